From an optimization exercise on the open Yosys and OpenROAD flow, aimed at small area and a short achievable clock period; shortcuts taken in it are not production practice.
Where RTL was checked, it was by simulation tests only, not by an equivalence proof against the original.
The runs stand in the order in which they began. Some may have run side by side, so a run need not build on the results above it, and the first need not be the original design.
Not every run is shown, and edits may drop behaviour that the tests do not exercise.
Only the layout flow was run in runs 2 to 10; the RTL was not checked for function there.

==> flow/design.v <==
module commit_fifo #(
    parameter int P_ADDR_WIDTH = 5,
    parameter int P_DATA_WIDTH = 32
) (
    input  logic                    clk,
    input  logic                    rst,
    input  logic                    wr_en,
    input  logic                    commit,
    input  logic [P_DATA_WIDTH-1:0] data_in,
    output logic                    full,
    input  logic                    rd_en,
    output logic [P_DATA_WIDTH-1:0] data_out,
    output logic                    empty
);
logic [P_DATA_WIDTH-1:0] ram [2**P_ADDR_WIDTH];
logic [P_ADDR_WIDTH:0] waddr_q;
logic [P_ADDR_WIDTH:0] waddr_commit;
logic [P_ADDR_WIDTH:0] raddr_q;
logic  addr_eq;
logic  addr_wrap;
assign addr_eq   = raddr_q[P_ADDR_WIDTH-1:0] == waddr_q[P_ADDR_WIDTH-1:0];
assign addr_wrap = raddr_q[P_ADDR_WIDTH]     != waddr_q[P_ADDR_WIDTH];  
logic [P_ADDR_WIDTH:0] waddr_inc;
assign waddr_inc = waddr_q + 'd1;
assign full = addr_eq && addr_wrap;
always_ff @(posedge clk)
    if (wr_en && !full)
        ram[waddr_q[P_ADDR_WIDTH-1:0]] <= data_in;
logic discarding;
always_ff @(posedge clk)
    if (rst)
        discarding <= 0;
    else if (wr_en)
        if (commit)
            discarding <= 0;
        else if (full)
            discarding <= 1;
always_ff @(posedge clk)
    if (rst) begin
        waddr_q      <= 0;
        waddr_commit <= 0;
    end else if (wr_en)
        if (full || discarding) begin
            waddr_q <= waddr_commit;
        end else begin
            waddr_q <= waddr_inc;
            if (commit)
                waddr_commit <= waddr_inc;
        end
logic  empty_p;
assign empty_p = waddr_commit == raddr_q;
logic output_slot_avail;
logic ready;
always_ff @(posedge clk)
    if (rst)
        output_slot_avail <= 1'b1;
    else 
        output_slot_avail <= empty_p && ready;
assign ready = rd_en || output_slot_avail;
assign empty = output_slot_avail;
always_ff @(posedge clk)
    if (rst)
        raddr_q <= 'h0;
    else if (ready && !empty_p)
        raddr_q <= raddr_q + 1;
always_ff @(posedge clk)
    if (ready)
        data_out <= ram[raddr_q[P_ADDR_WIDTH-1:0]];
endmodule
==> flow/run.sh <==
#!/bin/bash
# synth_recipe.tcl (not shown) runs the flow's synth.tcl, then flattens the netlist and writes it again
# the make line also repeats each setting of config.mk as NAME=value (left out here)
make -C /OpenROAD-flow-scripts/flow DESIGN_CONFIG=/design/flow/config.mk WORK_HOME=/design/flow/orfs CLKGATE_MAP_FILE= SYNTH_SCRIPT=/design/flow/synth_recipe.tcl finish
==> flow/config.mk <==
export PLATFORM = sky130hd
export DESIGN_NAME = commit_fifo
export DESIGN_NICKNAME = commit_fifo
export VERILOG_FILES = /design/flow/design.v
export SDC_FILE = /design/flow/constraint.sdc
export NUM_CORES = 4
export LEC_CHECK = 0
export CAP_MARGIN = 20
export CORE_MARGIN = 2
export CORE_UTILIZATION = 40
export SLEW_MARGIN = 20
==> flow/constraint.sdc <==
create_clock -name core_clock -period 5.0 [get_ports {clk}]
set_input_delay 1.0000 -clock core_clock [delete_from_list [all_inputs] [get_ports {clk}]]
set_output_delay 1.0000 -clock core_clock [all_outputs]
set_load 0.01 [all_outputs]
==> results.cfg, run 1 <==
[timing]
rsz0062_at_grt = false
max_freq_mhz = 249
post-route-min-period_ns = 4.01
hold_viol = 0
finalMaxSlewViolations = 0
setup_tns_ns = 0
worst_pin_slew_ns = 1.15
slew_headroom_pct = 22.7
finalSetupViolCount = 0
clock-skew-final_ns = 0.0344
fin_crit_sh_pct = 80.3

[global_route]
grt_start_max_net_pins = 142
grt_overflow = 0
grt_pass1_vias = 20500
grt_usage_pct = 19.3
antenna_found_initial = 5
grt_pass1_wl_um = 148000

[hold_path]
hold_start = waddr_commit[0]$_SDFFE_PP0P_
hold_class = register to register

[setup_path]
worst-setup-path-type = register to output pin
critPathMaxFanout = 33
regToRegStartpoint = raddr_q[1]$_SDFFE_PP0P_
cp_data_arrival_time_ns = 3.01
start_kind = register
endpoint_kind = output pin
startpoint = raddr_q[1]$_SDFFE_PP0P_
critPathRequiredTime_ns = 4.00

[synthesis]
synth_area_sq_mm = 0.0415
yosysMostFrequentCell = edfxtp_1
synth_flop_cell = edfxtp_1
seq_area_frac_synth_pct = 77.3
synth_top_area_share_pct = 76.3
netlist_top_cells_area = edfxtp_1 (76%), mux2i_1 (7.8%), mux4_2 (6.9%)
syn_nets = 2098
synth.distinct_cells = 44
synth_edf_count = 1056
synth_cells = 2056
avgSynthCellArea_sq_um = 20.2
synth-seq-cells = 1076
synth_common_cells = edfxtp_1 (1056), mux2i_1 (325), mux4_2 (128)
postSynth.asyncResetShare_pct = 0
synth_top_area_cell = edfxtp_1
yosysWarnings = 1

[clocking]
htreeDepth = 3
clkLatencyLatePin_ns = 0.68
ctsResizeCount = 0
cts_buffers = 109
cts.path.max_buffers = 3
cts_tree = built
root_buffer = clkbuf_16
hold_buffers = 0
path_clk_slew_ns = 0.06
post_cts_buffers = 0
cts.sinks = 1076

[detailed_routing]
drc = 0
routedWlPerCell_um = 28.1
wl_um = 103000
firstDrtPassIters = 5
drt_iter0_markers = 2318
vias_per_cell = 5.57
vias = 20500
ant_nets = 0

[layout]
areaGrowthSynthToFinish_pct = 15.9
fin_nets = 2251
multiInputGateArea_sq_mm = 0.00905
fill_cells = 8460
ff_latch_area_sq_mm = 0.0321
finalNonFillerCells = 3678
final_layout_size_suffix_gt1_share_pct = 18.8

[die]
die-area_sq_mm = 0.106
num_rows = 118
die_x_um = 326
die_height_um = 326
core_sq_mm = 0.103
initial_core_util_pct = 40.3
ios = 71

[run]
maxCapViolations = 0

[placed_design]
hpwl_um = 63400
place_congestion = 0.844
place_inst = 3472
io_buffers = 70

[run_status]
run_status = complete, no violations
## state kept, by name, indices dropped and copies added, names as in the netlist
register,flops
waddr_commit,6
raddr_q,6
output_slot_avail,1
data_out,32
waddr_q,6
ram,1024
discarding,1
## worst max-delay path: stages, from the launching register on
cell and delay, ns:
dfxtp_4 0.75, xor2_1 0.20, nor4_4 0.46, nand2_2 0.22, inv_2 0.15, clkdlybuf4s50_1 0.54
## routing by layer
layer	GRT usage [%]	share of wire [%]	vias to the layer above
met5	0	0	-
li1	-	-	8785
met4	4.71	1.8	0
met2	29.8	46	860
met1	27.9	43	10700
met3	4.50	8.9	105
## cell type report
type	count	share of cell area (%)
multi-input cells	860	18.8
diodes	1	0.00520
clock buffers	130	5.87
flip-flops and latches	1076	66.7
inverters	6	0.0468
well taps	1380	3.59
clock inverters	69	1.75
repair buffers	156	3.25
## stage by stage
stage	hold slack [ns]	util [%]	setup WS [ns]	cell area [sq um]
2_1_floorplan	0.499	-	1.46	41500
3_3_place_gp	0.524	43.0	1.14	44300
3_5_place_dp	0.531	43.0	1.15	44300
4_1_cts	0.537	46.5	0.919	48000
5_1_grt	0.565	46.7	0.811	48200
6_report	0.530	46.7	0.987	48200
## cell usage in the layout (no fill, tap or decap), types with 3 or more instances in the layout
cell type,count
a211oi_1,3
a211oi_2,4
a21oi_1,40
a22o_1,50
a22oi_1,46
a31oi_1,33
and3_1,9
buf_12,12
buf_16,4
buf_4,70
bufinv_16,17
clkbuf_1,20
clkbuf_16,110
clkdlybuf4s50_1,68
clkinv_1,20
clkinv_2,21
clkinvlp_4,6
dfxtp_1,17
dfxtp_4,3
edfxtp_1,1056
ha_1,5
inv_1,4
mux2i_1,325
mux4_2,128
nand2_1,42
nand3_1,9
nand3b_1,4
nand4_1,3
nor2_1,19
nor2_4,33
nor2b_1,3
nor3_1,27
o21a_1,3
o221ai_1,32
xnor2_1,8
xor2_1,11
## cells by family after synthesis
| group | synth area share [%] |
|---|---|
| and+or+nand+nor | 1.90 |
| AOI/OAI and AO/OA | 3.90 |
| adders and majority gates | 0.151 |
| xor gates and xnor gates | 0.401 |
| buffers and inverters | 1.56 |
| DFF | 77.3 |
| muxes | 14.8 |
## final timing paths
kind,end,slack [ns],cells after the start
hold reg to reg,waddr_commit[0]$_SDFFE_PP0P_,0.53,2
setup / recovery,full,0.99,5
hold / removal,waddr_commit[0]$_SDFFE_PP0P_,0.53,2
setup reg to reg,data_out[1]$_DFFE_PP_,1.54,5
Power of run 1 is not shown: the default activity estimate is doubtful for this run.
==> run 2, diff against run 1 <==
==> flow/design.v (replaced) <==
module commit_fifo #(
    parameter int P_ADDR_WIDTH = 5,
    parameter int P_DATA_WIDTH = 32
) (
    input  logic                    clk,
    input  logic                    rst,
    input  logic                    wr_en,
    input  logic                    commit,
    input  logic [P_DATA_WIDTH-1:0] data_in,
    output logic                    full,
    input  logic                    rd_en,
    output logic [P_DATA_WIDTH-1:0] data_out,
    output logic                    empty
);
localparam int N = 2**P_ADDR_WIDTH;
logic [P_DATA_WIDTH-1:0] ram [N];
logic [P_ADDR_WIDTH:0] waddr_q;
logic [P_ADDR_WIDTH:0] waddr_commit;
logic [P_ADDR_WIDTH:0] raddr_q;
logic                  full_q;       
logic                  empty_p;      
logic                  discarding;
logic                  output_slot_avail;
logic [P_ADDR_WIDTH:0] waddr_inc;
logic [P_ADDR_WIDTH:0] raddr_inc;
logic                  occ_m1;       
logic                  ccnt_full;    
logic                  ccnt_one;     
assign waddr_inc = waddr_q + 1'b1;
assign raddr_inc = raddr_q + 1'b1;
assign occ_m1    = (waddr_inc    ^ raddr_q) == {1'b1, {P_ADDR_WIDTH{1'b0}}};
assign ccnt_full = (waddr_commit ^ raddr_q) == {1'b1, {P_ADDR_WIDTH{1'b0}}};
assign ccnt_one  = waddr_commit == raddr_inc;
logic ready, adv, wr_ok, wr_drop, wr_commit;
assign ready     = rd_en || output_slot_avail;
assign adv       = ready && !empty_p;
assign wr_ok     = wr_en && !full_q && !discarding;
assign wr_drop   = wr_en && (full_q || discarding);
assign wr_commit = wr_ok && commit;
assign full  = full_q;
assign empty = output_slot_avail;
always_ff @(posedge clk)
    if (!full_q)
        ram[waddr_q[P_ADDR_WIDTH-1:0]] <= data_in;
always_ff @(posedge clk)
    if (rst) begin
        discarding        <= 1'b0;
        waddr_q           <= '0;
        waddr_commit      <= '0;
        raddr_q           <= '0;
        full_q            <= 1'b0;
        empty_p           <= 1'b1;
        output_slot_avail <= 1'b1;
    end else begin
        if (wr_en)
            discarding <= !commit && (full_q || discarding);
        if (wr_drop)
            waddr_q <= waddr_commit;
        else if (wr_ok)
            waddr_q <= waddr_inc;
        if (wr_commit)
            waddr_commit <= waddr_inc;
        if (adv)
            raddr_q <= raddr_inc;
        full_q  <= !adv && (wr_ok ? occ_m1 : wr_drop ? ccnt_full : full_q);
        empty_p <= !wr_commit && (adv ? ccnt_one : empty_p);
        output_slot_avail <= empty_p && ready;
    end
always_ff @(posedge clk)
    if (ready)
        data_out <= ram[raddr_q[P_ADDR_WIDTH-1:0]];
endmodule
==> results.cfg, run 2 <==
[synthesis]
seq_area_frac_synth_pct = 78.1
yosysMostFrequentCell = edfxtp_1
synth_edf_count = 1056
synth.distinct_cells = 39
avgSynthCellArea_sq_um = 24.3
syn_nets = 1734
synth_top_area_share_pct = 77.1
synth-seq-cells = 1078
synth_area_sq_mm = 0.0411
netlist_top_cells_area = edfxtp_1 (77%), mux4_2 (18%), dfxtp_1 (1.1%)
synth_common_cells = edfxtp_1 (1056), mux4_2 (320), clkbuf_1 (58)
synth_cells = 1691
synth_flop_cell = edfxtp_1
postSynth.asyncResetShare_pct = 0
synth_top_area_cell = edfxtp_1
yosysWarnings = 1

[hold_path]
hold_start = empty_p$_SDFF_PP1_
hold_class = register to register
worstHoldEndpoint = output_slot_avail$_SDFF_PP1_
min_path_cells = 1

[setup_path]
critPathRequiredTime_ns = 5.42
r2r_setup_slack_ns = 1.79
cp_data_arrival_time_ns = 3.62
worst-setup-path-type = register to register
reg2reg_to = data_out[10]$_DFFE_PN_
critPathMaxFanout = 69
start_kind = register
reg2reg_depth = 4
regToRegStartpoint = raddr_q[0]$_SDFFE_PP0P_
endpoint_kind = register

[placed_design]
placed_area_sq_mm = 0.0441
place_congestion = 0.736
place_inst = 3107
hpwl_um = 52100
io_buffers = 70

[detailed_routing]
routedWlPerCell_um = 29.7
wl_um = 97900
ant_nets = 0
firstDrtPassIters = 5
vias_per_cell = 5.62
drt_iter0_markers = 2231
drc = 0
vias = 18600

[layout]
fill_cells = 8318
areaGrowthSynthToFinish_pct = 15.3
final_common_cell = edfxtp_1
fin_nets = 1891
finalNonFillerCells = 3303
largest_register_ffs = 1024
layout_common_cells = edfxtp_1 (1056), mux4_2 (320), clkbuf_16 (107)
final_layout_size_suffix_gt1_share_pct = 32.0
final_area_sq_mm = 0.0475
diodes = 0

[die]
die_height_um = 325
ios = 71
die-area_sq_mm = 0.105
num_rows = 117
die_x_um = 325
core_sq_mm = 0.102
initial_core_util_pct = 40.4

[run_status]
run_status = complete, no violations

[global_route]
antenna_found_initial = 5
grt_pass1_wl_um = 140000
grt_overflow = 0
grt_pass1_vias = 19300
grt_start_max_net_pins = 85
grt_usage_pct = 18.6

[clocking]
clkLatencyLatePin_ns = 0.67
post_cts_buffers = 0
ctsResizeCount = 0
htreeDepth = 3
cts.sinks = 1078
path_clk_slew_ns = 0.06
cts_tree = built
cts.path.max_buffers = 3
root_buffer = clkbuf_16
cts_buffers = 107
hold_buffers = 0

[timing]
finalSetupViolCount = 0
finalMaxSlewViolations = 0
max_freq_mhz = 312
hold_viol = 0
post-route-min-period_ns = 3.21
worst_pin_slew_ns = 1.15
rsz0062_at_grt = false
setup_tns_ns = 0
fin_crit_sh_pct = 64.1
clock-skew-final_ns = 0.0323
slew_headroom_pct = 23.2

[run]
maxCapViolations = 0
-- run 2: cell types whose count changed after synthesis, sizes merged, moves of 33 or more --
cell | previous run | this run
a21oi | 42 | 6
a22o | 50 | 1
a22oi | 46 | 4
buf | 89 | 34
clkbuf | 25 | 58
mux2i | 325 | 2
mux4 | 128 | 320
-- run 2: cell type report --
type	instances	area, sq um	area share [%]
Inverter	3	11.3	0.0237
Clock buffer	126	2750	5.79
Tap cell	1368	1710	3.61
Timing Repair Buffer	140	1370	2.90
Clock inverter	70	659	1.39
Multi-Input combinational cell	518	8780	18.5
Sequential cell	1078	32200	67.8
-- run 2: routing by layer --
layer  up-vias  wire [um]  track usage (%)
li1       7586          -                -
met2       644      49600             31.2
met5         -         39                0
met1     10200      39700             24.9
met4         6       2000             4.57
met3       150       6560             3.77
-- run 2: cells by family after synthesis --
kind of cell / after synthesis / share of synthesized area [%]
buffers and inverters: 95 / 1.11
adder cells (fa/ha/maj): 6 / 0.182
AND/OR/NAND/NOR: 105 / 1.16
AO/OA/AOI/OAI: 32 / 0.520
multiplexers: 354 / 18.4
flip-flops: 1078 / 78.1
XOR/XNOR: 21 / 0.447
-- run 2: critical path, stage by stage (launching register included) --
cell,delay (ns)
dfxtp_4,0.92
buf_12,0.54
mux4_2,0.59
mux4_2,0.52
mux2_2,0.28
-- run 2: worst max path at each step --
stage | from | endpoint | slack, ns | cells after the start
final | raddr_q[0]$_SDFFE_PP0P_ | data_out[10]$_DFFE_PN_ | 1.79 | 4
after global routing | raddr_q[0]$_SDFFE_PP0P_ | data_out[10]$_DFFE_PN_ | 1.58 | 4
after CTS | raddr_q[0]$_SDFFE_PP0P_ | data_out[10]$_DFFE_PN_ | 1.69 | 4
after detailed placement | raddr_q[0]$_SDFFE_PP0P_ | data_out[10]$_DFFE_PN_ | 1.69 | 4
after global placement | raddr_q[0]$_SDFFE_PP0P_ | data_out[0]$_DFFE_PN_ | 1.73 | 4
after floorplan | waddr_q[3]$_SDFFE_PP0P_ | ram[10][0]$_DFFE_PP_ | 2.11 | 3
-- run 2: metrics by stage --
step	util [%]	hold slack (ns)	setup WS, ns
4_1_cts	46.6	0.482	1.69
6_report	46.6	0.476	1.79
3_5_place_dp	43.2	0.466	1.69
3_3_place_gp	43.1	0.459	1.73
2_1_floorplan	-	0.441	2.11
5_1_grt	46.6	0.502	1.58
Power of run 2 is not shown: the default activity estimate is doubtful for this run.
==> run 3, diff against run 2 <==
==> flow/design.v (replaced) <==
module commit_fifo #(
    parameter int P_ADDR_WIDTH = 5,
    parameter int P_DATA_WIDTH = 32
) (
    input  logic                    clk,
    input  logic                    rst,
    input  logic                    wr_en,
    input  logic                    commit,
    input  logic [P_DATA_WIDTH-1:0] data_in,
    output logic                    full,
    input  logic                    rd_en,
    output logic [P_DATA_WIDTH-1:0] data_out,
    output logic                    empty
);
localparam int N = 2**P_ADDR_WIDTH;
logic [P_DATA_WIDTH-1:0] ram [N];
logic [P_ADDR_WIDTH:0] waddr_q;
logic [P_ADDR_WIDTH:0] waddr_commit;
logic [P_ADDR_WIDTH:0] raddr_q;
logic [N-1:0]          rsel_q;       
logic                  full_q;       
logic                  not_full_q;   
logic                  empty_p;      
logic                  discarding;
logic                  output_slot_avail;   
logic                  slot_used_q;         
logic [P_ADDR_WIDTH:0] waddr_inc;
logic [P_ADDR_WIDTH:0] raddr_inc;
logic                  occ_m1;       
logic                  ccnt_full;    
logic                  ccnt_one;     
assign waddr_inc = waddr_q + 1'b1;
assign raddr_inc = raddr_q + 1'b1;
assign occ_m1    = (waddr_inc    ^ raddr_q) == {1'b1, {P_ADDR_WIDTH{1'b0}}};
assign ccnt_full = (waddr_commit ^ raddr_q) == {1'b1, {P_ADDR_WIDTH{1'b0}}};
assign ccnt_one  = waddr_commit == raddr_inc;
logic ready, adv, wr_ok, wr_drop, wr_commit, full_next, avail_next;
assign ready     = rd_en || !slot_used_q;
assign adv       = ready && !empty_p;
assign wr_ok     = wr_en && not_full_q && !discarding;
assign wr_drop   = wr_en && !(not_full_q && !discarding);
assign wr_commit = wr_ok && commit;
assign full_next  = !rst && !adv && (wr_ok ? occ_m1 : wr_drop ? ccnt_full : !not_full_q);
assign avail_next = rst || (empty_p && ready);
assign full  = full_q;
assign empty = output_slot_avail;
for (genvar i = 0; i < N; i++) begin : g_ram
    always_ff @(posedge clk)
        if (not_full_q && waddr_q[P_ADDR_WIDTH-1:0] == i)
            ram[i] <= data_in;
end
logic [P_DATA_WIDTH-1:0] rdata;
always_comb begin
    rdata = '0;
    for (int i = 0; i < N; i++)
        rdata = rdata | ({P_DATA_WIDTH{rsel_q[i]}} & ram[i]);
end
always_ff @(posedge clk) begin
    full_q            <= full_next;
    not_full_q        <= !full_next;
    output_slot_avail <= avail_next;
    slot_used_q       <= !avail_next;
end
always_ff @(posedge clk)
    if (rst) begin
        discarding        <= 1'b0;
        waddr_q           <= '0;
        waddr_commit      <= '0;
        raddr_q           <= '0;
        rsel_q            <= {{(N-1){1'b0}}, 1'b1};
        empty_p           <= 1'b1;
    end else begin
        if (wr_en)
            discarding <= !commit && !(not_full_q && !discarding);
        if (wr_drop)
            waddr_q <= waddr_commit;
        else if (wr_ok)
            waddr_q <= waddr_inc;
        if (wr_commit)
            waddr_commit <= waddr_inc;
        if (adv) begin
            raddr_q <= raddr_inc;
            rsel_q  <= {rsel_q[N-2:0], rsel_q[N-1]};
        end
        empty_p <= !wr_commit && (adv ? ccnt_one : empty_p);
    end
always_ff @(posedge clk)
    if (ready)
        data_out <= rdata;
endmodule
--- a/flow/config.mk
+++ b/flow/config.mk
@@ -8,4 +8,5 @@
 export CAP_MARGIN = 20
 export CORE_MARGIN = 2
 export CORE_UTILIZATION = 40
+export SETUP_SLACK_MARGIN = 2.8
 export SLEW_MARGIN = 20
==> results.cfg, run 3 <==
[clocking]
path_clk_slew_ns = 0.06
htreeDepth = 3
cts.path.max_buffers = 3
clkLatencyLatePin_ns = 0.71
cts_buffers = 110
cts_tree = built
cts.sinks = 1112
root_buffer = clkbuf_16
hold_buffers = 0

[synthesis]
synth.distinct_cells = 40
yosysMostFrequentCell = edfxtp_1
synth_edf_count = 1056
netlist_top_cells_area = edfxtp_1 (80%), a22oi_1 (9.7%), dfxtp_1 (2.8%)
synth_flop_cell = edfxtp_1
syn_nets = 2249
yosysWarnings = 2
synth_cells = 2205
synth_area_sq_mm = 0.0397
synth-seq-cells = 1112
avgSynthCellArea_sq_um = 18.0
postSynth.asyncResetShare_pct = 0
synth_common_cells = edfxtp_1 (1056), a22oi_1 (515), clkbuf_1 (148)
synth_top_area_share_pct = 79.8
seq_area_frac_synth_pct = 82.6
synth_top_area_cell = edfxtp_1

[die]
die_height_um = 319
die-area_sq_mm = 0.102
die_x_um = 319
ios = 71
num_rows = 115
core_sq_mm = 0.0984
initial_core_util_pct = 40.4

[placed_design]
dp_slack_ns = 1.68
hpwl_um = 65900
place_congestion = 0.812
io_buffers = 70

[layout]
final_layout_size_suffix_gt1_share_pct = 17.7
areaGrowthSynthToFinish_pct = 17.7
layout_common_cells = edfxtp_1 (1056), a22oi_1 (515), nand4_1 (129)
final_util_pct = 47.5
fill_cells = 8192
fin_nets = 2425
final_common_cell = edfxtp_1
largest_register_ffs = 1024

[setup_path]
cp_num_cells = 1
reg2reg_depth = 4
cp_data_arrival_time_ns = 1.34
critPathSlowestCell = edfxtp_1
startpoint = data_out[30]$_DFFE_PN_
path_delay_family = flip-flops
path_buf_inv = 1
critPathRequiredTime_ns = 4.00
regToRegStartpoint = rsel_q[17]$_SDFFE_PP0P_
start_kind = register
crit_chain = buf_2
reg2reg_to = data_out[17]$_DFFE_PN_
cpPeakStageDelay_ns = 0.46
critPathMaxFanout = 1
endpoint_kind = output pin
r2r_setup_slack_ns = 2.75
worst-setup-path-type = register to output pin
worstSetupEndpoint = data_out[30]

[run]
maxCapViolations = 0

[timing]
clock-skew-final_ns = 0.0579
rsz0062_at_grt = true
fin_crit_sh_pct = 46.7
finalSetupViolCount = 0
hold_viol = 0
setup_tns_ns = 0
finalMaxSlewViolations = 0
fin_ws_ns = 2.66
max_freq_mhz = 428
post-route-min-period_ns = 2.34
worst_pin_slew_ns = 1.08
slew_headroom_pct = 27.5

[global_route]
grt_overflow = 0
grt_start_max_net_pins = 55
antenna_found_initial = 4
grt_pass1_vias = 23000
grt_usage_pct = 24.7
grt_pass1_wl_um = 177000

[detailed_routing]
dr.max_layer_used = met5
wl_met3_um = 14000
firstDrtPassIters = 6
ant_nets = 0
vias_per_cell = 6.34
wl_met1_um = 48000
wl_um = 128000
drt_iter0_markers = 3748
routedWlPerCell_um = 34.1
vias = 23900
met2_length_um = 60300
drc = 0

[run_status]
run_status = complete, no violations

[hold_path]
hold_class = register to register
[run 3: worst reg2reg max path: stages, from the launching register on]
cell and delay [ns]:
dfxtp_2 0.45, buf_4 0.38, a22oi_1 0.27, nand4_1 0.21, or4_1 0.63
[run 3: layer usage]
metal / GRT usage, % / up-vias
met2: 39.4 / 1686
met4: 10.1 / 4
met3: 4.39 / 332
met5: 0 / -
met1: 33.5 / 12300
li1: - / 9500
[run 3: per-stage QoR]
stage | area (sq um) | instances | hold WS [ns]
final | 46800 | 3763 | 0.500
after global routing | 46800 | 3763 | 0.538
after CTS | 46700 | 3761 | 0.501
after detailed placement | 42400 | 3485 | 0.483
after global placement | 42300 | 3483 | 0.493
after floorplan | 39800 | 2205 | 0.475
[run 3: logic make-up after synthesis]
logic type                 synth area share (%)
muxes                                    0.0756
xor gates and xnor gates                  0.520
adders and majority gates                 0.220
AOI/OAI and AO/OA                          10.6
DFF                                        82.6
and+or+nand+nor                            4.42
buffers and inverters                      1.54
[run 3: worst min-delay path by stage]
stage / from / endpoint / slack, ns / depth (start not counted)
floorplan: empty_p$_SDFF_PP1_ / output_slot_avail$_DFF_P_ / 0.48 / 1
global placement: rsel_q[30]$_SDFFE_PP0P_ / rsel_q[30]$_SDFFE_PP0P_ / 0.49 / 2
detailed placement: rsel_q[30]$_SDFFE_PP0P_ / rsel_q[30]$_SDFFE_PP0P_ / 0.48 / 2
CTS: rsel_q[30]$_SDFFE_PP0P_ / rsel_q[30]$_SDFFE_PP0P_ / 0.50 / 2
global route: rsel_q[30]$_SDFFE_PP0P_ / rsel_q[30]$_SDFFE_PP0P_ / 0.54 / 2
finish: rsel_q[30]$_SDFFE_PP0P_ / rsel_q[30]$_SDFFE_PP0P_ / 0.50 / 2
[run 3: layout make-up]
class | instances | area (sq um) | area share (%)
Antenna cell | 1 | 2.50 | 0.00535
Clock buffer | 138 | 2910 | 6.22
Clock inverter | 68 | 773 | 1.65
Inverter | 6 | 22.5 | 0.0482
Multi-Input combinational cell | 936 | 6640 | 14.2
Sequential cell | 1112 | 32900 | 70.4
Tap cell | 1287 | 1610 | 3.44
Timing Repair Buffer | 215 | 1910 | 4.08
[run 3: repair_timing]
| item | in CTS | in global routing |
|---|---|---|
| gates cloned | 4 | 1 |
| buffers inserted | 66 | 0 |
| setup endpoints to repair | 998 | 119 |
| resized for setup | 181 | 17 |
| pin swaps | 33 | 0 |
Power of run 3 is not shown: the default activity estimate is doubtful for this run.
==> run 4, diff against run 3 <==
--- a/flow/config.mk
+++ b/flow/config.mk
@@ -8,5 +8,4 @@
 export CAP_MARGIN = 20
 export CORE_MARGIN = 2
 export CORE_UTILIZATION = 40
-export SETUP_SLACK_MARGIN = 2.8
 export SLEW_MARGIN = 20
==> results.cfg, run 4 <==
[run_status]
run_status = complete, no violations

[clocking]
post_cts_buffers = 0
clkLatencyLatePin_ns = 0.70
root_buffer = clkbuf_16
path_clk_slew_ns = 0.06
cts_tree = built
cts.path.max_buffers = 3
cts.sinks = 1112
ctsResizeCount = 0
cts_buffers = 110
htreeDepth = 3
hold_buffers = 0

[die]
initial_core_util_pct = 40.4
die_height_um = 319
ios = 71
num_rows = 115
core_sq_mm = 0.0984
die-area_sq_mm = 0.102
die_x_um = 319

[timing]
max_freq_mhz = 345
finalSetupViolCount = 0
post-route-min-period_ns = 2.90
finalMaxSlewViolations = 0
rsz0062_at_grt = false
hold_viol = 0
slew_headroom_pct = 20.1
setup_tns_ns = 0
worst_pin_slew_ns = 1.20
clock-skew-final_ns = 0.0412
fin_crit_sh_pct = 57.9
holdWs_ns = 0.460
fin_ws_ns = 2.10

[synthesis]
synth.distinct_cells = 40
synth_cells = 2205
netlist_top_cells_area = edfxtp_1 (80%), a22oi_1 (9.7%), dfxtp_1 (2.8%)
synth_top_family_by_area = compound AO/OA/AOI/OAI gates
synth_fa_ha_area_share_pct = 0.220
synth_common_cells = edfxtp_1 (1056), a22oi_1 (515), clkbuf_1 (148)
synth_simple_gate_area_share_pct = 4.42
yosysMostFrequentCell = edfxtp_1
synth_top_area_cell = edfxtp_1
postSynth.asyncResetShare_pct = 0
synth_xor_area_share_pct = 0.520
synth-seq-cells = 1112
yosysWarnings = 2
seq_area_frac_synth_pct = 82.6
synth_edf_count = 1056
synth_compound_area_share_pct = 10.6
synth_flop_cell = edfxtp_1
synthMuxAreaShare_pct = 0.0756
synth_top_area_share_pct = 79.8
avgSynthCellArea_sq_um = 18.0
syn_nets = 2249
synth_area_sq_mm = 0.0397

[placed_design]
place_inst = 3478
hpwl_um = 63300
dp_slack_ns = 1.81
io_buffers = 70
place_congestion = 0.792

[global_route]
grt_overflow = 0
met3_usage_pct = 4.55
grt_start_max_net_pins = 55
busiest_layer = met2
grt_usage_pct = 24.0
grt_pass1_vias = 22600
grt_pass1_wl_um = 173000
grtUsageMet2_pct = 39.0
met1_usage_pct = 32.7
antenna_found_initial = 3

[setup_path]
worst-setup-path-type = register to register
cp_data_arrival_time_ns = 3.24
regToRegStartpoint = waddr_q[0]$_SDFFE_PP0P_
start_kind = register
reg2reg_to = ram[23][13]$_DFFE_PP_
critPathRequiredTime_ns = 5.34
critPathMaxFanout = 19
reg2reg_depth = 4
endpoint_kind = register
r2r_setup_slack_ns = 2.10

[detailed_routing]
routedWlPerCell_um = 33.9
drt_iter0_markers = 3503
vias = 23300
firstDrtPassIters = 5
drc = 0
ant_nets = 0
vias_per_cell = 6.33
wl_um = 125000

[layout]
fill_cells = 8253
final_layout_size_suffix_gt1_share_pct = 12.7
layout_common_cells = edfxtp_1 (1056), a22oi_1 (515), nand4_1 (129)
multiInputGateArea_sq_mm = 0.00653
ff_latch_area_sq_mm = 0.0329
finalNonFillerCells = 3681
areaGrowthSynthToFinish_pct = 15.1
fin_nets = 2347
largest_register_ffs = 1024
final_common_cell = edfxtp_1

[hold_path]
worstHoldEndpoint = rsel_q[19]$_SDFFE_PP0P_
min_path_cells = 2
hold_class = register to register
hold_start = rsel_q[18]$_SDFFE_PP0P_

[run]
maxCapViolations = 0
-- run 4: cell count changes in the layout (fill, tap and decap cells not counted), sizes merged, moves of 2 or more --
| cell | before | now |
|---|---|---|
| bufinv | 14 | 10 |
| nor2 | 51 | 48 |
| buf | 186 | 82 |
| clkdlybuf4s50 | 27 | 59 |
| clkbuf | 138 | 136 |
| clkinvlp | 1 | 4 |
| clkinv | 50 | 48 |
-- run 4: kinds of logic (layout without fill, tap and decap cells) --
group,after synthesis,count (layout)
flip-flops,1112,1112
AO/OA/AOI/OAI,578,578
AND/OR/NAND/NOR,322,322
buffers and inverters,161,349
XOR/XNOR,22,22
adder cells (fa/ha/maj),7,7
multiplexers,3,3
other,0,1
-- run 4: area by class of cell --
cell class	count	area share, %
Inverter	6	0.0492
Clock inverter	66	1.36
Multi-Input combinational cell	932	14.3
Antenna cell	1	0.00547
Sequential cell	1112	71.9
Timing Repair Buffer	141	2.58
Clock buffer	136	6.37
Tap cell	1287	3.52
-- run 4: worst max path at each step --
stage / start / to / slack, ns
2_1_floorplan: rd_en / rsel_q[20]$_SDFFE_PP0P_ / 2.11
3_3_place_gp: rd_en / raddr_q[2]$_SDFFE_PP0P_ / 1.78
3_5_place_dp: rd_en / raddr_q[2]$_SDFFE_PP0P_ / 1.81
4_1_cts: waddr_q[0]$_SDFFE_PP0P_ / ram[7][11]$_DFFE_PP_ / 2.15
5_1_grt: waddr_q[0]$_SDFFE_PP0P_ / ram[7][11]$_DFFE_PP_ / 2.06
6_report: waddr_q[0]$_SDFFE_PP0P_ / ram[23][13]$_DFFE_PP_ / 2.10
-- run 4: worst max-delay path, cell delays in order (launching register included) --
cell	delay [ns]
dfxtp_1	0.51
ha_1	0.33
nand3_1	0.28
nor2_4	0.98
buf_4	0.46
-- run 4: metrics by stage --
stage	utilization (%)	cell area (sq um)
floorplan	-	39700
global placement	42.9	42300
detailed placement	42.9	42300
CTS	46.5	45800
global route	46.5	45700
finish	46.5	45800
-- run 4: per-layer routing --
metal | part of all wire, % | vias up
met3 | 11 | 244
met5 | 0.029 | -
met1 | 39 | 12200
met2 | 48 | 1543
li1 | - | 9335
met4 | 3.1 | 6
Power of run 4 is not shown: the default activity estimate is doubtful for this run.
==> run 5, diff against run 4 <==
--- a/flow/design.v
+++ b/flow/design.v
@@ -18,6 +18,7 @@
 logic [P_ADDR_WIDTH:0] waddr_commit;
 logic [P_ADDR_WIDTH:0] raddr_q;
 logic [N-1:0]          rsel_q;       
+logic [N-1:0]          wsel_q;       
 logic                  full_q;       
 logic                  not_full_q;   
 logic                  empty_p;      
@@ -44,9 +45,22 @@
 assign avail_next = rst || (empty_p && ready);
 assign full  = full_q;
 assign empty = output_slot_avail;
+logic [N-1:0] wsel_next;
+always_comb
+    for (int i = 0; i < N; i++)
+        if (rst)
+            wsel_next[i] = i == 0;
+        else if (wr_drop)
+            wsel_next[i] = waddr_commit[P_ADDR_WIDTH-1:0] == i;
+        else if (wr_ok)
+            wsel_next[i] = wsel_q[(i+N-1)%N];
+        else
+            wsel_next[i] = wsel_q[i];
+always_ff @(posedge clk)
+    wsel_q <= wsel_next;
 for (genvar i = 0; i < N; i++) begin : g_ram
     always_ff @(posedge clk)
-        if (not_full_q && waddr_q[P_ADDR_WIDTH-1:0] == i)
+        if (not_full_q && wsel_q[i])
             ram[i] <= data_in;
 end
 logic [P_DATA_WIDTH-1:0] rdata;
@@ -85,6 +99,5 @@
         empty_p <= !wr_commit && (adv ? ccnt_one : empty_p);
     end
 always_ff @(posedge clk)
-    if (ready)
-        data_out <= rdata;
+    data_out <= (rdata & {P_DATA_WIDTH{ready}}) | (data_out & {P_DATA_WIDTH{!ready}});
 endmodule
--- a/flow/config.mk
+++ b/flow/config.mk
@@ -8,4 +8,5 @@
 export CAP_MARGIN = 20
 export CORE_MARGIN = 2
 export CORE_UTILIZATION = 40
+export SETUP_SLACK_MARGIN = 3.0
 export SLEW_MARGIN = 20
==> results.cfg, run 5 <==
[synthesis]
yosysWarnings = 2
syn_nets = 2390
synth_top_area_cell = edfxtp_1
synth_top_area_share_pct = 77.1
postSynth.asyncResetShare_pct = 0
avgSynthCellArea_sq_um = 17.5
synth_area_sq_mm = 0.0411
yosysMostFrequentCell = edfxtp_1
synth.distinct_cells = 42
synth-seq-cells = 1144
synth_common_cells = edfxtp_1 (1056), a22oi_1 (514), nand4_1 (131)
seq_area_frac_synth_pct = 81.4
netlist_top_cells_area = edfxtp_1 (77%), a22oi_1 (9.4%), dfxtp_1 (4.3%)
synth_flop_cell = edfxtp_1
synth_cells = 2351
synth_edf_count = 1056

[layout]
largest_register_ffs = 1024
final_layout_size_suffix_gt1_share_pct = 15.4
fill_cells = 8599
final_util_pct = 46.5
ff_latch_area_sq_mm = 0.0336
areaGrowthSynthToFinish_pct = 15.2
fin_nets = 2492
finalNonFillerCells = 3917
final_common_cell = edfxtp_1
layout_common_cells = edfxtp_1 (1056), a22oi_1 (505), nand4_1 (131)
multiInputGateArea_sq_mm = 0.00718

[detailed_routing]
ant_nets = 0
wl_um = 144000
drc = 0
vias_per_cell = 6.56
vias = 25700
firstDrtPassIters = 6
routedWlPerCell_um = 36.8
drt_iter0_markers = 4758

[setup_path]
path_buf_inv = 1
cp_num_cells = 1
cp_data_arrival_time_ns = 1.42
crit_chain = buf_2
start_kind = register
path_delay_family = flip-flops
critPathSlowestCell = edfxtp_1
cpPeakStageDelay_ns = 0.52
critPathRequiredTime_ns = 4.00
reg2reg_depth = 4
critPathMaxFanout = 1
worst-setup-path-type = register to output pin
endpoint_kind = output pin

[placed_design]
hpwl_um = 67600
dp_slack_ns = 1.87
place_inst = 3673
io_buffers = 70
place_congestion = 0.830

[timing]
worst_pin_slew_ns = 1.17
fin_ws_ns = 2.58
clock-skew-final_ns = 0.0382
hold_viol = 0
rsz0062_at_grt = true
post-route-min-period_ns = 2.42
fin_crit_sh_pct = 48.5
finalSetupViolCount = 0
finalMaxSlewViolations = 0
slew_headroom_pct = 21.6
max_freq_mhz = 413
setup_tns_ns = 0

[hold_path]
hold_class = register to register
min_path_cells = 2

[clocking]
cts_buffers = 109
clkLatencyLatePin_ns = 0.70
path_clk_slew_ns = 0.06
cts.sinks = 1144
cts_tree = built
cts.path.max_buffers = 3
htreeDepth = 3
root_buffer = clkbuf_16

[global_route]
grt_usage_pct = 25.3
grt_pass1_wl_um = 188000
grt_pass1_vias = 24200
grt_overflow = 0
antenna_found_initial = 9
grt_start_max_net_pins = 50

[die]
num_rows = 117
initial_core_util_pct = 40.4
die_height_um = 325
core_sq_mm = 0.102
die-area_sq_mm = 0.105
ios = 71
die_x_um = 325

[run]
maxCapViolations = 0

[run_status]
run_status = complete, no violations
[run 5: worst paths after layout]
path / startpoint / slack, ns / endpoint
setup / recovery: register / 2.58 / data_out[30]
hold / removal: rsel_q[8]$_SDFFE_PP0P_ / 0.46 / rsel_q[8]$_SDFFE_PP0P_
setup reg to reg: rsel_q[15]$_SDFFE_PP0P_ / 2.94 / register
hold reg to reg: rsel_q[8]$_SDFFE_PP0P_ / 0.46 / rsel_q[8]$_SDFFE_PP0P_
[run 5: final cells by class]
cell class | count | area share, %
diodes | 4 | 0.0211
well taps | 1368 | 3.61
repair inverters | 1 | 0.0158
multi-input cells | 1036 | 15.1
inverters | 3 | 0.0317
clock inverters | 53 | 1.04
flip-flops and latches | 1144 | 70.8
repair buffers | 158 | 3.03
clock buffers | 150 | 6.26
[run 5: timing repair]
action                                  CTS  global route
setup buffers                             9            19
gates cloned                              1             7
resized for setup                       231            18
hold buffers                              0             0
endpoints found under the hold margin     0             0
pin swaps                                 1             6
endpoints found under the setup margin  867           206
[run 5: metrics by stage]
step / cell area (sq um) / hold WS (ns)
4_1_cts: 47000 / 0.461
3_3_place_gp: 43400 / 0.439
2_1_floorplan: 41100 / 0.465
5_1_grt: 47400 / 0.495
3_5_place_dp: 43400 / 0.445
6_report: 47400 / 0.459
[run 5: kinds of logic (layout without fill, tap and decap cells)]
kind of cell	count (synthesis)	in the layout	share of synthesized area (%)
fa+ha+maj	2	2	0.0608
simple gates	395	402	5.28
flops	1144	1144	81.4
xor+xnor	27	27	0.609
other cells	0	4	0
buf+inv	178	365	1.76
compound gates	605	605	10.9
[run 5: layer usage]
layer  GRT usage (%)  vias to the layer above  share of wire [%]
li1                -                     9905                  -
met1            34.1                    13200                 36
met2            40.5                     2216                 46
met3            5.11                      401                 13
met4            9.49                        8                5.0
met5               0                        -              0.035
Power of run 5 is not shown: the default activity estimate is doubtful for this run.
==> run 6, diff against run 5 <==
--- a/flow/config.mk
+++ b/flow/config.mk
@@ -7,6 +7,6 @@
 export LEC_CHECK = 0
 export CAP_MARGIN = 20
 export CORE_MARGIN = 2
-export CORE_UTILIZATION = 40
+export CORE_UTILIZATION = 65
 export SETUP_SLACK_MARGIN = 3.0
 export SLEW_MARGIN = 20
==> results.cfg, run 6 <==
[run_status]
run_status = complete, no violations

[detailed_routing]
vias = 26000
firstDrtPassIters = 6
ant_nets = 0
routedWlPerCell_um = 40.6
vias_per_cell = 7.60
drc = 0
drt_iter0_markers = 5011
wl_um = 139000

[synthesis]
avgSynthCellArea_sq_um = 17.5
seq_area_frac_synth_pct = 81.4
synth.distinct_cells = 42
yosysMostFrequentCell = edfxtp_1
syn_nets = 2390
netlist_top_cells_area = edfxtp_1 (77%), a22oi_1 (9.4%), dfxtp_1 (4.3%)
synth_cells = 2351
synth_edf_count = 1056
postSynth.asyncResetShare_pct = 0
synth_flop_cell = edfxtp_1
synth_top_area_share_pct = 77.1
yosysWarnings = 2
synth_common_cells = edfxtp_1 (1056), a22oi_1 (514), nand4_1 (131)
synth_top_area_cell = edfxtp_1
synth_area_sq_mm = 0.0411
synth-seq-cells = 1144

[timing]
rsz0062_at_grt = true
slew_headroom_pct = 27.1
max_freq_mhz = 432
fin_crit_sh_pct = 46.3
finalMaxSlewViolations = 0
worst_pin_slew_ns = 1.09
finalSetupViolCount = 0
post-route-min-period_ns = 2.31
hold_viol = 0
setup_tns_ns = 0
clock-skew-final_ns = 0.0202
fin_ws_ns = 2.69

[clocking]
cts_buffers = 108
cts_tree = built
cts.sinks = 1144
clkLatencyLatePin_ns = 0.67
hold_buffers = 0
htreeDepth = 3
path_clk_slew_ns = 0.06
cts.path.max_buffers = 3
root_buffer = clkbuf_16

[placed_design]
dp_slack_ns = 1.82
place_congestion = 0.836
placed_area_sq_mm = 0.0428
hpwl_um = 64400
io_buffers = 70

[layout]
final_common_cell = edfxtp_1
final_area_sq_mm = 0.0469
largest_register_ffs = 1024
fin_nets = 2519
layout_common_cells = edfxtp_1 (1056), a22oi_1 (510), nand4_1 (131)
areaGrowthSynthToFinish_pct = 14.1
fill_cells = 3745
final_util_pct = 74.6
final_layout_size_suffix_gt1_share_pct = 15.9

[die]
die-area_sq_mm = 0.0653
die_x_um = 256
die_height_um = 256
num_rows = 92
core_sq_mm = 0.0629
initial_core_util_pct = 65.4
ios = 71

[setup_path]
crit_chain = buf_2
path_delay_family = flip-flops
worst-setup-path-type = register to output pin
critPathRequiredTime_ns = 4.00
endpoint_kind = output pin
r2r_setup_slack_ns = 2.95
start_kind = register
cp_num_cells = 1
cp_data_arrival_time_ns = 1.31
reg2reg_depth = 4
regToRegStartpoint = rsel_q[29]$_SDFFE_PP0P_
worstSetupEndpoint = data_out[3]
critPathSlowestCell = edfxtp_1
cpPeakStageDelay_ns = 0.47
critPathMaxFanout = 1
path_buf_inv = 1

[global_route]
grt_start_max_net_pins = 48
grt_pass1_vias = 24300
grt_usage_pct = 42.4
grt_pass1_wl_um = 189000
antenna_found_initial = 5
grt_overflow = 0

[run]
maxCapViolations = 0

[hold_path]
hold_class = register to register
-- run 6: cell types whose count changed in the layout (fill, tap and decap cells not counted), moves of 4 or more --
cell	before	now
bufinv_16	7	11
buf_8	5	12
clkbuf_1	34	20
buf_6	22	18
buf_12	15	7
a22oi_1	505	510
clkinv_2	15	29
and2_2	8	17
clkdlybuf4s50_1	18	33
buf_2	49	34
a22oi_2	9	4
buf_4	47	70
-- run 6: cell type report --
class	count	area (sq um)	share of cell area (%)
sequential	1144	33600	71.6
multi-input combinational	1047	7230	15.4
clock buffer	132	2870	6.11
timing repair buffer	175	1550	3.31
tap	846	1060	2.26
clock inverter	69	601	1.28
inverter	3	15.0	0.0320
antenna	5	12.5	0.0267
timing repair inverter	1	7.51	0.0160
-- run 6: through the flow --
step,hold WS (ns),cells
finish,0.509,3422
global route,0.542,3418
CTS,0.512,3409
detailed placement,0.500,3160
global placement,0.483,3160
floorplan,0.465,2351
-- run 6: per-layer routing --
layer  global-route usage [%]  share of wire, %  vias to the layer above
li1                         -                 -                     9973
met1                     60.2                34                    13100
met2                     62.4                44                     2514
met3                     10.4                16                      419
met4                     21.1               5.7                        6
met5                        0             0.027                        -
-- run 6: worst register-to-register path, stage by stage, from the launching register on --
cell     delay (ns)
dfxtp_2        0.45
buf_6          0.30
a22oi_1        0.26
nand4_1        0.13
or4_1          0.61
-- run 6: what timing repair did --
| item | CTS | global route |
|---|---|---|
| cloned | 19 | 0 |
| setup buffers | 29 | 8 |
| gates resized for setup | 238 | 21 |
| pin swaps | 22 | 0 |
| setup endpoints to repair | 1190 | 109 |
-- run 6: worst min-delay path by stage --
stage                       startpoint                       to  slack [ns]  cells past startpoint
2_1_floorplan   wsel_q[0]$_SDFFE_PP1P_   wsel_q[0]$_SDFFE_PP1P_        0.46                      2
3_3_place_gp    wsel_q[0]$_SDFFE_PP1P_   wsel_q[0]$_SDFFE_PP1P_        0.48                      2
3_5_place_dp   wsel_q[31]$_SDFFE_PP0P_  wsel_q[31]$_SDFFE_PP0P_        0.50                      2
4_1_cts        wsel_q[31]$_SDFFE_PP0P_  wsel_q[31]$_SDFFE_PP0P_        0.51                      2
5_1_grt        wsel_q[31]$_SDFFE_PP0P_   wsel_q[0]$_SDFFE_PP1P_        0.54                      2
6_report       wsel_q[31]$_SDFFE_PP0P_  wsel_q[31]$_SDFFE_PP0P_        0.51                      2
-- run 6: kinds of logic (layout without fill, tap and decap cells) --
| kind of cell | Yosys count | count (layout) | synth area share, % |
|---|---|---|---|
| xor+xnor | 27 | 27 | 0.609 |
| flops | 1144 | 1144 | 81.4 |
| buf+inv | 178 | 380 | 1.76 |
| simple gates | 395 | 413 | 5.28 |
| fa+ha+maj | 2 | 2 | 0.0608 |
| other cells | 0 | 5 | 0 |
| compound gates | 605 | 605 | 10.9 |
Power of run 6 is not shown: the default activity estimate is doubtful for this run.
==> run 7, diff against run 6 <==
--- a/flow/config.mk
+++ b/flow/config.mk
@@ -8,5 +8,6 @@
 export CAP_MARGIN = 20
 export CORE_MARGIN = 2
 export CORE_UTILIZATION = 65
+export CTS_BUF_LIST = sky130_fd_sc_hd__clkbuf_8
 export SETUP_SLACK_MARGIN = 3.0
 export SLEW_MARGIN = 20
==> results.cfg, run 7 <==
[run_status]
run_status = complete, no violations

[synthesis]
synth_top_area_share_pct = 77.1
yosysWarnings = 2
synth_simple_gate_area_share_pct = 5.28
synth_flop_cell = edfxtp_1
seq_area_frac_synth_pct = 81.4
synthMuxAreaShare_pct = 0
avgSynthCellArea_sq_um = 17.5
yosysMostFrequentCell = edfxtp_1
synth_compound_area_share_pct = 10.9
synth_fa_ha_area_share_pct = 0.0609
synth_cells = 2351
synth_area_sq_mm = 0.0411
synth-seq-cells = 1144
synth_edf_count = 1056
synth_top_area_cell = edfxtp_1
syn_nets = 2390
netlist_top_cells_area = edfxtp_1 (77%), a22oi_1 (9.4%), dfxtp_1 (4.3%)
synth_common_cells = edfxtp_1 (1056), a22oi_1 (514), nand4_1 (131)
synth_top_family_by_area = compound AO/OA/AOI/OAI gates
synth.distinct_cells = 42
postSynth.asyncResetShare_pct = 0
synth_xor_area_share_pct = 0.609

[setup_path]
worst-setup-path-type = register to output pin
critPathSlowestCell = edfxtp_1
cpPeakStageDelay_ns = 0.46
start_kind = register
critPathMaxFanout = 1
cp_data_arrival_time_ns = 1.46
regToRegStartpoint = not_full_q$_DFF_P_
endpoint_kind = output pin
path_buf_inv = 1
path_delay_family = flip-flops
critPathRequiredTime_ns = 4.00
crit_chain = buf_2

[global_route]
antenna_found_initial = 5
grt_pass1_wl_um = 180000
grt_overflow = 0
grt_pass1_vias = 24400
grt_usage_pct = 40.0
grt_start_max_net_pins = 48

[layout]
fin_nets = 2554
layout_common_cells = edfxtp_1 (1056), a22oi_1 (512), clkbuf_8 (184)
final_layout_size_suffix_gt1_share_pct = 15.9
areaGrowthSynthToFinish_pct = 12.4
final_util_pct = 73.5
fill_cells = 3886
final_common_cell = edfxtp_1
largest_register_ffs = 1024

[timing]
finalMaxSlewViolations = 0
setup_tns_ns = 0
finalSetupViolCount = 0
post-route-min-period_ns = 2.46
clock-skew-final_ns = 0.0207
hold_viol = 0
max_freq_mhz = 407
worst_pin_slew_ns = 1.10
fin_crit_sh_pct = 49.2
slew_headroom_pct = 26.5
rsz0062_at_grt = true

[detailed_routing]
vias = 25700
drt_iter0_markers = 4886
ant_nets = 0
vias_per_cell = 7.35
wl_um = 131000
drc = 0
routedWlPerCell_um = 37.5
firstDrtPassIters = 7

[placed_design]
place_congestion = 0.836
io_buffers = 70
hpwl_um = 64400

[die]
ios = 71
die-area_sq_mm = 0.0653
initial_core_util_pct = 65.4
core_sq_mm = 0.0629
num_rows = 92
die_x_um = 256
die_height_um = 256

[clocking]
root_buffer = clkbuf_8
cts.sinks = 1144
htreeDepth = 4
cts_buffers = 173
clkLatencyLatePin_ns = 0.82
cts.path.max_buffers = 3
path_clk_slew_ns = 0.06
cts_tree = built

[hold_path]
hold_start = wsel_q[31]$_SDFFE_PP0P_
hold_class = register to register

[run]
maxCapViolations = 0
-- run 7: cell counts after synthesis --
Identical to the previous run, type by type.
-- run 7: logic make-up (layout without fill, tap and decap cells) --
group | count (synthesis) | in the layout
fa+ha+maj | 2 | 2
simple gates | 395 | 397
flops | 1144 | 1144
other cells | 0 | 4
compound gates | 605 | 605
xor+xnor | 27 | 27
buf+inv | 178 | 469
-- run 7: metal layers --
layer | up-vias | track usage (%) | part of all wire, %
li1 | 10000 | - | -
met1 | 13000 | 57.3 | 35
met2 | 2261 | 60.4 | 46
met3 | 379 | 9.88 | 15
met4 | 4 | 15.9 | 4.3
met5 | - | 0 | 0.018
-- run 7: final timing paths --
kind              cells past startpoint                      end  slack (ns)
hold / removal                        2  wsel_q[31]$_SDFFE_PP0P_        0.51
setup / recovery                      1              data_out[3]        2.54
hold reg to reg                       2  wsel_q[31]$_SDFFE_PP0P_        0.51
setup reg to reg                      3     ram[8][30]$_DFFE_PP_        2.87
-- run 7: final cells by class --
type / instances / area (sq um) / area share, %
Timing Repair inverter: 1 / 7.51 / 0.0162
Antenna cell: 4 / 10.0 / 0.0217
Sequential cell: 1144 / 33600 / 72.6
Inverter: 3 / 15.0 / 0.0325
Clock buffer: 184 / 2530 / 5.48
Multi-Input combinational cell: 1031 / 7090 / 15.3
Timing Repair Buffer: 161 / 1410 / 3.05
Clock inverter: 120 / 514 / 1.11
Tap cell: 846 / 1060 / 2.29
-- run 7: through the flow --
stage | std cells | worst slack (ns) | hold WS (ns) | cell area, sq um
floorplan | 2351 | 2.90 | 0.465 | 41100
global placement | 3160 | 1.87 | 0.483 | 42800
detailed placement | 3160 | 1.82 | 0.500 | 42800
CTS | 3477 | 2.51 | 0.512 | 46000
global route | 3493 | 2.49 | 0.544 | 46200
finish | 3494 | 2.54 | 0.510 | 46200
-- run 7: repair_timing --
action,in CTS,in global routing
gates resized for setup,239,12
hold buffers,0,0
gates cloned,2,1
endpoints found under the setup margin,1137,274
buffers inserted,11,12
Power of run 7 is not shown: the default activity estimate is doubtful for this run.
==> run 8, diff against run 7 <==
--- a/flow/design.v
+++ b/flow/design.v
@@ -98,6 +98,12 @@
         end
         empty_p <= !wr_commit && (adv ? ccnt_one : empty_p);
     end
+logic [P_DATA_WIDTH-1:0] data_hold;
+logic hold;
+assign hold = slot_used_q && !rd_en;    
 always_ff @(posedge clk)
-    data_out <= (rdata & {P_DATA_WIDTH{ready}}) | (data_out & {P_DATA_WIDTH{!ready}});
+    if (!hold)
+        data_hold <= rdata;
+always_ff @(posedge clk)
+    data_out <= ready ? rdata : data_hold;
 endmodule
--- a/flow/config.mk
+++ b/flow/config.mk
@@ -8,6 +8,5 @@
 export CAP_MARGIN = 20
 export CORE_MARGIN = 2
 export CORE_UTILIZATION = 65
-export CTS_BUF_LIST = sky130_fd_sc_hd__clkbuf_8
 export SETUP_SLACK_MARGIN = 3.0
 export SLEW_MARGIN = 20
==> results.cfg, run 8 <==
[run_status]
run_status = complete, no violations

[setup_path]
regToRegStartpoint = not_full_q$_DFF_P_
reg2reg_to = ram[28][0]$_DFFE_PP_
crit_chain = buf_6
cpPeakStageDelay_ns = 0.39
worst-setup-path-type = register to output pin
path_delay_family = flip-flops
r2r_setup_slack_ns = 2.94
critPathRequiredTime_ns = 4.00
critPathSlowestCell = dfxtp_4
start_kind = register
cp_data_arrival_time_ns = 1.17
path_buf_inv = 1
critPathMaxFanout = 1
endpoint_kind = output pin
cp_num_cells = 1
reg2reg_depth = 2

[synthesis]
synthMuxAreaShare_pct = 1.10
synth_xor_area_share_pct = 0.518
avgSynthCellArea_sq_um = 17.8
synth_top_area_cell = edfxtp_1
synth_simple_gate_area_share_pct = 5.23
synth.distinct_cells = 43
synth_top_family_by_area = compound AO/OA/AOI/OAI gates
synth_cells = 2420
synth-seq-cells = 1176
synth_edf_count = 1056
netlist_top_cells_area = edfxtp_1 (73%), a22oi_1 (8.2%), dfxtp_1 (5.6%)
synth_flop_cell = edfxtp_1
seq_area_frac_synth_pct = 79.0
synth_fa_ha_area_share_pct = 0.0579
postSynth.asyncResetShare_pct = 0
synth_compound_area_share_pct = 10.9
yosysWarnings = 2
yosysMostFrequentCell = edfxtp_1
synth_top_area_share_pct = 73.4
synth_common_cells = edfxtp_1 (1056), a22oi_1 (470), nand4_1 (130)
synth_area_sq_mm = 0.0432
syn_nets = 2459

[hold_path]
hold_class = register to register
hold_start = data_hold[4]$_DFFE_PN_
worstHoldEndpoint = data_out[4]$_DFF_P_
min_path_cells = 1

[detailed_routing]
vias = 27200
met2_length_um = 64700
wl_met3_um = 22500
drc = 0
routedWlPerCell_um = 41.2
drt_iter0_markers = 5183
vias_per_cell = 7.62
wl_met1_um = 50400
ant_nets = 0
dr.max_layer_used = met5
firstDrtPassIters = 6
wl_um = 147000

[placed_design]
place_congestion = 0.826
dp_slack_ns = 1.64
io_buffers = 70
hpwl_um = 66200

[clocking]
cts_buffers = 112
htreeDepth = 3
cts.path.max_buffers = 3
hold_buffers = 0
cts.sinks = 1176
root_buffer = clkbuf_16
path_clk_slew_ns = 0.06
clkLatencyLatePin_ns = 0.68
cts_tree = built

[global_route]
grt_overflow = 0
grt_start_max_net_pins = 45
antenna_found_initial = 4
grt_pass1_vias = 24800
grt_usage_pct = 42.4
grt_pass1_wl_um = 195000

[layout]
areaGrowthSynthToFinish_pct = 15.0
layout_common_cells = edfxtp_1 (1056), a22oi_1 (450), nand4_1 (130)
final_layout_size_suffix_gt1_share_pct = 21.9
largest_register_ffs = 1024
fill_cells = 3737
final_common_cell = edfxtp_1
fin_nets = 2634

[timing]
finalSetupViolCount = 0
finalMaxSlewViolations = 0
holdWs_ns = 0.476
clock-skew-final_ns = 0.0199
fin_ws_ns = 2.83
fin_crit_sh_pct = 43.5
slew_headroom_pct = 25.6
post-route-min-period_ns = 2.17
setup_tns_ns = 0
rsz0062_at_grt = true
max_freq_mhz = 460
hold_viol = 0
worst_pin_slew_ns = 1.11

[die]
die_x_um = 262
ios = 71
die-area_sq_mm = 0.0685
die_height_um = 262
core_sq_mm = 0.0657
num_rows = 94
initial_core_util_pct = 65.7

[run]
maxCapViolations = 0
[run 8: cell types whose count changed after synthesis, moves of 31 or more]
cell	before	now
a22oi_1	514	470
buf_6	0	81
mux2_4	0	31
clkbuf_1	127	52
a22oi_2	0	44
dfxtp_1	88	120
or4_1	32	1
or4_4	0	32
[run 8: stage by stage]
| step | instance area (sq um) | utilization [%] | cells |
|---|---|---|---|
| after floorplan | 43200 | - | 2420 |
| after global placement | 44200 | 67.2 | 3241 |
| after detailed placement | 44200 | 67.3 | 3242 |
| after CTS | 49300 | 75.0 | 3545 |
| after global routing | 49700 | 75.6 | 3559 |
| final | 49700 | 75.6 | 3565 |
[run 8: repair_timing]
action	4_1_cts	5_1_grt
gates resized for setup	303	41
pin swaps	23	7
gates cloned	18	5
buffers inserted	71	9
endpoints found under the hold margin	0	0
endpoints found under the setup margin	1197	115
[run 8: final cells by class]
class	count	area (sq um)	share of cell area [%]
clock buffer	150	3030	6.09
tap	864	1080	2.18
antenna	6	15.0	0.0302
inverter	4	15.0	0.0302
clock inverter	64	566	1.14
multi-input combinational	1076	8040	16.2
timing repair buffer	225	2680	5.40
sequential	1176	34300	69.0
[run 8: worst max-delay path by stage]
stage	startpoint	to
floorplan	rd_en	data_out[10]$_DFF_P_
global placement	rd_en	rsel_q[16]$_SDFFE_PP0P_
detailed placement	rd_en	rsel_q[16]$_SDFFE_PP0P_
CTS	data_out[31]$_DFF_P_	data_out[31]
global route	data_out[31]$_DFF_P_	data_out[31]
finish	data_out[31]$_DFF_P_	data_out[31]
[run 8: cell families after synthesis]
kind of cell               count (synthesis)
buffers and inverters                    182
DFF                                     1176
and+or+nand+nor                          395
AOI/OAI and AO/OA                        609
xor gates and xnor gates                  24
adders and majority gates                  2
muxes                                     32
[run 8: routing by layer]
layer	vias to the layer above	GRT usage [%]
li1	10300	-
met1	13800	60.0
met2	2541	63.8
met3	538	9.79
met4	4	19.6
met5	-	0
Power of run 8 is not shown: the default activity estimate is doubtful for this run.
==> run 9, diff against run 8 <==
--- a/flow/design.v
+++ b/flow/design.v
@@ -17,7 +17,7 @@
 logic [P_ADDR_WIDTH:0] waddr_q;
 logic [P_ADDR_WIDTH:0] waddr_commit;
 logic [P_ADDR_WIDTH:0] raddr_q;
-logic [N-1:0]          rsel_q;       
+logic [N-1:0]          rsel_n;       
 logic [N-1:0]          wsel_q;       
 logic                  full_q;       
 logic                  not_full_q;   
@@ -65,9 +65,9 @@
 end
 logic [P_DATA_WIDTH-1:0] rdata;
 always_comb begin
-    rdata = '0;
+    rdata = '1;
     for (int i = 0; i < N; i++)
-        rdata = rdata | ({P_DATA_WIDTH{rsel_q[i]}} & ram[i]);
+        rdata = rdata & ({P_DATA_WIDTH{rsel_n[i]}} | ram[i]);
 end
 always_ff @(posedge clk) begin
     full_q            <= full_next;
@@ -81,7 +81,7 @@
         waddr_q           <= '0;
         waddr_commit      <= '0;
         raddr_q           <= '0;
-        rsel_q            <= {{(N-1){1'b0}}, 1'b1};
+        rsel_n            <= {{(N-1){1'b1}}, 1'b0};
         empty_p           <= 1'b1;
     end else begin
         if (wr_en)
@@ -94,7 +94,7 @@
             waddr_commit <= waddr_inc;
         if (adv) begin
             raddr_q <= raddr_inc;
-            rsel_q  <= {rsel_q[N-2:0], rsel_q[N-1]};
+            rsel_n  <= {rsel_n[N-2:0], rsel_n[N-1]};
         end
         empty_p <= !wr_commit && (adv ? ccnt_one : empty_p);
     end
==> results.cfg, run 9 <==
[setup_path]
r2r_setup_slack_ns = 2.95
critPathSlowestCell = dfxtp_4
path_delay_family = flip-flops
cp_data_arrival_time_ns = 1.16
critPathMaxFanout = 1
crit_chain = buf_6
cpPeakStageDelay_ns = 0.37
start_kind = register
critPathRequiredTime_ns = 4.00
path_buf_inv = 1
endpoint_kind = output pin
worst-setup-path-type = register to output pin

[synthesis]
synth_simple_gate_area_share_pct = 6.60
synth_top_area_cell = edfxtp_1
synth_top_area_share_pct = 76.0
synth_area_sq_mm = 0.0417
synth-seq-cells = 1176
synth_fa_ha_area_share_pct = 0.0600
avgSynthCellArea_sq_um = 16.6
synth_edf_count = 1056
synthMuxAreaShare_pct = 0.0480
synth_xor_area_share_pct = 0.543
synth_common_cells = edfxtp_1 (1056), o22ai_1 (512), nand2_1 (188)
synth_top_family_by_area = compound AO/OA/AOI/OAI gates
synth_compound_area_share_pct = 9.13
syn_nets = 2555
netlist_top_cells_area = edfxtp_1 (76%), o22ai_1 (7.7%), dfxtp_1 (5.8%)
postSynth.asyncResetShare_pct = 0
yosysWarnings = 2
synth_cells = 2516
seq_area_frac_synth_pct = 81.8
yosysMostFrequentCell = edfxtp_1
synth.distinct_cells = 43
synth_flop_cell = edfxtp_1

[timing]
post-route-min-period_ns = 2.16
clock-skew-final_ns = 0.0234
rsz0062_at_grt = true
finalMaxSlewViolations = 0
max_freq_mhz = 463
slew_headroom_pct = 26.0
worst_pin_slew_ns = 1.11
hold_viol = 0
fin_crit_sh_pct = 43.2
fin_ws_ns = 2.84
setup_tns_ns = 0
finalSetupViolCount = 0

[hold_path]
hold_class = register to register

[die]
die_height_um = 257
num_rows = 92
initial_core_util_pct = 65.9
ios = 71
die_x_um = 257
die-area_sq_mm = 0.0662
core_sq_mm = 0.0633

[layout]
fin_nets = 2749
multiInputGateArea_sq_mm = 0.00708
final_util_pct = 76.9
ff_latch_area_sq_mm = 0.0343
largest_register_ffs = 1024
layout_common_cells = edfxtp_1 (1056), o22ai_1 (512), nand2_1 (188)
final_common_cell = edfxtp_1
final_layout_size_suffix_gt1_share_pct = 18.1
fill_cells = 3617
areaGrowthSynthToFinish_pct = 16.7

[detailed_routing]
vias_per_cell = 7.46
drt_iter0_markers = 4840
drc = 0
wl_um = 145000
wl_met1_um = 47600
dr.max_layer_used = met5
met2_length_um = 64200
routedWlPerCell_um = 39.7
wl_met3_um = 24300
ant_nets = 0
vias = 27300
firstDrtPassIters = 5

[placed_design]
dp_slack_ns = 1.83
place_congestion = 0.821
hpwl_um = 65700
io_buffers = 70

[global_route]
grt_start_max_net_pins = 88
grt_overflow = 0
grt_pass1_vias = 25200
grt_usage_pct = 43.7
antenna_found_initial = 5
grt_pass1_wl_um = 196000

[clocking]
root_buffer = clkbuf_16
cts.path.max_buffers = 3
htreeDepth = 3
hold_buffers = 0
cts_tree = built
clkLatencyLatePin_ns = 0.68
cts.sinks = 1176
path_clk_slew_ns = 0.06
cts_buffers = 110

[run]
maxCapViolations = 0

[run_status]
run_status = complete, no violations
run 9: cell count changes after synthesis, moves of 32 or more:
| cell | change |
|---|---|
| and4_1 | +32 |
| clkbuf_1 | +56 |
| buf_2 | +38 |
| a22oi_1 | -451 |
| buf_6 | -81 |
| nand4_1 | -129 |
| nand2_1 | +108 |
| nor4_1 | +129 |
| a22oi_2 | -44 |
| o22ai_1 | +512 |
| or4_4 | -32 |
run 9: layout make-up:
cell class                      instances  area share (%)
Antenna cell                            6          0.0308
Clock buffer                          161            6.51
Clock inverter                         48           0.848
Inverter                                3          0.0283
Multi-Input combinational cell       1167            14.5
Sequential cell                      1176            70.4
Tap cell                              846            2.17
Timing Repair Buffer                  252            5.46
run 9: per-stage QoR:
stage                     std cells  area [sq um]  hold slack, ns
after CTS                      3608         48100           0.437
after global routing           3653         48700           0.453
final                          3659         48700           0.434
after floorplan                2516         41700           0.408
after detailed placement       3321         43300           0.423
after global placement         3321         43300           0.414
run 9: what timing repair did:
item	CTS	global route
endpoints found under the hold margin	0	0
buffers inserted	69	44
setup endpoints to repair	1234	101
gates cloned	9	1
gates resized for setup	271	31
pin swaps	19	1
run 9: worst paths after layout:
| check | from | to | cells past startpoint |
|---|---|---|---|
| max | data_out[27]$_DFF_P_ | data_out[27] | 1 |
| min | data_hold[23]$_DFFE_PN_ | data_out[23]$_DFF_P_ | 2 |
| min reg2reg | data_hold[23]$_DFFE_PN_ | data_out[23]$_DFF_P_ | 2 |
| max reg2reg | rsel_n[25]$_SDFFE_PP1P_ | data_out[31]$_DFF_P_ | 6 |
run 9: metal layers:
layer  vias up  GRT usage, %
met4         8          23.2
met2      2740          64.6
li1      10600             -
met5         -             0
met1     13400          58.6
met3       566          14.0
run 9: logic make-up after synthesis:
logic type,count (synthesis)
simple gates,521
compound gates,608
fa+ha+maj,2
xor+xnor,25
buf+inv,182
mux,2
flops,1176
Power of run 9 is not shown: the default activity estimate is doubtful for this run.
==> run 10, diff against run 9 <==
--- a/flow/config.mk
+++ b/flow/config.mk
@@ -8,5 +8,5 @@
 export CAP_MARGIN = 20
 export CORE_MARGIN = 2
 export CORE_UTILIZATION = 65
-export SETUP_SLACK_MARGIN = 3.0
+export SETUP_SLACK_MARGIN = 2.85
 export SLEW_MARGIN = 20
==> results.cfg, run 10 <==
[run_status]
run_status = complete, no violations

[clocking]
cts_buffers = 111
clkLatencyLatePin_ns = 0.67
path_clk_slew_ns = 0.06
hold_buffers = 0
htreeDepth = 3
cts_tree = built
root_buffer = clkbuf_16
cts.path.max_buffers = 3
cts.sinks = 1176

[setup_path]
reg2reg_to = data_out[1]$_DFF_P_
critPathSlowestCell = dfxtp_4
regToRegStartpoint = rsel_n[18]$_SDFFE_PP1P_
worst-setup-path-type = register to register
worstSetupEndpoint = data_out[1]$_DFF_P_
cp_common_cell = nand2_1
cp_data_arrival_time_ns = 2.80
startpoint = rsel_n[18]$_SDFFE_PP1P_
cpPeakStageDelay_ns = 0.95
reg2reg_depth = 5
endpoint_kind = register
critPathRequiredTime_ns = 5.62
critPathMaxFanout = 34
start_kind = register
crit_chain = o22ai_1, nor4_1, and4_1, nand2_1, nand2_1
r2r_setup_slack_ns = 2.81

[timing]
slew_headroom_pct = 24.5
post-route-min-period_ns = 2.19
clock-skew-final_ns = 0.0240
holdWs_ns = 0.435
finalSetupViolCount = 0
hold_viol = 0
max_freq_mhz = 457
rsz0062_at_grt = true
fin_crit_sh_pct = 43.7
setup_tns_ns = 0
finalMaxSlewViolations = 0
worst_pin_slew_ns = 1.13

[placed_design]
hpwl_um = 66800
io_buffers = 70
place_congestion = 0.839

[die]
die_x_um = 257
core_sq_mm = 0.0633
initial_core_util_pct = 65.9
die-area_sq_mm = 0.0662
ios = 71
die_height_um = 257
num_rows = 92

[layout]
areaGrowthSynthToFinish_pct = 14.9
largest_register_ffs = 1024
layout_common_cells = edfxtp_1 (1056), o22ai_1 (512), nand2_1 (188)
final_util_pct = 75.7
final_common_cell = edfxtp_1
final_layout_size_suffix_gt1_share_pct = 15.7
fin_nets = 2681

[global_route]
grt_usage_pct = 40.9
grt_pass1_wl_um = 185000
grt_start_max_net_pins = 88
grt_overflow = 0
antenna_found_initial = 1
grt_pass1_vias = 24300

[synthesis]
netlist_top_cells_area = edfxtp_1 (76%), o22ai_1 (7.7%), dfxtp_1 (5.8%)
synth_edf_count = 1056
synth_flop_cell = edfxtp_1
synth.distinct_cells = 43
synth_cells = 2516
synth-seq-cells = 1176
synth_top_area_share_pct = 76.0
syn_nets = 2555
yosysWarnings = 2
yosysMostFrequentCell = edfxtp_1
synth_common_cells = edfxtp_1 (1056), o22ai_1 (512), nand2_1 (188)
seq_area_frac_synth_pct = 81.8
synth_area_sq_mm = 0.0417
postSynth.asyncResetShare_pct = 0
synth_top_area_cell = edfxtp_1
avgSynthCellArea_sq_um = 16.6

[hold_path]
hold_class = register to register

[detailed_routing]
drt_iter0_markers = 4869
vias = 26500
wl_um = 139000
firstDrtPassIters = 6
ant_nets = 0
routedWlPerCell_um = 38.7
drc = 0
vias_per_cell = 7.38

[run]
maxCapViolations = 0
-- run 10: cell counts after synthesis --
Identical to the previous run, type by type.
-- run 10: worst max-delay path: cells and delay by family, from the launching register on --
family           cells  cell delay, ns
AO/OA/AOI/OAI        1            0.14
AND/OR/NAND/NOR      4            1.03
flip-flops           1            0.95
-- run 10: worst min-delay path by stage --
stage	from	slack, ns	depth (start not counted)	end
6_report	data_hold[24]$_DFFE_PN_	0.44	2	data_out[24]$_DFF_P_
5_1_grt	data_hold[4]$_DFFE_PN_	0.46	2	data_out[4]$_DFF_P_
4_1_cts	data_hold[18]$_DFFE_PN_	0.44	2	data_out[18]$_DFF_P_
3_5_place_dp	data_hold[24]$_DFFE_PN_	0.42	2	data_out[24]$_DFF_P_
3_3_place_gp	data_hold[7]$_DFFE_PN_	0.42	2	data_out[7]$_DFF_P_
2_1_floorplan	data_hold[0]$_DFFE_PN_	0.41	2	data_out[0]$_DFF_P_
-- run 10: cell families (layout without fill, tap and decap cells) --
group           count (synthesis)  after routing  share of synthesized area [%]
simple gates                  521            521                           6.60
compound gates                608            608                           9.13
buf+inv                       182            406                           1.84
mux                             2              2                         0.0480
flops                        1176           1176                           81.8
fa+ha+maj                       2              2                         0.0600
xor+xnor                       25             25                          0.543
other cells                     0              2                              0
-- run 10: final cells by class --
class	instances	area (sq um)
Clock inverter	62	668
Inverter	3	12.5
Clock buffer	149	3150
Timing Repair Buffer	192	1850
Sequential cell	1176	34200
Fill cell	3686	15400
Multi-Input combinational cell	1158	6940
Tap cell	846	1060
Antenna cell	2	5.00
-- run 10: layer usage --
layer / vias up / share of wire [%] / track usage, %
met3: 438 / 17 / 10.5
met5: - / 0 / 0
li1: 10400 / - / -
met1: 13100 / 34 / 57.9
met4: 0 / 5.0 / 15.4
met2: 2515 / 45 / 62.3
-- run 10: timing repair --
action | 4_1_cts | 5_1_grt
pin swaps | 9 | 0
hold endpoints to repair | 0 | 0
buffers inserted | 21 | 32
gates resized for setup | 219 | 17
setup endpoints to repair | 1216 | 66
-- run 10: through the flow --
step | cell area [sq um] | setup WS (ns) | std cells
after CTS | 47500 | 2.85 | 3554
after global placement | 43300 | 1.84 | 3322
after floorplan | 41700 | 2.94 | 2516
after global routing | 47900 | 2.84 | 3587
after detailed placement | 43300 | 1.86 | 3322
final | 47900 | 2.81 | 3588
Power of run 10 is not shown: the default activity estimate is doubtful for this run.
==> run 11, diff against run 10 <==
--- a/flow/design.v
+++ b/flow/design.v
@@ -50,17 +50,21 @@
     for (int i = 0; i < N; i++)
         if (rst)
             wsel_next[i] = i == 0;
+        else if (full_next)
+            wsel_next[i] = 1'b0;
         else if (wr_drop)
             wsel_next[i] = waddr_commit[P_ADDR_WIDTH-1:0] == i;
         else if (wr_ok)
             wsel_next[i] = wsel_q[(i+N-1)%N];
+        else if (!not_full_q)
+            wsel_next[i] = !rsel_n[i];
         else
             wsel_next[i] = wsel_q[i];
 always_ff @(posedge clk)
     wsel_q <= wsel_next;
 for (genvar i = 0; i < N; i++) begin : g_ram
     always_ff @(posedge clk)
-        if (not_full_q && wsel_q[i])
+        if (wsel_q[i])
             ram[i] <= data_in;
 end
 logic [P_DATA_WIDTH-1:0] rdata;
--- a/flow/config.mk
+++ b/flow/config.mk
@@ -8,5 +8,7 @@
 export CAP_MARGIN = 20
 export CORE_MARGIN = 2
 export CORE_UTILIZATION = 65
+export CTS_CLUSTER_DIAMETER = 100
+export CTS_CLUSTER_SIZE = 30
 export SETUP_SLACK_MARGIN = 2.85
 export SLEW_MARGIN = 20
==> results.cfg, run 11 <==
[run_status]
run_status = complete, no violations

[timing]
slew_headroom_pct = 28.4
worst_pin_slew_ns = 1.07
fin_crit_sh_pct = 43.1
finalMaxSlewViolations = 0
hold_viol = 0
post-route-min-period_ns = 2.16
finalSetupViolCount = 0
fin_ws_ns = 2.84
max_freq_mhz = 464
clock-skew-final_ns = 0.0351
setup_tns_ns = 0
rsz0062_at_grt = true

[global_route]
antenna_found_initial = 3
grt_start_max_net_pins = 67
grt_pass1_vias = 23800
grt_overflow = 0
grt_usage_pct = 41.0
grt_pass1_wl_um = 186000

[placed_design]
place_inst = 3337
place_congestion = 0.846
io_buffers = 70
dp_slack_ns = 1.11
hpwl_um = 61400

[clocking]
cts_tree = built
root_buffer = clkbuf_16
cts.path.max_buffers = 3
cts.sinks = 1176
path_clk_slew_ns = 0.11
htreeDepth = 2
clkLatencyLatePin_ns = 0.65
cts_buffers = 45

[synthesis]
netlist_top_cells_area = edfxtp_1 (76%), o22ai_1 (7.9%), dfxtp_1 (5.7%)
synth_flop_cell = edfxtp_1
synth_area_sq_mm = 0.0419
synth_top_area_share_pct = 75.8
yosysWarnings = 2
postSynth.asyncResetShare_pct = 0
synth_cells = 2528
yosysMostFrequentCell = edfxtp_1
seq_area_frac_synth_pct = 81.5
synth_top_area_cell = edfxtp_1
avgSynthCellArea_sq_um = 16.6
synth_edf_count = 1056
synth-seq-cells = 1176
synth_common_cells = edfxtp_1 (1056), o22ai_1 (531), nand2_1 (181)
syn_nets = 2567
synth.distinct_cells = 53

[layout]
final_common_cell = edfxtp_1
final_layout_size_suffix_gt1_share_pct = 12.2
areaGrowthSynthToFinish_pct = 9.41
largest_register_ffs = 1024
fin_nets = 2623
layout_common_cells = edfxtp_1 (1056), o22ai_1 (531), nand2_1 (180)
finalNonFillerCells = 3477

[die]
initial_core_util_pct = 65.3
die_height_um = 258
die-area_sq_mm = 0.0664
num_rows = 93
ios = 71
die_x_um = 258
core_sq_mm = 0.0641

[setup_path]
path_delay_family = flip-flops
cp_data_arrival_time_ns = 1.16
endpoint_kind = output pin
critPathRequiredTime_ns = 4.00
critPathSlowestCell = dfxtp_4
regToRegStartpoint = rsel_n[11]$_SDFFE_PP1P_
worst-setup-path-type = register to output pin
critPathMaxFanout = 1
crit_chain = buf_6
path_buf_inv = 1
reg2reg_to = data_out[8]$_DFF_P_
reg2reg_depth = 6
r2r_setup_slack_ns = 2.87
cpPeakStageDelay_ns = 0.41
start_kind = register

[hold_path]
hold_start = data_hold[26]$_DFFE_PN_
worstHoldEndpoint = data_out[26]$_DFF_P_
hold_class = register to register
min_path_cells = 2

[detailed_routing]
dr.max_layer_used = met5
vias = 26500
met2_length_um = 62400
ant_nets = 0
wl_met1_um = 47700
wl_met3_um = 23800
routedWlPerCell_um = 40.7
vias_per_cell = 7.63
firstDrtPassIters = 6
wl_um = 141000
drt_iter0_markers = 5233
drc = 0

[run]
maxCapViolations = 0
-- run 11: area by class of cell --
cell class,count,area (sq um)
diodes,4,10.0
clock buffers,80,1270
clock inverters,1,30.0
fillers,4071,18300
inverters,7,28.8
multi-input cells,1163,7050
flip-flops and latches,1176,34300
well taps,855,1070
repair buffers,191,2060
-- run 11: kinds of logic (layout without fill, tap and decap cells) --
group	after synthesis	count (layout)	synth area share (%)
flip-flops	1176	1176	81.5
AO/OA/AOI/OAI	661	663	10.0
AND/OR/NAND/NOR	471	471	5.81
buffers and inverters	191	279	1.97
XOR/XNOR	27	27	0.634
adder cells (fa/ha/maj)	2	2	0.0598
other	0	4	0
-- run 11: per-layer routing --
metal  vias up  global-route usage, %
li1      10300                      -
met1     13200                   59.4
met2      2510                   63.2
met3       449                   8.50
met4         4                   14.7
met5         -                      0
-- run 11: worst max-delay path by stage --
stage                               from                 endpoint  slack, ns  cells past startpoint
floorplan                          rd_en  wsel_q[22]$_SDFFE_PP0P_       2.85                      9
global placement                   wr_en  wsel_q[17]$_SDFFE_PP0P_       1.11                     10
detailed placement                 wr_en  wsel_q[17]$_SDFFE_PP0P_       1.11                     10
CTS                 data_out[24]$_DFF_P_             data_out[24]       2.85                      1
global route        data_out[24]$_DFF_P_             data_out[24]       2.84                      1
finish              data_out[24]$_DFF_P_             data_out[24]       2.84                      1
-- run 11: stage by stage --
stage	utilization (%)	area, sq um	hold slack, ns
4_1_cts	70.7	45300	0.442
2_1_floorplan	-	41900	0.408
3_3_place_gp	67.8	43500	0.414
5_1_grt	71.4	45800	0.467
3_5_place_dp	67.8	43500	0.416
6_report	71.4	45800	0.440
-- run 11: timing repair --
action                                  4_1_cts  5_1_grt
gates resized for setup                     202       28
endpoints found under the hold margin         0        0
hold buffers                                  0        0
pin swaps                                     5        2
endpoints found under the setup margin      199       91
setup buffers                                25       24
gates cloned                                  4        2
Power of run 11 is not shown: the default activity estimate is doubtful for this run.
==> run 12, diff against run 11 <==
--- a/flow/config.mk
+++ b/flow/config.mk
@@ -8,7 +8,7 @@
 export CAP_MARGIN = 20
 export CORE_MARGIN = 2
 export CORE_UTILIZATION = 65
-export CTS_CLUSTER_DIAMETER = 100
-export CTS_CLUSTER_SIZE = 30
-export SETUP_SLACK_MARGIN = 2.85
+export CTS_CLUSTER_DIAMETER = 80
+export CTS_CLUSTER_SIZE = 24
+export SETUP_SLACK_MARGIN = 3.0
 export SLEW_MARGIN = 20
==> results.cfg, run 12 <==
[detailed_routing]
drc = 0
drt_iter0_markers = 5274
vias_per_cell = 7.53
vias = 26700
routedWlPerCell_um = 40.1
firstDrtPassIters = 6
ant_nets = 0
wl_um = 142000

[setup_path]
path_buf_inv = 1
crit_chain = buf_6
cp_data_arrival_time_ns = 1.16
critPathRequiredTime_ns = 4.00
critPathMaxFanout = 1
critPathSlowestCell = dfxtp_4
endpoint_kind = output pin
start_kind = register
path_delay_family = flip-flops
worst-setup-path-type = register to output pin
cpPeakStageDelay_ns = 0.40

[die]
die_height_um = 258
ios = 71
die_x_um = 258
core_sq_mm = 0.0641
initial_core_util_pct = 65.3
num_rows = 93
die-area_sq_mm = 0.0664

[clocking]
htreeDepth = 2
hold_buffers = 0
root_buffer = clkbuf_16
cts.sinks = 1176
cts_tree = built
cts.path.max_buffers = 3
path_clk_slew_ns = 0.09
clkLatencyLatePin_ns = 0.66
cts_buffers = 55

[global_route]
grt_start_max_net_pins = 64
antenna_found_initial = 7
grt_usage_pct = 42.7
grt_pass1_wl_um = 192000
grt_pass1_vias = 24200
grt_overflow = 0

[layout]
layout_common_cells = edfxtp_1 (1056), o22ai_1 (531), nand2_1 (181)
fin_nets = 2687
multiInputGateArea_sq_mm = 0.00707
ff_latch_area_sq_mm = 0.0343
final_util_pct = 73.1
final_area_sq_mm = 0.0469
fill_cells = 3936
largest_register_ffs = 1024
areaGrowthSynthToFinish_pct = 12.0
final_common_cell = edfxtp_1
final_layout_size_suffix_gt1_share_pct = 15.1

[synthesis]
avgSynthCellArea_sq_um = 16.6
postSynth.asyncResetShare_pct = 0
synth_top_area_cell = edfxtp_1
synth_top_area_share_pct = 75.8
netlist_top_cells_area = edfxtp_1 (76%), o22ai_1 (7.9%), dfxtp_1 (5.7%)
synth.distinct_cells = 53
synth-seq-cells = 1176
seq_area_frac_synth_pct = 81.5
yosysWarnings = 2
syn_nets = 2567
yosysMostFrequentCell = edfxtp_1
synth_common_cells = edfxtp_1 (1056), o22ai_1 (531), nand2_1 (181)
synth_edf_count = 1056
synth_cells = 2528
synth_area_sq_mm = 0.0419
synth_flop_cell = edfxtp_1

[placed_design]
hpwl_um = 63000
io_buffers = 70
place_congestion = 0.860
placed_area_sq_mm = 0.0435

[timing]
post-route-min-period_ns = 2.16
finalMaxSlewViolations = 0
clock-skew-final_ns = 0.0231
hold_viol = 0
fin_crit_sh_pct = 43.1
setup_tns_ns = 0
holdWs_ns = 0.439
slew_headroom_pct = 25.9
finalSetupViolCount = 0
rsz0062_at_grt = true
worst_pin_slew_ns = 1.11
max_freq_mhz = 464

[hold_path]
hold_class = register to register

[run]
maxCapViolations = 0

[run_status]
run_status = complete, no violations
## run 12: per-stage QoR
| stage | cells | setup slack, ns |
|---|---|---|
| 3_5_place_dp | 3334 | 1.19 |
| 3_3_place_gp | 3334 | 1.21 |
| 2_1_floorplan | 2528 | 2.89 |
| 6_report | 3546 | 2.84 |
| 5_1_grt | 3545 | 2.84 |
| 4_1_cts | 3496 | 2.84 |
## run 12: logic make-up after synthesis
| kind of cell | after synthesis | synth area share (%) |
|---|---|---|
| compound gates | 661 | 10.0 |
| xor+xnor | 27 | 0.634 |
| fa+ha+maj | 2 | 0.0598 |
| buf+inv | 191 | 1.97 |
| flops | 1176 | 81.5 |
| simple gates | 471 | 5.81 |
## run 12: metal layers
layer / wire (um) / global-route usage, % / vias up
met4: 7820 / 19.2 / 10
met5: 78 / 0 / -
met1: 47400 / 59.2 / 13400
li1: - / - / 10500
met3: 22600 / 10.7 / 431
met2: 64400 / 65.3 / 2417
## run 12: final timing paths
path         slack, ns  cells past startpoint               startpoint                   end
max               2.84                      1     data_out[20]$_DFF_P_          data_out[20]
min               0.44                      2  data_hold[21]$_DFFE_PN_  data_out[21]$_DFF_P_
max reg2reg       2.92                      5  rsel_n[27]$_SDFFE_PP1P_  data_out[11]$_DFF_P_
min reg2reg       0.44                      2  data_hold[21]$_DFFE_PN_  data_out[21]$_DFF_P_
## run 12: area by class of cell
type,count,area share (%)
Clock buffer,95,3.35
Sequential cell,1176,73.2
Multi-Input combinational cell,1161,15.1
Timing Repair inverter,1,0.0160
Clock inverter,3,0.0587
Inverter,7,0.125
Tap cell,855,2.28
Antenna cell,2,0.0107
Timing Repair Buffer,246,5.86
## run 12: repair_timing
| action | 4_1_cts | 5_1_grt |
|---|---|---|
| pin swaps | 3 | 3 |
| setup endpoints to repair | 198 | 166 |
| cloned | 4 | 1 |
| resized for setup | 225 | 36 |
| setup buffers | 60 | 47 |
Power of run 12 is not shown: the default activity estimate is doubtful for this run.
==> run 13, diff against run 12 <==
--- a/flow/design.v
+++ b/flow/design.v
@@ -18,7 +18,6 @@
 logic [P_ADDR_WIDTH:0] waddr_commit;
 logic [P_ADDR_WIDTH:0] raddr_q;
 logic [N-1:0]          rsel_n;       
-logic [N-1:0]          wsel_q;       
 logic                  full_q;       
 logic                  not_full_q;   
 logic                  empty_p;      
@@ -45,26 +44,9 @@
 assign avail_next = rst || (empty_p && ready);
 assign full  = full_q;
 assign empty = output_slot_avail;
-logic [N-1:0] wsel_next;
-always_comb
-    for (int i = 0; i < N; i++)
-        if (rst)
-            wsel_next[i] = i == 0;
-        else if (full_next)
-            wsel_next[i] = 1'b0;
-        else if (wr_drop)
-            wsel_next[i] = waddr_commit[P_ADDR_WIDTH-1:0] == i;
-        else if (wr_ok)
-            wsel_next[i] = wsel_q[(i+N-1)%N];
-        else if (!not_full_q)
-            wsel_next[i] = !rsel_n[i];
-        else
-            wsel_next[i] = wsel_q[i];
-always_ff @(posedge clk)
-    wsel_q <= wsel_next;
 for (genvar i = 0; i < N; i++) begin : g_ram
     always_ff @(posedge clk)
-        if (wsel_q[i])
+        if (not_full_q && waddr_q[P_ADDR_WIDTH-1:0] == i)
             ram[i] <= data_in;
 end
 logic [P_DATA_WIDTH-1:0] rdata;
==> results.cfg, run 13 <==
[run_status]
run_status = complete, no violations

[clocking]
clkLatencyLatePin_ns = 0.67
htreeDepth = 2
hold_buffers = 0
cts.path.max_buffers = 3
path_clk_slew_ns = 0.10
cts_buffers = 54
root_buffer = clkbuf_16
cts_tree = built
cts.sinks = 1144

[detailed_routing]
routedWlPerCell_um = 40.8
firstDrtPassIters = 6
wl_um = 136000
drt_iter0_markers = 4731
vias_per_cell = 7.60
ant_nets = 0
vias = 25200
drc = 0

[layout]
fill_cells = 3609
areaGrowthSynthToFinish_pct = 14.7
largest_register_ffs = 1024
final_layout_size_suffix_gt1_share_pct = 18.5
final_common_cell = edfxtp_1
fin_nets = 2528
finalNonFillerCells = 3319
layout_common_cells = edfxtp_1 (1056), o22ai_1 (512), nor4_1 (120)

[timing]
finalSetupViolCount = 0
post-route-min-period_ns = 2.17
rsz0062_at_grt = true
fin_crit_sh_pct = 43.4
hold_viol = 0
setup_tns_ns = 0
clock-skew-final_ns = 0.0344
finalMaxSlewViolations = 0
max_freq_mhz = 461
worst_pin_slew_ns = 1.12
fin_ws_ns = 2.83
slew_headroom_pct = 25.1

[setup_path]
critPathMaxFanout = 1
critPathSlowestCell = dfxtp_4
regToRegStartpoint = waddr_q[1]$_SDFFE_PP0P_
worst-setup-path-type = register to output pin
startpoint = data_out[3]$_DFF_P_
cp_data_arrival_time_ns = 1.17
path_buf_inv = 1
critPathRequiredTime_ns = 4.00
cpPeakStageDelay_ns = 0.38
path_delay_family = flip-flops
start_kind = register
crit_chain = buf_6
endpoint_kind = output pin

[hold_path]
hold_start = data_hold[0]$_DFFE_PN_
hold_class = register to register

[synthesis]
netlist_top_cells_area = edfxtp_1 (79%), o22ai_1 (8.0%), dfxtp_1 (4.4%)
postSynth.asyncResetShare_pct = 0
yosysMostFrequentCell = edfxtp_1
synth_edf_count = 1056
avgSynthCellArea_sq_um = 17.5
synth_flop_cell = edfxtp_1
synth.distinct_cells = 45
synth_common_cells = edfxtp_1 (1056), o22ai_1 (512), nor4_1 (129)
yosysWarnings = 2
synthMuxAreaShare_pct = 0.0746
synth-seq-cells = 1144
synth_simple_gate_area_share_pct = 5.18
seq_area_frac_synth_pct = 83.1
synth_fa_ha_area_share_pct = 0.218
synth_area_sq_mm = 0.0403
synth_top_area_cell = edfxtp_1
synth_cells = 2302
synth_top_area_share_pct = 78.8
syn_nets = 2346
synth_compound_area_share_pct = 9.12
synth_top_family_by_area = compound AO/OA/AOI/OAI gates
synth_xor_area_share_pct = 0.556

[die]
die_height_um = 253
initial_core_util_pct = 65.5
die_x_um = 253
core_sq_mm = 0.0615
die-area_sq_mm = 0.0639
ios = 71
num_rows = 91

[placed_design]
io_buffers = 70
hpwl_um = 65400
place_congestion = 0.825
dp_slack_ns = 1.64
place_inst = 3083

[global_route]
grt_pass1_wl_um = 181000
antenna_found_initial = 5
grt_pass1_vias = 23000
grt_usage_pct = 42.2
grt_start_max_net_pins = 66
grt_overflow = 0

[run]
maxCapViolations = 0
## run 13: cell count changes after synthesis, sizes merged, moves of 4 or more
cell / change
nor2: +10
dfxtp: -32
nand3: -30
a221oi: -4
o32ai: -6
and2: +27
o22ai: -19
nor4: -21
clkbuf: -4
ha: +5
buf: -21
a211o: +31
nand2: -71
a21oi: -75
## run 13: per-stage QoR
step | utilization, % | cell area (sq um) | hold slack (ns)
after floorplan | - | 40600 | 0.408
final | 75.1 | 46200 | 0.430
after global routing | 75.1 | 46200 | 0.463
after CTS | 74.0 | 45500 | 0.441
after global placement | 68.7 | 42200 | 0.414
after detailed placement | 68.8 | 42300 | 0.423
## run 13: layout make-up
type	instances	area (sq um)	area share (%)
Timing Repair Buffer	277	3180	6.89
Multi-Input combinational cell	999	6730	14.6
Tap cell	790	988	2.14
Sequential cell	1144	33600	72.9
Clock buffer	94	1540	3.34
Clock inverter	5	43.8	0.0949
Antenna cell	2	5.00	0.0108
Inverter	8	32.5	0.0705
## run 13: cell families after synthesis
family                     Yosys count
DFF                               1144
AOI/OAI and AO/OA                  575
and+or+nand+nor                    382
buffers and inverters              167
xor gates and xnor gates            24
adders and majority gates            7
muxes                                3
## run 13: timing repair
item,4_1_cts,5_1_grt
resized for setup,315,62
gates cloned,7,6
setup buffers,100,22
setup endpoints to repair,1154,851
pin swaps,33,6
## run 13: per-layer routing
metal | track usage [%] | wire [um]
met1 | 58.7 | 46600
met2 | 62.3 | 60000
met3 | 11.8 | 21000
met4 | 21.1 | 7970
met5 | 0 | 43
## run 13: path summary, 6_finish.rpt
check,to,slack [ns],cells after the start
setup / recovery,data_out[3],2.83,1
hold / removal,data_out[0]$_DFF_P_,0.43,2
setup reg to reg,ram[28][24]$_DFFE_PP_,2.94,6
hold reg to reg,data_out[0]$_DFF_P_,0.43,2
Power of run 13 is not shown: the default activity estimate is doubtful for this run.
==> run 14, diff against run 13 <==
--- a/flow/config.mk
+++ b/flow/config.mk
@@ -7,8 +7,8 @@
 export LEC_CHECK = 0
 export CAP_MARGIN = 20
 export CORE_MARGIN = 2
-export CORE_UTILIZATION = 65
-export CTS_CLUSTER_DIAMETER = 80
-export CTS_CLUSTER_SIZE = 24
+export CORE_UTILIZATION = 70
+export CTS_CLUSTER_DIAMETER = 90
+export CTS_CLUSTER_SIZE = 27
 export SETUP_SLACK_MARGIN = 3.0
 export SLEW_MARGIN = 20
==> results.cfg, run 14 <==
[run_status]
run_status = complete, no violations

[synthesis]
synth_top_area_share_pct = 78.8
synth-seq-cells = 1144
synth_fa_ha_area_share_pct = 0.218
synth_common_cells = edfxtp_1 (1056), o22ai_1 (512), nor4_1 (129)
synth_simple_gate_area_share_pct = 5.18
synth_top_family_by_area = compound AO/OA/AOI/OAI gates
synth_cells = 2302
synth_area_sq_mm = 0.0403
synth_compound_area_share_pct = 9.12
postSynth.asyncResetShare_pct = 0
synth_edf_count = 1056
synth_flop_cell = edfxtp_1
synth.distinct_cells = 45
seq_area_frac_synth_pct = 83.1
syn_nets = 2346
synth_top_area_cell = edfxtp_1
yosysMostFrequentCell = edfxtp_1
synth_xor_area_share_pct = 0.556
netlist_top_cells_area = edfxtp_1 (79%), o22ai_1 (8.0%), dfxtp_1 (4.4%)
avgSynthCellArea_sq_um = 17.5
yosysWarnings = 2
synthMuxAreaShare_pct = 0.0746

[timing]
post-route-min-period_ns = 2.15
worst_pin_slew_ns = 1.14
hold_viol = 0
finalSetupViolCount = 0
finalMaxSlewViolations = 0
slew_headroom_pct = 24.0
fin_crit_sh_pct = 43.0
setup_tns_ns = 0
rsz0062_at_grt = true
max_freq_mhz = 465
clock-skew-final_ns = 0.0231

[layout]
final_common_cell = edfxtp_1
final_layout_size_suffix_gt1_share_pct = 19.0
fill_cells = 2834
fin_nets = 2551
areaGrowthSynthToFinish_pct = 14.1
largest_register_ffs = 1024
layout_common_cells = edfxtp_1 (1056), o22ai_1 (512), buf_4 (150)

[detailed_routing]
routedWlPerCell_um = 41.4
vias = 25900
drt_iter0_markers = 5061
firstDrtPassIters = 8
ant_nets = 0
drc = 0
vias_per_cell = 7.83
wl_um = 137000

[hold_path]
hold_class = register to register

[setup_path]
endpoint_kind = output pin
critPathMaxFanout = 1
cp_data_arrival_time_ns = 1.15
critPathRequiredTime_ns = 4.00
startpoint = data_out[9]$_DFF_P_
path_buf_inv = 1
regToRegStartpoint = rsel_n[15]$_SDFFE_PP1P_
path_delay_family = flip-flops
reg2reg_to = data_out[10]$_DFF_P_
cp_num_cells = 1
cpPeakStageDelay_ns = 0.38
r2r_setup_slack_ns = 2.89
reg2reg_depth = 6
crit_chain = buf_6
worst-setup-path-type = register to output pin
start_kind = register
worstSetupEndpoint = data_out[9]
critPathSlowestCell = dfxtp_4

[die]
core_sq_mm = 0.0566
die_x_um = 244
num_rows = 87
die_height_um = 244
ios = 71
die-area_sq_mm = 0.0594
initial_core_util_pct = 71.1

[placed_design]
io_buffers = 70
hpwl_um = 65000
place_congestion = 0.855

[clocking]
cts.path.max_buffers = 3
root_buffer = clkbuf_16
cts_tree = built
htreeDepth = 2
cts.sinks = 1144
path_clk_slew_ns = 0.10
cts_buffers = 48
clkLatencyLatePin_ns = 0.65

[global_route]
grt_pass1_vias = 23600
grt_pass1_wl_um = 184000
grt_usage_pct = 45.9
busiest_layer = met2
met3_usage_pct = 17.4
grt_overflow = 0
grtUsageMet2_pct = 65.1
antenna_found_initial = 6
grt_start_max_net_pins = 66
met1_usage_pct = 62.9

[run]
maxCapViolations = 0
==> run 14: cell counts after synthesis <==
Identical to the previous run, type by type.
==> run 14: cells by family after synthesis <==
| logic type | after synthesis |
|---|---|
| muxes | 3 |
| buffers and inverters | 167 |
| AOI/OAI and AO/OA | 575 |
| DFF | 1144 |
| adders and majority gates | 7 |
| xor gates and xnor gates | 24 |
| and+or+nand+nor | 382 |
==> run 14: cell type report <==
class | instances | area, sq um | share of cell area, %
Tap cell | 756 | 946 | 2.06
Sequential cell | 1144 | 33600 | 73.2
Inverter | 8 | 32.5 | 0.0708
Multi-Input combinational cell | 997 | 6670 | 14.5
Timing Repair Buffer | 308 | 3220 | 7.01
Clock inverter | 2 | 36.3 | 0.0790
Antenna cell | 4 | 10.0 | 0.0218
Clock buffer | 85 | 1380 | 3.01
==> run 14: repair_timing <==
action / in CTS / in global routing
pin swaps: 35 / 3
hold buffers: 0 / 0
resized for setup: 293 / 47
setup endpoints to repair: 1173 / 374
buffers inserted: 137 / 28
cloned: 4 / 2
==> run 14: layer usage <==
metal / vias to the layer above / wire (um)
met2: 2796 / 59200
met4: 6 / 8430
met1: 12700 / 43000
met5: - / 122
met3: 556 / 26000
li1: 9811 / -
==> run 14: how the worst min path moves through the flow <==
stage,startpoint,endpoint,depth (start not counted)
3_3_place_gp,data_hold[28]$_DFFE_PN_,data_out[28]$_DFF_P_,2
3_5_place_dp,data_hold[30]$_DFFE_PN_,data_out[30]$_DFF_P_,2
4_1_cts,data_hold[30]$_DFFE_PN_,data_out[30]$_DFF_P_,2
5_1_grt,data_hold[27]$_DFFE_PN_,data_out[27]$_DFF_P_,2
2_1_floorplan,data_hold[0]$_DFFE_PN_,data_out[0]$_DFF_P_,2
6_report,data_hold[17]$_DFFE_PN_,data_out[17]$_DFF_P_,2
==> run 14: through the flow <==
stage	std cells	area, sq um	setup WS, ns	hold slack (ns)	util (%)
2_1_floorplan	2302	40600	2.75	0.408	-
6_report	3304	45900	2.85	0.446	81.2
3_5_place_dp	3042	42200	1.81	0.419	74.6
4_1_cts	3270	45500	2.84	0.444	80.4
5_1_grt	3301	45900	2.84	0.466	81.1
3_3_place_gp	3039	42100	1.47	0.412	74.4
Power of run 14 is not shown: the default activity estimate is doubtful for this run.
==> run 15, diff against run 14 <==
--- a/flow/config.mk
+++ b/flow/config.mk
@@ -7,8 +7,9 @@
 export LEC_CHECK = 0
 export CAP_MARGIN = 20
 export CORE_MARGIN = 2
-export CORE_UTILIZATION = 70
+export CORE_UTILIZATION = 65
 export CTS_CLUSTER_DIAMETER = 90
 export CTS_CLUSTER_SIZE = 27
+export PLACE_DENSITY = 0.75
 export SETUP_SLACK_MARGIN = 3.0
 export SLEW_MARGIN = 20
==> results.cfg, run 15 <==
[layout]
areaGrowthSynthToFinish_pct = 14.1
multiInputGateArea_sq_mm = 0.00677
ff_latch_area_sq_mm = 0.0336
fill_cells = 3418
fin_nets = 2519
final_util_pct = 74.7
layout_common_cells = edfxtp_1 (1056), o22ai_1 (512), nor4_1 (116)
largest_register_ffs = 1024
final_layout_size_suffix_gt1_share_pct = 18.0
final_common_cell = edfxtp_1
final_area_sq_mm = 0.0459

[setup_path]
critPathMaxFanout = 1
critPathSlowestCell = dfxtp_2
crit_chain = buf_6
path_buf_inv = 1
r2r_setup_slack_ns = 2.90
endpoint_kind = output pin
reg2reg_depth = 6
path_delay_family = flip-flops
regToRegStartpoint = rsel_n[26]$_SDFFE_PP1P_
critPathRequiredTime_ns = 4.00
cp_data_arrival_time_ns = 1.12
worst-setup-path-type = register to output pin
cpPeakStageDelay_ns = 0.35
reg2reg_to = data_out[21]$_DFF_P_
start_kind = register

[detailed_routing]
vias_per_cell = 7.69
ant_nets = 0
vias = 25400
drt_iter0_markers = 5087
firstDrtPassIters = 6
wl_um = 133000
routedWlPerCell_um = 40.1
drc = 0

[global_route]
antenna_found_initial = 6
grt_overflow = 0
grt_pass1_wl_um = 177000
grt_usage_pct = 41.1
grt_start_max_net_pins = 66
grt_pass1_vias = 23300

[clocking]
cts_buffers = 48
root_buffer = clkbuf_16
htreeDepth = 2
cts.sinks = 1144
hold_buffers = 0
path_clk_slew_ns = 0.11
cts.path.max_buffers = 3
clkLatencyLatePin_ns = 0.66
cts_tree = built

[timing]
slew_headroom_pct = 24.9
worst_pin_slew_ns = 1.12
max_freq_mhz = 472
setup_tns_ns = 0
clock-skew-final_ns = 0.0337
rsz0062_at_grt = true
finalSetupViolCount = 0
post-route-min-period_ns = 2.12
fin_crit_sh_pct = 42.4
hold_viol = 0
fin_ws_ns = 2.88
finalMaxSlewViolations = 0

[synthesis]
avgSynthCellArea_sq_um = 17.5
yosysMostFrequentCell = edfxtp_1
synth_top_area_share_pct = 78.8
yosysWarnings = 2
synth_flop_cell = edfxtp_1
synth_cells = 2302
synth_edf_count = 1056
postSynth.asyncResetShare_pct = 0
synth_area_sq_mm = 0.0403
syn_nets = 2346
synth_common_cells = edfxtp_1 (1056), o22ai_1 (512), nor4_1 (129)
synth.distinct_cells = 45
seq_area_frac_synth_pct = 83.1
netlist_top_cells_area = edfxtp_1 (79%), o22ai_1 (8.0%), dfxtp_1 (4.4%)
synth_top_area_cell = edfxtp_1
synth-seq-cells = 1144

[die]
num_rows = 91
initial_core_util_pct = 65.5
die-area_sq_mm = 0.0639
core_sq_mm = 0.0615
ios = 71
die_height_um = 253
die_x_um = 253

[placed_design]
placed_area_sq_mm = 0.0423
io_buffers = 70
hpwl_um = 63300
dp_slack_ns = 1.90
place_congestion = 0.853

[run_status]
run_status = complete, no violations

[hold_path]
worstHoldEndpoint = data_out[0]$_DFF_P_
hold_class = register to register
min_path_cells = 2
hold_start = data_hold[0]$_DFFE_PN_

[run]
maxCapViolations = 0
==> run 15: cell counts after synthesis <==
No cell type changed its count.
==> run 15: final cells by class <==
type	count	share of cell area (%)
clock inverters	2	0.0708
inverters	8	0.0763
diodes	3	0.0163
flip-flops and latches	1144	73.2
clock buffers	88	3.04
multi-input cells	999	14.7
repair buffers	274	6.69
well taps	790	2.15
==> run 15: kinds of logic after synthesis <==
group	count (synthesis)	share of synthesized area, %
XOR/XNOR	24	0.556
flip-flops	1144	83.1
AO/OA/AOI/OAI	575	9.12
adder cells (fa/ha/maj)	7	0.218
buffers and inverters	167	1.70
AND/OR/NAND/NOR	382	5.18
multiplexers	3	0.0746
==> run 15: through the flow <==
| step | hold WS (ns) | instances |
|---|---|---|
| floorplan | 0.408 | 2302 |
| finish | 0.436 | 3308 |
| global route | 0.460 | 3306 |
| detailed placement | 0.420 | 3076 |
| global placement | 0.414 | 3071 |
| CTS | 0.442 | 3279 |
==> run 15: worst max path at each step <==
stage	start	end	cells after the start	slack, ns
2_1_floorplan	waddr_q[2]$_SDFFE_PP0P_	ram[3][0]$_DFFE_PP_	4	2.75
4_1_cts	data_out[14]$_DFF_P_	data_out[14]	1	2.88
5_1_grt	data_out[14]$_DFF_P_	data_out[14]	1	2.87
3_3_place_gp	rd_en	raddr_q[5]$_SDFFE_PP0P_	6	1.52
3_5_place_dp	wr_en	waddr_commit[1]$_SDFFE_PP0P_	5	1.90
6_report	data_out[14]$_DFF_P_	data_out[14]	1	2.88
==> run 15: routing by layer <==
metal	routed length, um	global-route usage (%)
met4	10800	26.5
met2	58100	60.5
met1	40900	53.8
met5	41	0
met3	22800	12.8
==> run 15: worst register-to-register path: stages (launching register included) <==
cell and delay, ns:
dfxtp_4 0.61, buf_8 0.32, o22ai_1 0.16, nor4_1 0.46, and4_1 0.32, nand2_1 0.07
nand2_1 0.09
==> run 15: repair_timing <==
item	in CTS	in global routing
resized for setup	300	46
endpoints found under the setup margin	1171	426
cloned	8	0
pin swaps	35	6
buffers inserted	105	26
Power of run 15 is not shown: the default activity estimate is doubtful for this run.
==> run 16, diff against run 15 <==
==> flow/flow/run.sh (new file) <==
#!/bin/bash
# Own layout flow: the standard flow, with one extra step after placement
# that moves the registers driving output ports next to their output
# buffers (see move_out_regs.tcl). Each tool's output goes to a log file of
# its own in the work folder.
set -euo pipefail
here=$(pwd)
res=$here/orfs/results/$FLOW_PLATFORM/commit_fifo/base
bash standard.sh synth floorplan place > $here/log_1_synth_floorplan_place.txt 2>&1
RES_DIR=$res openroad -no_init -exit $here/flow/move_out_regs.tcl > $here/log_2_move_out_regs.txt 2>&1
bash standard.sh > $here/log_3_cts_route_finish.txt 2>&1
test -s $here/out/final.def
==> flow/flow/move_out_regs.tcl (new file) <==
# Moves each register that drives an output port (through the port's output
# buffer) most of the way towards that buffer, then legalizes the placement.
# The register's output net is then short, and the longer wire moves to its
# input, which has timing slack to spare.
read_db $::env(RES_DIR)/3_place.odb
set block [ord::get_db_block]
set frac 0.75
set moved 0
foreach bterm [$block getBTerms] {
  if {[$bterm getIoType] ne "OUTPUT"} { continue }
  set net [$bterm getNet]
  set buf ""
  foreach it [$net getITerms] {
    if {[$it isOutputSignal]} { set buf [$it getInst] }
  }
  if {$buf eq ""} { continue }
  set bin ""
  foreach it [$buf getITerms] {
    if {[$it isInputSignal] && [$it getNet] ne "NULL"} { set bin [$it getNet] }
  }
  if {$bin eq ""} { continue }
  set ff ""
  foreach it [$bin getITerms] {
    if {[$it isOutputSignal]} { set ff [$it getInst] }
  }
  if {$ff eq ""} { continue }
  if {![[$ff getMaster] isSequential]} { continue }
  if {[llength [$bin getITerms]] != 2} { continue }
  set fl [$ff getLocation]
  set bl [$buf getLocation]
  set x [expr {int([lindex $fl 0] + $frac * ([lindex $bl 0] - [lindex $fl 0]))}]
  set y [expr {int([lindex $fl 1] + $frac * ([lindex $bl 1] - [lindex $fl 1]))}]
  puts "move [$ff getName] ([lindex $fl 0] [lindex $fl 1]) -> ($x $y), buffer [$buf getName] at ([lindex $bl 0] [lindex $bl 1])"
  $ff setLocation $x $y
  incr moved
}
puts "moved $moved registers"
detailed_placement
check_placement
write_db $::env(RES_DIR)/3_place.odb
==> flow/standard.sh (new file) <==
#!/bin/bash
# synth_recipe.tcl (not shown) runs the flow's synth.tcl, then flattens the netlist and writes it again
# the make line also repeats each setting of config.mk as NAME=value (left out here)
make -C /OpenROAD-flow-scripts/flow DESIGN_CONFIG=/design/flow/config.mk WORK_HOME=/design/flow/orfs CLKGATE_MAP_FILE= SYNTH_SCRIPT=/design/flow/synth_recipe.tcl "${@:-finish}"
--- a/flow/config.mk
+++ b/flow/config.mk
@@ -8,8 +8,7 @@
 export CAP_MARGIN = 20
 export CORE_MARGIN = 2
 export CORE_UTILIZATION = 65
-export CTS_CLUSTER_DIAMETER = 90
-export CTS_CLUSTER_SIZE = 27
-export PLACE_DENSITY = 0.75
+export CTS_CLUSTER_DIAMETER = 80
+export CTS_CLUSTER_SIZE = 24
 export SETUP_SLACK_MARGIN = 3.0
 export SLEW_MARGIN = 20
removed: flow/run.sh
==> results.cfg, run 16 <==
[synthesis]
synth_fa_ha_area_share_pct = 0.218
synth_edf_count = 1056
yosysWarnings = 2
synth.distinct_cells = 45
synth_top_area_share_pct = 78.8
synth_area_sq_mm = 0.0403
synth_compound_area_share_pct = 9.12
synth_common_cells = edfxtp_1 (1056), o22ai_1 (512), nor4_1 (129)
synth_top_area_cell = edfxtp_1
synth_cells = 2302
postSynth.asyncResetShare_pct = 0
seq_area_frac_synth_pct = 83.1
synth-seq-cells = 1144
synth_flop_cell = edfxtp_1
yosysMostFrequentCell = edfxtp_1
synth_xor_area_share_pct = 0.556
netlist_top_cells_area = edfxtp_1 (79%), o22ai_1 (8.0%), dfxtp_1 (4.4%)
synth_top_family_by_area = compound AO/OA/AOI/OAI gates
syn_nets = 2346
synthMuxAreaShare_pct = 0.0746
avgSynthCellArea_sq_um = 17.5
synth_simple_gate_area_share_pct = 5.18

[timing]
clock-skew-final_ns = 0.0225
max_freq_mhz = 474
post-route-min-period_ns = 2.11
fin_crit_sh_pct = 42.2
finalMaxSlewViolations = 0
rsz0062_at_grt = true
slew_headroom_pct = 25.2
finalSetupViolCount = 0
hold_viol = 0
setup_tns_ns = 0
worst_pin_slew_ns = 1.12

[layout]
multiInputGateArea_sq_mm = 0.00671
layout_common_cells = edfxtp_1 (1056), o22ai_1 (512), nor4_1 (120)
final_common_cell = edfxtp_1
largest_register_ffs = 1024
areaGrowthSynthToFinish_pct = 14.2
final_area_sq_mm = 0.0460
final_layout_size_suffix_gt1_share_pct = 18.1
ff_latch_area_sq_mm = 0.0336
fin_nets = 2515
fill_cells = 3581

[hold_path]
min_path_cells = 2
hold_class = register to register

[setup_path]
cp_num_cells = 1
start_kind = register
regToRegStartpoint = waddr_q[1]$_SDFFE_PP0P_
critPathSlowestCell = dfxtp_2
worstSetupEndpoint = data_out[12]
endpoint_kind = output pin
startpoint = data_out[12]$_DFF_P_
path_buf_inv = 1
worst-setup-path-type = register to output pin
r2r_setup_slack_ns = 2.95
reg2reg_depth = 7
crit_chain = buf_6
critPathMaxFanout = 1
cp_data_arrival_time_ns = 1.11
cpPeakStageDelay_ns = 0.33
reg2reg_to = not_full_q$_DFF_P_
path_delay_family = flip-flops
critPathRequiredTime_ns = 4.00

[run_status]
run_status = complete, no violations

[die]
initial_core_util_pct = 65.5
ios = 71
num_rows = 91
die-area_sq_mm = 0.0639
die_height_um = 253
core_sq_mm = 0.0615
die_x_um = 253

[global_route]
grt_start_max_net_pins = 66
grt_usage_pct = 41.9
grt_overflow = 0
antenna_found_initial = 2
grt_pass1_vias = 22900
grt_pass1_wl_um = 181000

[detailed_routing]
vias = 25100
drt_iter0_markers = 4422
wl_um = 134000
drc = 0
ant_nets = 0
firstDrtPassIters = 9
vias_per_cell = 7.58
routedWlPerCell_um = 40.4

[placed_design]
io_buffers = 70
place_congestion = 0.825
placed_area_sq_mm = 0.0423
hpwl_um = 65400

[clocking]
path_clk_slew_ns = 0.09
clkLatencyLatePin_ns = 0.66
cts_buffers = 54
cts.path.max_buffers = 3
hold_buffers = 0
htreeDepth = 2
cts.sinks = 1144
cts_tree = built
root_buffer = clkbuf_16

[run]
maxCapViolations = 0
[run 16: cell types whose count changed in the layout (fill, tap and decap cells not counted), sizes merged, moves of 2 or more]
cell    before  now
and2        33   35
nand2b       5    7
nor2        57   53
clkbuf      90   95
buf        238  227
inv          9   13
[run 16: how the worst min path moves through the flow]
stage | startpoint | end | slack [ns]
floorplan | data_hold[0]$_DFFE_PN_ | data_out[0]$_DFF_P_ | 0.41
global placement | data_hold[0]$_DFFE_PN_ | data_out[0]$_DFF_P_ | 0.41
detailed placement | data_hold[0]$_DFFE_PN_ | data_out[0]$_DFF_P_ | 0.42
CTS | data_hold[20]$_DFFE_PN_ | data_out[20]$_DFF_P_ | 0.45
global route | data_hold[15]$_DFFE_PN_ | data_out[15]$_DFF_P_ | 0.48
finish | data_hold[20]$_DFFE_PN_ | data_out[20]$_DFF_P_ | 0.45
[run 16: cell type report]
class,count,area share [%]
sequential,1144,73.1
multi-input combinational,999,14.6
timing repair buffer,264,6.56
clock buffer,94,3.36
tap,790,2.15
clock inverter,6,0.109
inverter,8,0.0707
antenna,4,0.0218
[run 16: logic make-up (layout without fill, tap and decap cells)]
family          Yosys count  count (layout)
fa+ha+maj                 7               7
flops                  1144            1144
xor+xnor                 24              24
simple gates            382             390
other cells               0               4
mux                       3               3
buf+inv                 167             372
compound gates          575             575
[run 16: worst register-to-register path: cells and delay by family (launching register included)]
family / cells / cell delay [ns]
AO/OA/AOI/OAI: 1 / 0.09
flip-flops: 1 / 0.38
AND/OR/NAND/NOR: 3 / 0.95
XOR/XNOR: 1 / 0.12
adder cells (fa/ha/maj): 2 / 0.40
[run 16: what timing repair did]
item / 4_1_cts / 5_1_grt
endpoints found under the hold margin: 0 / 0
gates resized for setup: 310 / 64
pin swaps: 29 / 3
setup buffers: 100 / 12
gates cloned: 8 / 2
endpoints found under the setup margin: 1145 / 742
[run 16: metal layers]
metal | vias to the layer above | global-route usage, % | wire, um | share of wire (%)
li1 | 9751 | - | - | -
met1 | 12500 | 58.7 | 44900 | 34
met2 | 2408 | 62.0 | 59300 | 44
met3 | 407 | 12.1 | 22400 | 17
met4 | 4 | 19.2 | 7230 | 5.4
met5 | - | 0 | 27 | 0.020
[run 16: through the flow]
stage / util (%) / setup WS [ns] / std cells / hold slack [ns]
finish: 74.8 / 2.89 / 3309 / 0.450
floorplan: - / 2.75 / 2302 / 0.408
CTS: 74.1 / 2.87 / 3291 / 0.449
detailed placement: 68.8 / 1.64 / 3083 / 0.423
global placement: 68.7 / 1.58 / 3080 / 0.414
global route: 74.8 / 2.86 / 3305 / 0.482
Power of run 16 is not shown: the default activity estimate is doubtful for this run.
==> run 17, diff against run 16 <==
==> flow/flow/run.sh (replaced) <==
#!/bin/bash
# Own layout flow: the standard flow, with one extra step after placement
# that moves the registers driving output ports next to their output
# buffers (see move_out_regs.tcl), and clock tree synthesis without dummy
# loads (the same arguments as the standard flow's otherwise). Each tool's output goes to a log file of
# its own in the work folder.
set -euo pipefail
here=$(pwd)
res=$here/orfs/results/$FLOW_PLATFORM/commit_fifo/base
bash standard.sh synth floorplan place > $here/log_1_synth_floorplan_place.txt 2>&1
RES_DIR=$res openroad -no_init -exit $here/flow/move_out_regs.tcl > $here/log_2_move_out_regs.txt 2>&1
export CTS_ARGS="-sink_clustering_enable -repair_clock_nets -sink_clustering_size 24 -sink_clustering_max_diameter 80 -dont_use_dummy_load"
bash standard.sh > $here/log_3_cts_route_finish.txt 2>&1
test -s $here/out/final.def
==> results.cfg, run 17 <==
[run_status]
run_status = complete, no violations

[layout]
final_layout_size_suffix_gt1_share_pct = 18.4
largest_register_ffs = 1024
layout_common_cells = edfxtp_1 (1056), o22ai_1 (512), nor4_1 (121)
areaGrowthSynthToFinish_pct = 14.0
final_common_cell = edfxtp_1
fin_nets = 2518
final_area_sq_mm = 0.0459
fill_cells = 3602

[timing]
clock-skew-final_ns = 0.0479
fin_crit_sh_pct = 42.2
post-route-min-period_ns = 2.11
setup_tns_ns = 0
holdWs_ns = 0.450
finalMaxSlewViolations = 0
rsz0062_at_grt = true
slew_headroom_pct = 25.3
hold_viol = 0
worst_pin_slew_ns = 1.12
fin_ws_ns = 2.89
max_freq_mhz = 474
finalSetupViolCount = 0

[clocking]
cts_tree = built
root_buffer = clkbuf_16
clkLatencyLatePin_ns = 0.66
cts_buffers = 54
cts.path.max_buffers = 3
path_clk_slew_ns = 0.09
cts.sinks = 1144
htreeDepth = 2

[setup_path]
path_delay_family = flip-flops
start_kind = register
crit_chain = buf_6
endpoint_kind = output pin
cp_data_arrival_time_ns = 1.11
critPathSlowestCell = dfxtp_2
critPathRequiredTime_ns = 4.00
worst-setup-path-type = register to output pin
critPathMaxFanout = 1
cpPeakStageDelay_ns = 0.34
path_buf_inv = 1

[synthesis]
yosysMostFrequentCell = edfxtp_1
synth.distinct_cells = 45
synth_top_area_share_pct = 78.8
avgSynthCellArea_sq_um = 17.5
synth_edf_count = 1056
synth_flop_cell = edfxtp_1
syn_nets = 2346
synth-seq-cells = 1144
postSynth.asyncResetShare_pct = 0
synth_cells = 2302
synth_area_sq_mm = 0.0403
netlist_top_cells_area = edfxtp_1 (79%), o22ai_1 (8.0%), dfxtp_1 (4.4%)
synth_common_cells = edfxtp_1 (1056), o22ai_1 (512), nor4_1 (129)
seq_area_frac_synth_pct = 83.1
synth_top_area_cell = edfxtp_1
yosysWarnings = 2

[detailed_routing]
wl_met1_um = 45400
firstDrtPassIters = 6
vias = 25200
wl_um = 136000
drt_iter0_markers = 4995
wl_met3_um = 22700
routedWlPerCell_um = 41.6
ant_nets = 0
vias_per_cell = 7.71
dr.max_layer_used = met5
drc = 0
met2_length_um = 60300

[global_route]
grt_start_max_net_pins = 66
grt_overflow = 0
grt_pass1_wl_um = 180000
grt_pass1_vias = 22800
grt_usage_pct = 41.8
antenna_found_initial = 8

[die]
die_x_um = 253
die_height_um = 253
num_rows = 91
core_sq_mm = 0.0615
die-area_sq_mm = 0.0639
initial_core_util_pct = 65.5
ios = 71

[placed_design]
dp_slack_ns = 1.64
placed_area_sq_mm = 0.0423
hpwl_um = 65400
place_congestion = 0.825
io_buffers = 70

[run]
maxCapViolations = 0

[hold_path]
hold_class = register to register
run 17: cell families (layout without fill, tap and decap cells):
group | after synthesis | count (layout) | synth area share (%)
flops | 1144 | 1144 | 83.1
xor+xnor | 24 | 24 | 0.556
other cells | 0 | 4 | 0
compound gates | 575 | 575 | 9.12
mux | 3 | 3 | 0.0746
simple gates | 382 | 390 | 5.18
buf+inv | 167 | 329 | 1.70
fa+ha+maj | 7 | 7 | 0.218
run 17: final timing paths:
path,startpoint,to,slack (ns),cells after the start
worst max-delay path,data_out[27]$_DFF_P_,data_out[27],2.89,1
worst min-delay path,data_hold[20]$_DFFE_PN_,data_out[20]$_DFF_P_,0.45,2
worst max register to register,not_full_q$_DFF_P_,ram[1][17]$_DFFE_PP_,2.94,5
worst min register to register,data_hold[20]$_DFFE_PN_,data_out[20]$_DFF_P_,0.45,2
run 17: final cells by class:
cell class / instances / area (sq um) / area share [%]
flip-flops and latches: 1144 / 33600 / 73.3
multi-input cells: 999 / 6720 / 14.7
repair buffers: 267 / 3130 / 6.82
clock buffers: 54 / 1350 / 2.95
well taps: 790 / 988 / 2.15
inverters: 8 / 37.5 / 0.0818
diodes: 4 / 10.0 / 0.0218
run 17: metal layers:
| layer | vias up | GRT usage [%] |
|---|---|---|
| met3 | 441 | 12.6 |
| met2 | 2473 | 61.5 |
| met5 | - | 0 |
| li1 | 9706 | - |
| met4 | 14 | 20.4 |
| met1 | 12500 | 58.2 |
run 17: through the flow:
step,utilization [%],cells
floorplan,-,2302
global placement,68.7,3080
detailed placement,68.8,3083
CTS,73.4,3227
global route,74.6,3262
finish,74.6,3266
run 17: what timing repair did:
item,4_1_cts,5_1_grt
cloned,8,6
hold buffers,0,0
gates resized for setup,315,74
setup endpoints to repair,1137,351
pin swaps,32,7
setup buffers,82,29
Power of run 17 is not shown: the default activity estimate is doubtful for this run.
==> run 18, diff against run 17 <==
==> flow/flow/run.sh (replaced) <==
#!/bin/bash
# Own layout flow: the standard flow, with one extra step after placement
# that moves the registers driving output ports next to their output
# buffers (see move_out_regs.tcl). Each tool's output goes to a log file of
# its own in the work folder.
set -euo pipefail
here=$(pwd)
res=$here/orfs/results/$FLOW_PLATFORM/commit_fifo/base
bash standard.sh synth floorplan place > $here/log_1_synth_floorplan_place.txt 2>&1
RES_DIR=$res openroad -no_init -exit $here/flow/move_out_regs.tcl > $here/log_2_move_out_regs.txt 2>&1
bash standard.sh > $here/log_3_cts_route_finish.txt 2>&1
test -s $here/out/final.def
--- a/flow/config.mk
+++ b/flow/config.mk
@@ -12,3 +12,4 @@
 export CTS_CLUSTER_SIZE = 24
 export SETUP_SLACK_MARGIN = 3.0
 export SLEW_MARGIN = 20
+export TNS_END_PERCENT = 20
==> results.cfg, run 18 <==
[synthesis]
postSynth.asyncResetShare_pct = 0
synth.distinct_cells = 45
synth_flop_cell = edfxtp_1
yosysWarnings = 2
syn_nets = 2346
yosysMostFrequentCell = edfxtp_1
synth_top_area_share_pct = 78.8
synth_common_cells = edfxtp_1 (1056), o22ai_1 (512), nor4_1 (129)
synth_cells = 2302
seq_area_frac_synth_pct = 83.1
netlist_top_cells_area = edfxtp_1 (79%), o22ai_1 (8.0%), dfxtp_1 (4.4%)
synth_area_sq_mm = 0.0403
synth_edf_count = 1056
synth-seq-cells = 1144
avgSynthCellArea_sq_um = 17.5
synth_top_area_cell = edfxtp_1

[detailed_routing]
firstDrtPassIters = 5
ant_nets = 0
wl_um = 139000
drt_iter0_markers = 4764
drc = 0
vias = 25600
routedWlPerCell_um = 41.4
vias_per_cell = 7.64

[global_route]
grt_pass1_vias = 22900
grt_overflow = 0
grt_pass1_wl_um = 182000
antenna_found_initial = 6
grt_start_max_net_pins = 55
grt_usage_pct = 42.3

[setup_path]
start_kind = register
endpoint_kind = register
cp_data_arrival_time_ns = 2.53
worst-setup-path-type = register to register
critPathMaxFanout = 23
critPathRequiredTime_ns = 5.29

[placed_design]
io_buffers = 70
place_congestion = 0.845
hpwl_um = 67100

[run]
maxCapViolations = 0

[die]
num_rows = 91
die_height_um = 253
initial_core_util_pct = 65.5
die_x_um = 253
die-area_sq_mm = 0.0639
core_sq_mm = 0.0615
ios = 71

[clocking]
cts.path.max_buffers = 3
cts.sinks = 1144
htreeDepth = 2
root_buffer = clkbuf_16
clkLatencyLatePin_ns = 0.66
path_clk_slew_ns = 0.10
cts_tree = built
cts_buffers = 53

[timing]
setup_tns_ns = 0
fin_crit_sh_pct = 44.8
hold_viol = 0
slew_headroom_pct = 21.9
finalMaxSlewViolations = 0
worst_pin_slew_ns = 1.17
finalSetupViolCount = 0
max_freq_mhz = 446
clock-skew-final_ns = 0.0281
rsz0062_at_grt = true
post-route-min-period_ns = 2.24

[layout]
areaGrowthSynthToFinish_pct = 14.2
final_layout_size_suffix_gt1_share_pct = 17.8
fin_nets = 2556
final_common_cell = edfxtp_1
largest_register_ffs = 1024
layout_common_cells = edfxtp_1 (1056), o22ai_1 (512), buf_4 (150)

[hold_path]
hold_class = register to register

[run_status]
run_status = complete, no violations
[run 18: cell counts after synthesis]
Identical to the previous run, type by type.
[run 18: logic make-up (layout without fill, tap and decap cells)]
group                      count (synthesis)  after routing  share of synthesized area [%]
muxes                                      3              3                         0.0746
AOI/OAI and AO/OA                        575            575                           9.12
DFF                                     1144           1144                           83.1
buffers and inverters                    167            413                           1.70
other                                      0              3                              0
adders and majority gates                  7              7                          0.218
and+or+nand+nor                          382            390                           5.18
xor gates and xnor gates                  24             24                          0.556
[run 18: through the flow]
stage / hold WS [ns] / util, % / setup slack, ns / instances / cell area (sq um)
after floorplan: 0.408 / - / 2.75 / 2302 / 40300
after global placement: 0.413 / 68.6 / 1.65 / 3080 / 42200
after detailed placement: 0.420 / 68.8 / 1.59 / 3085 / 42300
after CTS: 0.441 / 73.3 / 2.82 / 3273 / 45000
after global routing: 0.455 / 74.7 / 2.81 / 3346 / 46000
final: 0.435 / 74.8 / 2.76 / 3349 / 46000
[run 18: layer usage]
metal / global-route usage [%] / vias to the layer above / part of all wire, %
met2: 61.6 / 2560 / 44
met5: 0 / - / 0.026
li1: - / 9836 / -
met3: 12.9 / 452 / 17
met1: 59.3 / 12700 / 33
met4: 20.6 / 6 / 6.0
[run 18: worst max-delay path, cell delays in order (launching register included)]
cell and delay [ns]:
dfxtp_4 0.37, buf_4 0.12, ha_4 0.13, buf_4 0.15, nand3_2 0.29, nor2_4 0.33
buf_6 0.44
[run 18: repair_timing]
action | 4_1_cts | 5_1_grt
cloned | 6 | 4
endpoints found under the setup margin | 1155 | 700
hold buffers | 0 | 0
resized for setup | 244 | 36
pin swaps | 29 | 6
buffers inserted | 83 | 69
[run 18: area by class of cell]
type / instances / area (sq um)
antenna: 3 / 7.51
clock buffer: 97 / 1530
clock inverter: 2 / 17.5
fill: 3598 / 15500
inverter: 8 / 37.5
multi-input combinational: 999 / 6620
sequential: 1144 / 33600
tap: 790 / 988
timing repair buffer: 306 / 3150
[run 18: path summary, 6_finish.rpt]
path	startpoint	to	slack, ns	cells after the start
setup / recovery	waddr_q[1]$_SDFFE_PP0P_	ram[23][12]$_DFFE_PP_	2.76	6
hold / removal	data_hold[2]$_DFFE_PN_	data_out[2]$_DFF_P_	0.43	2
setup reg to reg	waddr_q[1]$_SDFFE_PP0P_	ram[23][12]$_DFFE_PP_	2.76	6
hold reg to reg	data_hold[2]$_DFFE_PN_	data_out[2]$_DFF_P_	0.43	2
Power of run 18 is not shown: the default activity estimate is doubtful for this run.
==> run 19, diff against run 18 <==
--- a/flow/config.mk
+++ b/flow/config.mk
@@ -10,6 +10,6 @@
 export CORE_UTILIZATION = 65
 export CTS_CLUSTER_DIAMETER = 80
 export CTS_CLUSTER_SIZE = 24
+export PLACE_DENSITY = 0.75
 export SETUP_SLACK_MARGIN = 3.0
 export SLEW_MARGIN = 20
-export TNS_END_PERCENT = 20
==> results.cfg, run 19 <==
[layout]
largest_register_ffs = 1024
layout_common_cells = edfxtp_1 (1056), o22ai_1 (512), nor4_1 (116)
final_common_cell = edfxtp_1
fill_cells = 3392
fin_nets = 2524
final_area_sq_mm = 0.0460
finalNonFillerCells = 3320
areaGrowthSynthToFinish_pct = 14.3
final_layout_size_suffix_gt1_share_pct = 18.5

[synthesis]
synth_edf_count = 1056
postSynth.asyncResetShare_pct = 0
avgSynthCellArea_sq_um = 17.5
synth_area_sq_mm = 0.0403
syn_nets = 2346
synth_cells = 2302
yosysMostFrequentCell = edfxtp_1
synth_top_area_cell = edfxtp_1
synth-seq-cells = 1144
synth.distinct_cells = 45
synth_flop_cell = edfxtp_1
synth_top_area_share_pct = 78.8
seq_area_frac_synth_pct = 83.1
netlist_top_cells_area = edfxtp_1 (79%), o22ai_1 (8.0%), dfxtp_1 (4.4%)
yosysWarnings = 2
synth_common_cells = edfxtp_1 (1056), o22ai_1 (512), nor4_1 (129)

[setup_path]
worst-setup-path-type = register to output pin
crit_chain = buf_6
regToRegStartpoint = rsel_n[1]$_SDFFE_PP1P_
endpoint_kind = output pin
start_kind = register
startpoint = data_out[25]$_DFF_P_
reg2reg_depth = 6
critPathRequiredTime_ns = 4.00
path_delay_family = flip-flops
cp_data_arrival_time_ns = 1.11
path_buf_inv = 1
critPathMaxFanout = 1
r2r_setup_slack_ns = 2.91
critPathSlowestCell = dfxtp_2
cpPeakStageDelay_ns = 0.34
reg2reg_to = data_out[3]$_DFF_P_

[timing]
hold_viol = 0
worst_pin_slew_ns = 1.08
clock-skew-final_ns = 0.0199
fin_crit_sh_pct = 42.2
holdWs_ns = 0.434
finalSetupViolCount = 0
post-route-min-period_ns = 2.11
rsz0062_at_grt = true
finalMaxSlewViolations = 0
setup_tns_ns = 0
slew_headroom_pct = 27.6
max_freq_mhz = 474

[die]
die_height_um = 253
core_sq_mm = 0.0615
num_rows = 91
die_x_um = 253
initial_core_util_pct = 65.5
ios = 71
die-area_sq_mm = 0.0639

[global_route]
antenna_found_initial = 7
grt_usage_pct = 41.8
grt_start_max_net_pins = 66
grt_overflow = 0
grt_pass1_wl_um = 180000
grt_pass1_vias = 23500

[run_status]
run_status = complete, no violations

[clocking]
cts_tree = built
cts_buffers = 54
cts.path.max_buffers = 3
htreeDepth = 2
root_buffer = clkbuf_16
clkLatencyLatePin_ns = 0.66
path_clk_slew_ns = 0.10
cts.sinks = 1144

[detailed_routing]
wl_um = 134000
firstDrtPassIters = 8
vias_per_cell = 7.69
drc = 0
vias = 25500
routedWlPerCell_um = 40.4
drt_iter0_markers = 5100
ant_nets = 0

[placed_design]
placed_area_sq_mm = 0.0423
place_congestion = 0.853
place_inst = 3076
io_buffers = 70
hpwl_um = 63300

[hold_path]
hold_start = data_hold[4]$_DFFE_PN_
worstHoldEndpoint = data_out[4]$_DFF_P_
min_path_cells = 2
hold_class = register to register

[run]
maxCapViolations = 0
==> run 19: area by class of cell <==
type | count | area (sq um) | area share (%)
flip-flops and latches | 1144 | 33600 | 73.1
multi-input cells | 999 | 6740 | 14.7
repair buffers | 273 | 3000 | 6.52
clock buffers | 93 | 1530 | 3.32
well taps | 790 | 988 | 2.15
clock inverters | 6 | 68.8 | 0.150
inverters | 8 | 32.5 | 0.0707
diodes | 7 | 17.5 | 0.0381
==> run 19: kinds of logic after synthesis <==
logic type               synth area share, %
flip-flops                              83.1
adder cells (fa/ha/maj)                0.218
buffers and inverters                   1.70
AND/OR/NAND/NOR                         5.18
multiplexers                          0.0746
AO/OA/AOI/OAI                           9.12
XOR/XNOR                               0.556
==> run 19: worst max-delay path by stage <==
| stage | to | slack (ns) | depth (start not counted) |
|---|---|---|---|
| after global placement | raddr_q[5]$_SDFFE_PP0P_ | 1.52 | 6 |
| final | data_out[25] | 2.89 | 1 |
| after global routing | data_out[25] | 2.87 | 1 |
| after detailed placement | waddr_commit[1]$_SDFFE_PP0P_ | 1.90 | 5 |
| after floorplan | ram[3][0]$_DFFE_PP_ | 2.75 | 4 |
| after CTS | data_out[13] | 2.88 | 1 |
==> run 19: routing by layer <==
metal	up-vias	routed length, um	track usage (%)
met4	10	11300	28.3
met1	12400	41000	53.9
met2	2754	58400	61.0
li1	9777	-	-
met5	-	103	0
met3	597	23500	13.8
==> run 19: repair_timing <==
item / 4_1_cts / 5_1_grt
hold buffers: 0 / 0
endpoints found under the setup margin: 1167 / 494
pin swaps: 33 / 7
buffers inserted: 107 / 23
cloned: 8 / 0
gates resized for setup: 277 / 67
==> run 19: stage by stage <==
stage / util (%) / setup slack (ns)
floorplan: - / 2.75
detailed placement: 68.8 / 1.90
global route: 74.8 / 2.87
CTS: 74.1 / 2.88
finish: 74.8 / 2.89
global placement: 68.6 / 1.52
Power of run 19 is not shown: the default activity estimate is doubtful for this run.
==> run 20, diff against run 19 <==
--- a/flow/config.mk
+++ b/flow/config.mk
@@ -10,6 +10,5 @@
 export CORE_UTILIZATION = 65
 export CTS_CLUSTER_DIAMETER = 80
 export CTS_CLUSTER_SIZE = 24
-export PLACE_DENSITY = 0.75
-export SETUP_SLACK_MARGIN = 3.0
+export SETUP_SLACK_MARGIN = 3.1
 export SLEW_MARGIN = 20
==> results.cfg, run 20 <==
[run_status]
run_status = complete, no violations

[timing]
finalSetupViolCount = 0
clock-skew-final_ns = 0.0231
max_freq_mhz = 473
fin_crit_sh_pct = 42.3
rsz0062_at_grt = true
hold_viol = 0
slew_headroom_pct = 23.1
setup_tns_ns = 0
post-route-min-period_ns = 2.11
worst_pin_slew_ns = 1.15
finalMaxSlewViolations = 0

[detailed_routing]
drc = 0
ant_nets = 0
drt_iter0_markers = 4938
vias = 25600
wl_um = 138000
routedWlPerCell_um = 41.2
vias_per_cell = 7.62
firstDrtPassIters = 6

[synthesis]
synth_flop_cell = edfxtp_1
synth_area_sq_mm = 0.0403
synth_common_cells = edfxtp_1 (1056), o22ai_1 (512), nor4_1 (129)
synth_fa_ha_area_share_pct = 0.218
synth_top_area_share_pct = 78.8
synth-seq-cells = 1144
syn_nets = 2346
avgSynthCellArea_sq_um = 17.5
synth_simple_gate_area_share_pct = 5.18
yosysWarnings = 2
netlist_top_cells_area = edfxtp_1 (79%), o22ai_1 (8.0%), dfxtp_1 (4.4%)
synth.distinct_cells = 45
synth_compound_area_share_pct = 9.12
synth_xor_area_share_pct = 0.556
synthMuxAreaShare_pct = 0.0746
synth_top_family_by_area = compound AO/OA/AOI/OAI gates
yosysMostFrequentCell = edfxtp_1
synth_top_area_cell = edfxtp_1
synth_edf_count = 1056
postSynth.asyncResetShare_pct = 0
synth_cells = 2302
seq_area_frac_synth_pct = 83.1

[setup_path]
critPathMaxFanout = 1
path_delay_family = flip-flops
start_kind = register
regToRegStartpoint = waddr_q[2]$_SDFFE_PP0P_
endpoint_kind = output pin
path_buf_inv = 1
worst-setup-path-type = register to output pin
reg2reg_to = full_q$_DFF_P_
cpPeakStageDelay_ns = 0.32
reg2reg_depth = 5
crit_chain = buf_2
critPathSlowestCell = dfxtp_1
r2r_setup_slack_ns = 3.03
critPathRequiredTime_ns = 4.00
cp_data_arrival_time_ns = 1.11

[layout]
fill_cells = 3504
final_layout_size_suffix_gt1_share_pct = 20.3
layout_common_cells = edfxtp_1 (1056), o22ai_1 (512), buf_4 (119)
largest_register_ffs = 1024
areaGrowthSynthToFinish_pct = 16.4
fin_nets = 2564
final_common_cell = edfxtp_1

[clocking]
hold_buffers = 0
cts.sinks = 1144
cts_buffers = 54
clkLatencyLatePin_ns = 0.67
root_buffer = clkbuf_16
cts_tree = built
path_clk_slew_ns = 0.10
htreeDepth = 2
cts.path.max_buffers = 3

[run]
maxCapViolations = 0

[global_route]
grtUsageMet2_pct = 62.0
met1_usage_pct = 59.3
busiest_layer = met2
grt_overflow = 0
antenna_found_initial = 4
grt_usage_pct = 42.8
met3_usage_pct = 13.0
grt_start_max_net_pins = 55
grt_pass1_wl_um = 184000
grt_pass1_vias = 23400

[hold_path]
min_path_cells = 2
hold_class = register to register
hold_start = data_hold[6]$_DFFE_PN_
worstHoldEndpoint = data_out[6]$_DFF_P_

[die]
die_height_um = 253
core_sq_mm = 0.0615
initial_core_util_pct = 65.5
ios = 71
die_x_um = 253
num_rows = 91
die-area_sq_mm = 0.0639

[placed_design]
io_buffers = 70
place_congestion = 0.860
hpwl_um = 65300
run 20: changes by cell type in the layout (fill, tap and decap cells not counted), moves of 4 or more:
cell             delta
diode_2             -6
clkbuf_16           +6
buf_4               +9
and2_4              +5
and2_1              -4
buf_12             +30
clkdlybuf4s50_1    -17
dfxtp_1             -6
buf_6               +5
dlymetal6s2s_1     +13
dfxtp_2             +6
run 20: through the flow:
stage	hold WS, ns	instance area (sq um)	worst slack [ns]	utilization (%)	instances
after floorplan	0.408	40600	2.78	-	2302
after CTS	0.451	46000	2.87	74.8	3321
after global placement	0.413	42200	1.93	68.7	3075
final	0.448	46900	2.89	76.2	3356
after detailed placement	0.417	42300	1.99	68.7	3077
after global routing	0.470	46900	2.87	76.2	3356
run 20: repair_timing:
action,CTS,global route
resized for setup,320,111
pin swaps,31,13
cloned,8,5
buffers inserted,135,29
endpoints found under the setup margin,1209,1124
run 20: cell families (layout without fill, tap and decap cells):
group | Yosys count | after routing
AOI/OAI and AO/OA | 575 | 575
xor gates and xnor gates | 24 | 24
DFF | 1144 | 1144
buffers and inverters | 167 | 424
other | 0 | 1
muxes | 3 | 3
and+or+nand+nor | 382 | 388
adders and majority gates | 7 | 7
run 20: worst max path at each step:
| stage | from | end | cells past startpoint |
|---|---|---|---|
| 2_1_floorplan | waddr_q[3]$_SDFFE_PP0P_ | ram[20][0]$_DFFE_PP_ | 4 |
| 3_3_place_gp | wr_en | empty_p$_SDFF_PP1_ | 6 |
| 3_5_place_dp | wr_en | waddr_commit[1]$_SDFFE_PP0P_ | 5 |
| 4_1_cts | data_out[26]$_DFF_P_ | data_out[26] | 1 |
| 5_1_grt | full_q$_DFF_P_ | full | 1 |
| 6_report | data_out[19]$_DFF_P_ | data_out[19] | 1 |
run 20: metal layers:
| layer | vias to the layer above | wire length (um) |
|---|---|---|
| met1 | 12700 | 45500 |
| met5 | - | 43 |
| li1 | 9842 | - |
| met4 | 6 | 8840 |
| met3 | 477 | 24000 |
| met2 | 2534 | 59900 |
run 20: tightest hold or removal path, cell delays in order (launching register included):
cell and delay, ns:
edfxtp_1 0.33, nand2_1 0.05, nand2_1 0.05
run 20: layout make-up:
| class | instances | area [sq um] | area share (%) |
|---|---|---|---|
| antenna | 1 | 2.50 | 0.00534 |
| clock buffer | 97 | 1580 | 3.36 |
| clock inverter | 4 | 37.5 | 0.0801 |
| inverter | 8 | 45.0 | 0.0961 |
| multi-input combinational | 997 | 6780 | 14.5 |
| sequential | 1144 | 33600 | 71.8 |
| tap | 790 | 988 | 2.11 |
| timing repair buffer | 314 | 3790 | 8.08 |
| timing repair inverter | 1 | 6.26 | 0.0134 |
Power of run 20 is not shown: the default activity estimate is doubtful for this run.

==> re-timing with driven ports <==
The flow's constraints put no driver on any port. The routed layouts listed below were extracted and timed again, unchanged, in two steps. Step 1 sets driving cells, clkbuf_16 on the clock port and buf_2 on the other inputs (assumed; they add their load-dependent delay and slew). Step 2 times the ports against the registers' clock, not the clock port: input delays grow and output delays shrink by t, the midpoint of the rising clock arrivals with the driver on. Three values: ideal ports, drivers, drivers and shift; two values: the first two.
run	shift t [ns]	slack for setup (ns)	latest minus earliest clock arrival (ns)	worst slew at a driven data input, ns	pins driven straight from the clock port
run 1	0.740	0.987 / 0.913 / 1.092	0.035 / 0.035	0.09	1
run 2	0.724	1.794 / 1.794 / 1.794	0.041 / 0.041	0.14	1
run 3	0.755	2.664 / 2.588 / 2.239	0.062 / 0.062	0.10	1
run 4	0.746	2.105 / 2.105 / 1.857	0.045 / 0.045	0.16	1
run 5	0.748	2.576 / 2.507 / 2.294	0.039 / 0.039	0.13	1
run 6	0.724	2.686 / 2.617 / 2.357	0.024 / 0.024	0.12	1
run 7	0.879	2.541 / 2.474 / 2.293	0.028 / 0.029	0.12	1
run 8	0.742	2.825 / 2.757 / 2.396	0.022 / 0.021	0.11	1
run 9	0.730	2.841 / 2.777 / 2.282	0.026 / 0.027	0.09	1
run 10	0.726	2.814 / 2.799 / 2.347	0.027 / 0.027	0.11	1
run 11	0.701	2.843 / 2.774 / 2.223	0.036 / 0.036	0.10	1
run 12	0.716	2.845 / 2.777 / 2.412	0.031 / 0.032	0.11	1
run 13	0.719	2.832 / 2.767 / 2.350	0.034 / 0.034	0.10	1
run 14	0.712	2.852 / 2.784 / 2.312	0.026 / 0.025	0.09	1
run 15	0.712	2.880 / 2.812 / 2.337	0.041 / 0.041	0.10	1
run 16	0.718	2.892 / 2.826 / 2.351	0.024 / 0.024	0.09	1
run 17	0.700	2.889 / 2.825 / 2.298	0.051 / 0.051	0.10	1
run 18	0.716	2.759 / 2.759 / 2.316	0.029 / 0.029	0.12	1
run 19	0.716	2.891 / 2.827 / 2.352	0.023 / 0.023	0.11	1
run 20	0.722	2.885 / 2.820 / 2.387	0.027 / 0.028	0.13	1
After both steps every run listed still meets setup and hold. The setup slack of run 11, which loses most, moves by -0.069 ns with the drivers and by -0.620 ns with both steps.
